This is an optimization exercise on Yosys and OpenROAD, whose aim is small area, not a production implementation.
In this exercise RTL edits were held to simulation tests only and were not proved equivalent to the original.
The runs stand in the order in which they began. Some may have run side by side, so a run need not build on the results above it, and the first need not be the original design.
The series may have gaps, and a smaller design here may also do less where the tests do not look.
Power figures rest on the tool's default switching activity, not on a simulated workload.

[design/flow/design.v]
module windowBuffer
(
  input wire n_rst,
  input wire clk,
  input reg start_shift,
  input reg start_read,
  input reg [1:0] shift_direc,
  input reg [7:0] data_r,
  input reg [3:0] count,
  output reg [3:0] count_o,
  output reg read_done,
  output reg shift_done,
  output reg [0:8][7:0] windowBufferOut
);
  reg [0:8][7:0] windowBuffer;
  reg [0:8][7:0] windowBufferNext;
  always_ff @ (negedge n_rst, posedge clk)
	begin
		if( n_rst == 1'b0 )
		begin
			windowBuffer <= '0;
		end
		else
		begin
			windowBuffer <= windowBufferNext;
		end
	end
  always_comb
  begin
	windowBufferNext = windowBuffer;
    if(start_shift == 1 && start_read == 0)
    begin
      if (shift_direc == 2'b00 && count >= 0)
      begin
	read_done = 0;
	shift_done = 0;
	count_o = 0;
      end
      else if(shift_direc == 2'b01 && count >= 0)   
      begin
        windowBufferNext [0] = windowBuffer [1];
        windowBufferNext [3] = windowBuffer [4];
        windowBufferNext [6] = windowBuffer [7];
        windowBufferNext [1] = windowBuffer [2];
        windowBufferNext [4] = windowBuffer [5];
        windowBufferNext [7] = windowBuffer [8];
        windowBufferNext [2] = 0;
        windowBufferNext [5] = 0;
        windowBufferNext [8] = 0;
        read_done = 0;
        shift_done = 1;
	count_o = 0;
      end
      else if(shift_direc == 2'b10 && count >= 0)  
      begin
	windowBufferNext [2] = windowBuffer [1];
        windowBufferNext [5] = windowBuffer [4];
        windowBufferNext [8] = windowBuffer [7];
        windowBufferNext [1] = windowBuffer [0];
        windowBufferNext [4] = windowBuffer [3];
        windowBufferNext [7] = windowBuffer [6];
        windowBufferNext [6] = 0;
        windowBufferNext [3] = 0;
        windowBufferNext [0] = 0;
        count_o = 0;
        read_done = 0;
        shift_done = 1;
      end
      else if(shift_direc == 2'b11 && count >= 0)  
      begin
        windowBufferNext [6] = windowBuffer [3];
        windowBufferNext [7] = windowBuffer [4];
        windowBufferNext [8] = windowBuffer [5];
        windowBufferNext [3] = windowBuffer [0];
        windowBufferNext [4] = windowBuffer [1];
        windowBufferNext [5] = windowBuffer [2];
        windowBufferNext [0] = 0;
        windowBufferNext [1] = 0;
        windowBufferNext [2] = 0;
        count_o = 0;
        read_done = 0;
        shift_done = 1;
      end
	else
	begin
	windowBufferNext [6] = 0;
        windowBufferNext [7] = 0;
        windowBufferNext [8] = 0;
        windowBufferNext [3] = 0;
        windowBufferNext [4] = 0;
        windowBufferNext [5] = 0;
        windowBufferNext [0] = 0;
        windowBufferNext [1] = 0;
        windowBufferNext [2] = 0;
		read_done = 0;
		shift_done = 0;
		count_o = 0;
	end
	count_o = 0;
    end
    else if(start_read == 1 && start_shift == 0)
    begin
	if(shift_direc == 2'b00 )
	begin
		if(count == 0)
		begin
			windowBufferNext[6] = data_r;
		end
		else if(count == 1)
		begin
			windowBufferNext[7] = data_r;
		end
		else if(count == 2)
		begin
			windowBufferNext[8] = data_r;
		end
		else if(count == 3)
		begin
			windowBufferNext[3] = data_r;
		end
		else if(count == 4)
		begin
			windowBufferNext[4] = data_r;
		end
		else if(count == 5)
		begin
			windowBufferNext[5] = data_r;
		end
		else if(count == 6)
		begin
			windowBufferNext[0] = data_r;
		end
		else if(count == 7)
		begin
			windowBufferNext[1] = data_r;
		end
		else if(count == 8)
		begin
			windowBufferNext[2] = data_r;
		end
		else
		begin
			windowBufferNext [6] = 0;
			windowBufferNext [7] = 0;
       	 		windowBufferNext [8] = 0;
        		windowBufferNext [3] = 0;
        		windowBufferNext [4] = 0;
			windowBufferNext [5] = 0;
			windowBufferNext [0] = 0;
			windowBufferNext [1] = 0;
			windowBufferNext [2] = 0;
		end
    count_o = count + 1;
	end
	else if(shift_direc == 2'b01)
	begin
		if(count == 0)
		begin
			windowBufferNext[8] = data_r;
		end
		else if(count == 1)
		begin
			windowBufferNext[5] = data_r;
		end
		else if(count == 2)
		begin
			windowBufferNext[2] = data_r;
		end
		else
		begin
			windowBufferNext [6] = 0;
			windowBufferNext [7] = 0;
       	 		windowBufferNext [8] = 0;
        		windowBufferNext [3] = 0;
        		windowBufferNext [4] = 0;
			windowBufferNext [5] = 0;
			windowBufferNext [0] = 0;
			windowBufferNext [1] = 0;
			windowBufferNext [2] = 0;
		end
    count_o = count + 1;
	end
	else if(shift_direc == 2'b10)
	begin
		if(count == 0)
		begin
			windowBufferNext[6] = data_r;
		end
		else if(count == 1)
		begin
			windowBufferNext[3] = data_r;
		end
		else if(count == 2)
		begin
			windowBufferNext[0] = data_r;
		end
		else
		begin
			windowBufferNext [6] = 0;
			windowBufferNext [7] = 0;
       	 		windowBufferNext [8] = 0;
        		windowBufferNext [3] = 0;
        		windowBufferNext [4] = 0;
			windowBufferNext [5] = 0;
			windowBufferNext [0] = 0;
			windowBufferNext [1] = 0;
			windowBufferNext [2] = 0;
		end
    count_o = count + 1;
	end
        else  
	begin
		if(count == 0)
		begin
			windowBufferNext[0] = data_r;
		end
		else if(count == 1)
		begin
			windowBufferNext[1] = data_r;
		end
		else if(count == 2)
		begin
			windowBufferNext[2] = data_r;
		end
		else
		begin
			windowBufferNext [6] = 0;
			windowBufferNext [7] = 0;
       	 		windowBufferNext [8] = 0;
        		windowBufferNext [3] = 0;
        		windowBufferNext [4] = 0;
			windowBufferNext [5] = 0;
			windowBufferNext [0] = 0;
			windowBufferNext [1] = 0;
			windowBufferNext [2] = 0;
		end
    count_o = count + 1;
	end
	read_done = 1;
        shift_done = 0;
    end
    else
    begin
	read_done = 0;
	shift_done = 0;
	count_o = 0;
    end
    windowBufferOut = windowBuffer;
  end
endmodule
module horizontal_gradient(
	input reg [0:8][7:0] windowBuffer,
	input reg start_calculations,
	output reg signed [10:0] gx,
	output reg h_done
);
	reg signed [10:0] abs_gx;
	wire [7:0] P0;
	wire [7:0] P1;
	wire [7:0] P2;
	wire [7:0] P3;
	wire [7:0] P4;
	wire [7:0] P5;
	wire [7:0] P6;
	wire [7:0] P7;
	wire [7:0] P8;
	assign P0 = windowBuffer[0];
	assign P1= windowBuffer[1];
	assign P2 = windowBuffer[2];
	assign P3 = windowBuffer[3];
	assign P4 = windowBuffer[4];
	assign P5 = windowBuffer[5];
	assign P6 = windowBuffer[6];
	assign P7 = windowBuffer[7];
	assign P8 = windowBuffer[8];
	always_comb
	begin
		abs_gx = 0;
		if (start_calculations == 1)	
		begin
			abs_gx=((P2-P0)+((P5-P3)<<1)+(P8-P6));	 
			if (abs_gx[10] == 1)  
			begin
				gx = ~abs_gx + 1;
				h_done = 1;
			end	
			else
			begin
				gx = abs_gx;
				h_done = 1;
			end
		end
		else
		begin
			gx = 0;
			h_done = 0;
		end
	end
endmodule
module vertical_gradient(
	input reg [0:8][7:0] windowBuffer,
	input reg start_calculations,
	output reg [10:0] gy,
	output reg v_done
);
	reg signed [10:0] abs_gy;
	wire [7:0] P0;
	wire [7:0] P1;
	wire [7:0] P2;
	wire [7:0] P3;
	wire [7:0] P4;
	wire [7:0] P5;
	wire [7:0] P6;
	wire [7:0] P7;
	wire [7:0] P8;
	assign P0 = windowBuffer[0];
	assign P1 = windowBuffer[1];
	assign P2 = windowBuffer[2];
	assign P3 = windowBuffer[3];
	assign P4 = windowBuffer[4];
	assign P5 = windowBuffer[5];
	assign P6 = windowBuffer[6];
	assign P7 = windowBuffer[7];
	assign P8 = windowBuffer[8];
	always_comb
	begin
		abs_gy = 0;
		if (start_calculations == 1)	
		begin
			abs_gy = ((P0-P6)+((P1-P7)<<1)+(P2-P8));  
			if (abs_gy[10] == 1)  
			begin
				gy = ~abs_gy + 1;
				v_done = 1;
			end	
			else
			begin
				gy = abs_gy;
				v_done = 1;
			end
		end
		else
		begin
			gy = 0;
			v_done = 0;
		end
	end
endmodule
  module total_gradient (  
  input signed [10:0] gy,
  input signed [10:0] gx,
  input reg start_t_grad,
  output reg [7:0] g
);
reg [10:0] sum;			 
reg [10:0] final_sum;
	always_comb
	begin
		sum = 0;
		if (start_t_grad == 1)
		begin
			sum = (gx+gy);
			if (sum[10] | sum[9] | sum[8])
				g = 8'b11111111;
			else
				g = sum[7:0];
		end
		else
		begin
			g = 0;
		end
	end
endmodule
module sobel_window (
  input  wire        clk,
  input  wire        n_rst,
  input  wire        start_shift,
  input  wire        start_read,
  input  wire [1:0]  shift_direc,
  input  wire [7:0]  data_r,
  input  wire [3:0]  count,
  input  wire        start_calculations,
  input  wire        start_t_grad,
  output wire [3:0]  count_o,
  output wire        read_done,
  output wire        shift_done,
  output wire [71:0] window,
  output wire        h_done,
  output wire        v_done,
  output wire [7:0]  g
);
  wire [0:8][7:0] windowBufferOut;
  wire [10:0] gx;
  wire [10:0] gy;
  windowBuffer window_buffer (.clk(clk), .n_rst(n_rst), .start_shift(start_shift), .start_read(start_read), .shift_direc(shift_direc), .data_r(data_r), .count(count), .count_o(count_o), .read_done(read_done), .shift_done(shift_done), .windowBufferOut(windowBufferOut));
  horizontal_gradient horizontal_grad (.windowBuffer(windowBufferOut), .start_calculations(start_calculations), .gx(gx), .h_done(h_done));
  vertical_gradient vertical_grad (.windowBuffer(windowBufferOut), .start_calculations(start_calculations), .gy(gy), .v_done(v_done));
  total_gradient total_grad (.gy(gy), .gx(gx), .start_t_grad(start_t_grad), .g(g));
  genvar i;
  generate
    for (i = 0; i < 9; i = i + 1) begin : g_win
      assign window[8*i +: 8] = windowBufferOut[i];
    end
  endgenerate
endmodule
[design/flow/run.sh]
#!/bin/bash
# synth_recipe.tcl (not shown) runs the flow's synth.tcl, then flattens the netlist and writes it again
# the make line also repeats each setting of config.mk as NAME=value (left out here)
make -C /OpenROAD-flow-scripts/flow DESIGN_CONFIG=/design/flow/config.mk WORK_HOME=/design/flow/orfs CLKGATE_MAP_FILE= SYNTH_SCRIPT=/design/flow/synth_recipe.tcl finish
[design/flow/config.mk]
export PLATFORM = sky130hd
export DESIGN_NAME = sobel_window
export DESIGN_NICKNAME = sobel_window
export VERILOG_FILES = /design/flow/design.v
export SDC_FILE = /design/flow/constraint.sdc
export NUM_CORES = 4
export LEC_CHECK = 0
export CAP_MARGIN = 20
export CORE_MARGIN = 2
export CORE_UTILIZATION = 30
export SLEW_MARGIN = 20
[design/flow/constraint.sdc]
create_clock -name core_clock -period 12.0 [get_ports {clk}]
set_input_delay 2.4000 -clock core_clock [delete_from_list [all_inputs] [get_ports {clk}]]
set_output_delay 2.4000 -clock core_clock [all_outputs]
set_load 0.01 [all_outputs]
==> out/results.ini, run 1 <==
[floorplan]
die_y_um = 179
start_util = 0.303
num_io_pins = 108
die-area_um2 = 32200
num_rows = 64
core_area_um2 = 30400
die_w_um = 179

[synthesis]
async_flop_share = 1.00
syn-instance-count = 1154
synthFlopType = dfrtp_1
synth-edff-count = 0
muxShareOfSynthArea = 0.0705
synth_cell_type_count = 78
synth_compound_area_frac = 0.254
synthSimpleGateAreaFrac = 0.167
syn_nets = 1287
yosysWarnings = 4
synthAdderAreaFrac = 0.175
yosysSeqAreaShare = 0.195
synthXorXnorAreaFrac = 0.0674
synth_top_family_by_area = compound AO/OA/AOI/OAI gates
syn_area_per_cell_um2 = 8.00
netlist_area_um2 = 9230
synth-seq-cells = 72

[global_routing]
antenna_found_initial = 1
overflow = 0
grt_usage = 0.208
grt_pass1_wl_um = 51600
grt_max_degree = 73
first_global_vias = 8882

[cts]
insertion_delay_ps = 340
cts_resized = 0
cts_hold_buf = 0
clkTransAtPathRegs_ps = 70
cts_sinks = 72
cts.htree.levels = 3
cts-root-buf = clkbuf_16
clockBufferDepth = 2
cts_inserted_buffers = 9
postCtsSetupBuffers = 0
cts_tree = built

[sta]
rsz0062_at_grt = false
fin_ws_ps = 1700
worst_pin_slew_ps = 1050
post-route-period-util = 0.858
post-route-min-period_ps = 10300
finalSetupViolCount = 0
timing.setup.tns_ps = 0
slew_viol_final = 0
hold_violations = 0
fmax_ghz = 0.0971
slew_headroom = 0.296
finClkSkew_ps = 7.49

[cells_and_area]
largest_register = window_buffer.windowBuffer
nFillCells = 3160
fin_cells = 1634
stdcell_area_um2 = 11000
register_area_um2 = 1800
post-route-util = 0.360
largest_register_ffs = 72
fin_nets = 1365
drive_above_1_share = 0.0606
largestRegisters = window_buffer.windowBuffer x72
final_common_cell = inv_1
syn_to_final_growth_pct = 18.7
multi_input_area_um2 = 6780
layout_common_cells = 112 x inv_1, 104 x clkdlybuf4s50_1, 95 x nand2_1, 95 x nor2_1, 86 x ha_1

[detailed_routing]
routed_wl_um = 33300
vias_per_cell = 5.55
drt_iter0_drc = 824
drtPass1Iterations = 6
num_vias = 9068
ant_nets = 0
drc = 0
drt-wirelength-per-cell_um = 20.4

[place]
dpl_worst_slack_ps = 2160
dpl.hpwl_um = 25100
gp_congestion = 0.933
io_buffers = 107
place_inst = 1617
placed_area_um2 = 10700

[power_and_ir_drop]
ir_drop_mv = 0.255
leakage_nw = 4.64
powerDensity_nw_per_um2 = 297

[setup_path]
path_common_cell = o21ai_0
worstPathArrival_ps = 7900
critical_path_buf_inv_count = 3
r2r_setup_slack_ps = 10510
crit_path_max_incr_delay_ps = 820
slowest_stage = xnor2_1
critPathKind = flop to primary output
path_max_fanout = 15
crit_required_ps = 9600
end_kind = primary output
startpoint_type = flop
crit_family = compound AO/OA/AOI/OAI gates

[min_path]
holdCritPathClass = flop to flop

[job]
cap_violations = 0

[outcome]
outcome = timing/DRC/antenna clean

## kinds of logic (layout without fill, tap and decap cells)
kind of cell | count (synthesis) | in the layout
AOI/OAI and AO/OA | 349 | 349
and+or+nand+nor | 318 | 318
buffers and inverters | 168 | 251
adders and majority gates | 113 | 113
DFF | 72 | 72
xor gates and xnor gates | 71 | 71
muxes | 63 | 63
other | 0 | 1
## Yosys cell counts, types with 22 or more instances
master    count  area [um^2]
a21o_1       25          188
a21oi_1      80          400
a22oi_1      26          195
clkbuf_1     36          135
dfrtp_1      72         1800
fa_1         27          541
ha_1         86         1080
inv_1       112          420
mux2i_1      47          470
nand2_1      95          357
nand3_1      24          120
nor2_1       95          357
nor2b_1      22          138
o21ai_0      81          405
xnor2_1      37          324
xor2_1       34          298
## layer usage
| metal | global-route usage | vias up | part of all wire |
|---|---|---|---|
| met1 | 0.276 | 4260 | 0.43 |
| met2 | 0.343 | 471 | 0.46 |
| met5 | 0 | - | 0 |
| li1 | - | 4247 | - |
| met4 | 0.0736 | 0 | 0.036 |
| met3 | 0.0340 | 90 | 0.078 |
## where the power goes
part | internal, mW | switching (mW)
clock network | 0.146 | 0.116
logic | 1.26 | 1.45
registers | 0.254 | 0.0274
## worst reg2reg max path, delay by kind of cell, from the launching register on
kind	cells	cell delay (ps)
flip-flops	1	540
multiplexers	1	270
AO/OA/AOI/OAI	3	450
AND/OR/NAND/NOR	1	130
## area by class of cell
class / count / share of cell area
multi-input combinational: 914 / 0.619
sequential: 72 / 0.165
timing repair buffer: 122 / 0.107
tap: 396 / 0.0452
inverter: 113 / 0.0387
clock buffer: 10 / 0.0218
clock inverter: 6 / 0.00388
antenna: 1 / 0.000228
## through the flow
stage / hold WS [ps] / power, mW
finish: 576 / 3.25
global placement: 554 / 2.96
CTS: 578 / 3.27
global route: 610 / 3.60
detailed placement: 560 / 2.99
floorplan: 561 / 2.28
## final timing paths
check / startpoint / end / depth (start not counted)
max in group asynchronous: n_rst / window_buffer.windowBuffer[34]$_DFFE_PN0P_ / 1
min reg2reg: window_buffer.windowBuffer[7]$_DFFE_PN0P_ / window_buffer.windowBuffer[7]$_DFFE_PN0P_ / 1
max: window_buffer.windowBuffer[65]$_DFFE_PN0P_ / g[1] / 29
min in group asynchronous: n_rst / window_buffer.windowBuffer[38]$_DFFE_PN0P_ / 1
max reg2reg: window_buffer.windowBuffer[58]$_DFFE_PN0P_ / window_buffer.windowBuffer[58]$_DFFE_PN0P_ / 5
min: window_buffer.windowBuffer[7]$_DFFE_PN0P_ / window_buffer.windowBuffer[7]$_DFFE_PN0P_ / 1
==> inputs of run 2 (changes only) <==
==> design/flow/design.v (replaced) <==
module windowBuffer
(
  input  wire        n_rst,
  input  wire        clk,
  input  wire        start_shift,
  input  wire        start_read,
  input  wire [1:0]  shift_direc,
  input  wire [7:0]  data_r,
  input  wire [3:0]  count,
  output wire [3:0]  count_o,
  output wire        read_done,
  output wire        shift_done,
  output wire [0:8][7:0] windowBufferOut
);
  reg [0:8][7:0] windowBuffer;
  wire [0:8][7:0] windowBufferNext;
  wire rd = start_read & ~start_shift;
  wire sh = start_shift & ~start_read;
  wire d0 = ~shift_direc[1] & ~shift_direc[0];
  wire d1 = ~shift_direc[1] &  shift_direc[0];
  wire d2 =  shift_direc[1] & ~shift_direc[0];
  wire d3 =  shift_direc[1] &  shift_direc[0];
  wire sl = sh & d1;
  wire sr = sh & d2;
  wire sd = sh & d3;
  wire c0 = (count == 4'd0);
  wire c1 = (count == 4'd1);
  wire c2 = (count == 4'd2);
  wire [8:0] w;
  assign w[0] = rd & ((d0 & (count == 4'd6)) | (d2 & c2) | (d3 & c0));
  assign w[1] = rd & ((d0 & (count == 4'd7)) | (d3 & c1));
  assign w[2] = rd & ((d0 & (count == 4'd8)) | (d1 & c2) | (d3 & c2));
  assign w[3] = rd & ((d0 & (count == 4'd3)) | (d2 & c1));
  assign w[4] = rd & d0 & (count == 4'd4);
  assign w[5] = rd & ((d0 & (count == 4'd5)) | (d1 & c1));
  assign w[6] = rd & ((d0 & c0) | (d2 & c0));
  assign w[7] = rd & d0 & c1;
  assign w[8] = rd & ((d0 & c2) | (d1 & c0));
  wire valid = d0 ? (count <= 4'd8) : (count <= 4'd2);
  wire clr = rd & ~valid;
  wire busy = sl | sr | sd | clr;
  wire [8:0] h = ~({9{busy}} | w);
  wire [7:0] z = 8'd0;
  assign windowBufferNext[0] = ({8{h[0]}} & windowBuffer[0]) | ({8{sl}} & windowBuffer[1]) | ({8{w[0]}} & data_r);
  assign windowBufferNext[1] = ({8{h[1]}} & windowBuffer[1]) | ({8{sl}} & windowBuffer[2]) | ({8{sr}} & windowBuffer[0]) | ({8{w[1]}} & data_r);
  assign windowBufferNext[2] = ({8{h[2]}} & windowBuffer[2]) | ({8{sr}} & windowBuffer[1]) | ({8{w[2]}} & data_r);
  assign windowBufferNext[3] = ({8{h[3]}} & windowBuffer[3]) | ({8{sl}} & windowBuffer[4]) | ({8{sd}} & windowBuffer[0]) | ({8{w[3]}} & data_r);
  assign windowBufferNext[4] = ({8{h[4]}} & windowBuffer[4]) | ({8{sl}} & windowBuffer[5]) | ({8{sr}} & windowBuffer[3]) | ({8{sd}} & windowBuffer[1]) | ({8{w[4]}} & data_r);
  assign windowBufferNext[5] = ({8{h[5]}} & windowBuffer[5]) | ({8{sr}} & windowBuffer[4]) | ({8{sd}} & windowBuffer[2]) | ({8{w[5]}} & data_r);
  assign windowBufferNext[6] = ({8{h[6]}} & windowBuffer[6]) | ({8{sl}} & windowBuffer[7]) | ({8{sd}} & windowBuffer[3]) | ({8{w[6]}} & data_r);
  assign windowBufferNext[7] = ({8{h[7]}} & windowBuffer[7]) | ({8{sl}} & windowBuffer[8]) | ({8{sr}} & windowBuffer[6]) | ({8{sd}} & windowBuffer[4]) | ({8{w[7]}} & data_r);
  assign windowBufferNext[8] = ({8{h[8]}} & windowBuffer[8]) | ({8{sr}} & windowBuffer[7]) | ({8{sd}} & windowBuffer[5]) | ({8{w[8]}} & data_r);
  always_ff @(negedge n_rst, posedge clk)
    if (n_rst == 1'b0)
      windowBuffer <= '0;
    else
      windowBuffer <= windowBufferNext;
  assign count_o = rd ? count + 4'd1 : 4'd0;
  assign read_done = rd;
  assign shift_done = sh & (shift_direc != 2'b00);
  assign windowBufferOut = windowBuffer;
endmodule
module horizontal_gradient
(
  input  wire [0:8][7:0] windowBuffer,
  output wire [10:0]     sa,
  output wire [10:0]     sb
);
  wire [7:0] P0 = windowBuffer[0];
  wire [7:0] P1 = windowBuffer[1];
  wire [7:0] P2 = windowBuffer[2];
  wire [7:0] P3 = windowBuffer[3];
  wire [7:0] P5 = windowBuffer[5];
  wire [7:0] P6 = windowBuffer[6];
  wire [7:0] P7 = windowBuffer[7];
  wire [7:0] P8 = windowBuffer[8];
  wire [8:0] sd, se, sf, sh;
  ripple_add #(8) u_d (.a(P5), .b(~P3), .ci(1'b1), .s(sd));   
  ripple_add #(8) u_e (.a(P1), .b(~P7), .ci(1'b1), .s(se));   
  ripple_add #(8) u_f (.a(P2), .b(~P6), .ci(1'b1), .s(sf));   
  ripple_add #(8) u_h (.a(P8), .b(~P0), .ci(1'b1), .s(sh));   
  wire [8:0] ne = ~se;
  wire [8:0] ps_a, pc_a, ps_b, pc_b;
  genvar i;
  generate
    for (i = 0; i < 9; i = i + 1) begin : g_csa
      assign ps_a[i] = sd[i] ^ sf[i] ^ se[i];
      assign pc_a[i] = (sd[i] & sf[i]) | (se[i] & (sd[i] ^ sf[i]));
      assign ps_b[i] = sd[i] ^ sh[i] ^ ne[i];
      assign pc_b[i] = (sd[i] & sh[i]) | (ne[i] & (sd[i] ^ sh[i]));
    end
  endgenerate
  wire [10:0] ra, rb;
  ripple_add #(10) u_a (.a({1'b0, ps_a}), .b({pc_a, 1'b0}), .ci(1'b0), .s(ra));
  ripple_add #(10) u_b (.a({1'b0, ps_b}), .b({pc_b, 1'b1}), .ci(1'b0), .s(rb));
  assign sa = ra;
  assign sb = rb;
endmodule
module ripple_add #(parameter N = 8)
(
  input  wire [N-1:0] a,
  input  wire [N-1:0] b,
  input  wire         ci,
  output wire [N:0]   s
);
  wire [N:0] c;
  assign c[0] = ci;
  genvar i;
  generate
    for (i = 0; i < N; i = i + 1) begin : g_fa
      assign s[i]   = a[i] ^ b[i] ^ c[i];
      assign c[i+1] = (a[i] & b[i]) | (c[i] & (a[i] ^ b[i]));
    end
  endgenerate
  assign s[N] = c[N];
endmodule
module total_gradient
(
  input  wire [10:0] sa,
  input  wire [10:0] sb,
  input  wire        en,
  output wire [7:0]  g
);
  wire [2:0] ta = sa[10:8] + 3'd5;
  wire [2:0] tb = sb[10:8] + 3'd5;
  wire [10:0] A = {ta, sa[7:0]};
  wire [10:0] B = {tb, sb[7:0]};
  wire sA = A[10];
  wire sB = B[10];
  wire [9:0] a = A[9:0] ^ {10{sA}};
  wire [9:0] b = B[9:0] ^ {10{sB}};
  wire satA = (|a[9:7]) | (sA & (&a[6:0]));
  wire satB = (|b[9:7]) | (sB & (&b[6:0]));
  wire sat = satA | satB;
  wire [7:0] cmp = {1'b0, a[6:0]} + {1'b0, ~b[6:0]} + {7'd0, (sA | ~sB)};
  wire ge = cmp[7];
  wire [6:0] m0 = ge ? a[6:0] : b[6:0];
  wire       ms = ge ? sA : sB;
  wire [6:0] m = m0 + {6'd0, ms};
  assign g = en ? (sat ? 8'hff : {m, 1'b0}) : 8'h00;
endmodule
module sobel_window (
  input  wire        clk,
  input  wire        n_rst,
  input  wire        start_shift,
  input  wire        start_read,
  input  wire [1:0]  shift_direc,
  input  wire [7:0]  data_r,
  input  wire [3:0]  count,
  input  wire        start_calculations,
  input  wire        start_t_grad,
  output wire [3:0]  count_o,
  output wire        read_done,
  output wire        shift_done,
  output wire [71:0] window,
  output wire        h_done,
  output wire        v_done,
  output wire [7:0]  g
);
  wire [0:8][7:0] windowBufferOut;
  wire [10:0] sa;
  wire [10:0] sb;
  windowBuffer window_buffer (.clk(clk), .n_rst(n_rst), .start_shift(start_shift), .start_read(start_read), .shift_direc(shift_direc), .data_r(data_r), .count(count), .count_o(count_o), .read_done(read_done), .shift_done(shift_done), .windowBufferOut(windowBufferOut));
  horizontal_gradient grad_sums (.windowBuffer(windowBufferOut), .sa(sa), .sb(sb));
  total_gradient total_grad (.sa(sa), .sb(sb), .en(start_calculations & start_t_grad), .g(g));
  assign h_done = start_calculations;
  assign v_done = start_calculations;
  genvar i;
  generate
    for (i = 0; i < 9; i = i + 1) begin : g_win
      assign window[8*i +: 8] = windowBufferOut[i];
    end
  endgenerate
endmodule
--- a/design/flow/config.mk
+++ b/design/flow/config.mk
@@ -6,4 +6,5 @@
 export NUM_CORES = 4
 export LEC_CHECK = 0
+export ABC_AREA = 1
 export CAP_MARGIN = 20
 export CORE_MARGIN = 2
==> run 2 against run 1 <==
Against the previous run: flip-flop and latch count unchanged; worst setup slack worse by 1100 ps; hold slack lost 37 ps; maximum frequency is 9.9% lower; synthesized cell count is 33% lower; still clean on timing, DRC and antenna; routed wire length decreased by 34%; core utilization grew 2.5 points; first-iteration DRC count shrank 29%; critical endpoint is now g[3]; cell count fell by 29%.
==> out/results.ini, run 2 <==
[cts]
cts_tree = built
cts-root-buf = clkbuf_16
clkTransAtPathRegs_ps = 60
cts_hold_buf = 0
insertion_delay_ps = 340
cts_inserted_buffers = 9
cts.htree.levels = 3
cts_sinks = 72
clockBufferDepth = 2

[setup_path]
end_kind = primary output
crit_family = adder cells
worst-path-stages = 35
rr_worst_depth = 4
slowest_stage = clkdlybuf4s50_1
critical_path_buf_inv_count = 11
r2r_setup_slack_ps = 10750
startpoint_type = flop
critPathKind = flop to primary output
path_max_fanout = 16
worstPathArrival_ps = 9030
crit_path_max_incr_delay_ps = 570
crit_required_ps = 9600

[floorplan]
num_rows = 53
die-area_um2 = 22400
num_io_pins = 108
start_util = 0.304
core_area_um2 = 20900
die_w_um = 150
die_y_um = 150

[synthesis]
yosysTopAreaCellShare = 0.283
async_flop_share = 1.00
syn_nets = 878
synth_cell_type_count = 41
synth-seq-cells = 72
synthXorXnorAreaFrac = 0.0303
netlist_area_um2 = 6360
syn_area_per_cell_um2 = 8.17
ys_top_cells_by_area = dfrtp_1 28%, fa_1 17%, nand2_1 13%
synth_top_family_by_area = adder cells
muxShareOfSynthArea = 0
synth-edff-count = 0
syn-instance-count = 778
netlist_top_cells_count = 214 x nand2_1, 154 x inv_1, 72 x dfrtp_1
synthSimpleGateAreaFrac = 0.201
synthFlopType = dfrtp_1
synth_area_leader_cell = dfrtp_1
synthAdderAreaFrac = 0.220
yosysWarnings = 1
yosysSeqAreaShare = 0.283
synth_compound_area_frac = 0.156
synth.most_common_cell = nand2_1

[global_routing]
grt_pass1_wl_um = 34100
antenna_found_initial = 0
overflow = 0
grt_max_degree = 73
first_global_vias = 6057
grt_usage = 0.199

[sta]
fmax_ghz = 0.0875
slew_viol_final = 0
rsz0062_at_grt = false
finalSetupViolCount = 0
post-route-min-period_ps = 11430
worst_pin_slew_ps = 1090
finClkSkew_ps = 7.52
slew_headroom = 0.270
post-route-period-util = 0.952
hold_violations = 0
timing.setup.tns_ps = 0

[cells_and_area]
drive_above_1_share = 0.0664
final_common_cell = nand2_1
largest_register = window_buffer.windowBuffer
largestRegisters = window_buffer.windowBuffer x72
post-route-util = 0.385
syn_to_final_growth_pct = 26.6
diodes = 0
fin_nets = 984
layout_common_cells = 214 x nand2_1, 154 x inv_1, 106 x clkdlybuf4s50_1, 72 x dfrtp_1, 52 x fa_1
largest_register_ffs = 72
fin_cells = 1164
stdcell_area_um2 = 8050

[detailed_routing]
num_vias = 5994
vias_per_cell = 5.15
drc = 0
drt_iter0_drc = 581
drtPass1Iterations = 5
routed_wl_um = 22100
drt-wirelength-per-cell_um = 18.9
ant_nets = 0

[min_path]
hold_depth = 2
holdCritPathClass = flop to flop

[place]
io_buffers = 107
placed_area_um2 = 7710
place_inst = 1146
dpl.hpwl_um = 15800
gp_congestion = 0.861

[job]
cap_violations = 0

[outcome]
outcome = timing/DRC/antenna clean

## run 2: cell types whose count changed after synthesis, moves of 23 or more
cell       before  now
nand2_1        95  214
o21ai_0        81   12
a21oi_1        80   13
nor2_1         95   34
ha_1           86   27
mux2i_1        47    0
inv_1         112  154
o2111ai_1       4   40
a22oi_1        26    0
fa_1           27   53
xnor2_1        37   11
clkbuf_1       36   12
xor2_1         34   11
## run 2: per-stage QoR
step                      setup slack [ps]  hold slack [ps]
final                                  570              538
after global routing                  30.6              558
after CTS                              313              532
after detailed placement               694              515
after global placement                 757              520
after floorplan                       1780              539
## run 2: path summary, 6_finish.rpt
| path | from | end |
|---|---|---|
| max | window_buffer.windowBuffer[56]$_DFF_PN0_ | g[3] |
| min | window_buffer.windowBuffer[63]$_DFF_PN0_ | window_buffer.windowBuffer[63]$_DFF_PN0_ |
| max reg2reg | window_buffer.windowBuffer[60]$_DFF_PN0_ | window_buffer.windowBuffer[36]$_DFF_PN0_ |
| min reg2reg | window_buffer.windowBuffer[63]$_DFF_PN0_ | window_buffer.windowBuffer[63]$_DFF_PN0_ |
| max in group asynchronous | n_rst | window_buffer.windowBuffer[27]$_DFF_PN0_ |
| min in group asynchronous | n_rst | window_buffer.windowBuffer[45]$_DFF_PN0_ |
## run 2: layer usage
| metal | wire length (um) | vias up | GRT usage |
|---|---|---|---|
| met5 | 0 | - | 0 |
| met4 | 660 | 0 | 0.0790 |
| met3 | 1890 | 47 | 0.0387 |
| met2 | 10200 | 319 | 0.315 |
| met1 | 9340 | 2880 | 0.269 |
| li1 | - | 2748 | - |
## run 2: cell type report
class	instances	area (um^2)
fill	2132	12800
tap	275	344
timing repair buffer	115	1130
multi-input combinational	530	3870
inverter	156	586
sequential	72	1800
clock buffer	11	243
clock inverter	5	80.1
## run 2: logic make-up (layout without fill, tap and decap cells)
| family | after synthesis | after routing |
|---|---|---|
| flops | 72 | 72 |
| xor+xnor | 22 | 22 |
| compound gates | 129 | 129 |
| simple gates | 299 | 299 |
| fa+ha+maj | 80 | 80 |
| buf+inv | 176 | 287 |
## run 2: worst reg2reg max path, delay by kind of cell (launching register included)
family | cells | cell delay [ps]
AND/OR/NAND/NOR | 1 | 70
buffers and inverters | 1 | 170
AO/OA/AOI/OAI | 2 | 450
flip-flops | 1 | 410
## run 2: timing repair
item / 4_1_cts / 5_1_grt
buffers inserted: 0 / 2
endpoints found under the setup margin: 0 / 3
resized for setup: 0 / 1
Power of run 2 is not shown: the default activity estimate is doubtful for this run.
==> inputs of run 3 (changes only) <==
==> design/flow/design.v (replaced) <==
module windowBuffer
(
  input  wire        n_rst,
  input  wire        clk,
  input  wire        start_shift,
  input  wire        start_read,
  input  wire [1:0]  shift_direc,
  input  wire [7:0]  data_r,
  input  wire [3:0]  count,
  output wire [3:0]  count_o,
  output wire        read_done,
  output wire        shift_done,
  output wire [0:8][7:0] windowBufferOut
);
  reg [0:8][7:0] windowBuffer;
  wire [0:8][7:0] windowBufferNext;
  wire rd = start_read & ~start_shift;
  wire sh = start_shift & ~start_read;
  wire d0 = ~shift_direc[1] & ~shift_direc[0];
  wire d1 = ~shift_direc[1] &  shift_direc[0];
  wire d2 =  shift_direc[1] & ~shift_direc[0];
  wire d3 =  shift_direc[1] &  shift_direc[0];
  wire sl = sh & d1;
  wire sr = sh & d2;
  wire sd = sh & d3;
  wire [15:0] c;
  genvar j;
  generate
    for (j = 0; j < 16; j = j + 1) begin : g_c
      assign c[j] = (count == j);
    end
  endgenerate
  wire [8:0] w;
  assign w[0] = rd & ((d0 & c[6]) | (d2 & c[2]) | (d3 & c[0]));
  assign w[1] = rd & ((d0 & c[7]) | (d3 & c[1]));
  assign w[2] = rd & ((d0 & c[8]) | (~d0 & ~d2 & c[2]));
  assign w[3] = rd & ((d0 & c[3]) | (d2 & c[1]));
  assign w[4] = rd & d0 & c[4];
  assign w[5] = rd & ((d0 & c[5]) | (d1 & c[1]));
  assign w[6] = rd & ~shift_direc[0] & c[0];
  assign w[7] = rd & d0 & c[1];
  assign w[8] = rd & ((d0 & c[2]) | (d1 & c[0]));
  wire cnt_low = ~count[3] & ~count[2] & ~(count[1] & count[0]);
  wire valid = cnt_low | (d0 & (~count[3] | c[8]) );
  wire clr = rd & ~valid;
  wire busy = sl | sr | sd | clr;
  wire [8:0] h = ~({9{busy}} | w);
  ao_sel #(3) u_n0 (.s({h[0], sl, w[0]}),         .x({windowBuffer[0], windowBuffer[1], data_r}),                   .y(windowBufferNext[0]));
  ao_sel #(4) u_n1 (.s({h[1], sl, sr, w[1]}),     .x({windowBuffer[1], windowBuffer[2], windowBuffer[0], data_r}),  .y(windowBufferNext[1]));
  ao_sel #(3) u_n2 (.s({h[2], sr, w[2]}),         .x({windowBuffer[2], windowBuffer[1], data_r}),                   .y(windowBufferNext[2]));
  ao_sel #(4) u_n3 (.s({h[3], sl, sd, w[3]}),     .x({windowBuffer[3], windowBuffer[4], windowBuffer[0], data_r}),  .y(windowBufferNext[3]));
  ao_sel #(5) u_n4 (.s({h[4], sl, sr, sd, w[4]}), .x({windowBuffer[4], windowBuffer[5], windowBuffer[3], windowBuffer[1], data_r}), .y(windowBufferNext[4]));
  ao_sel #(4) u_n5 (.s({h[5], sr, sd, w[5]}),     .x({windowBuffer[5], windowBuffer[4], windowBuffer[2], data_r}),  .y(windowBufferNext[5]));
  ao_sel #(4) u_n6 (.s({h[6], sl, sd, w[6]}),     .x({windowBuffer[6], windowBuffer[7], windowBuffer[3], data_r}),  .y(windowBufferNext[6]));
  ao_sel #(5) u_n7 (.s({h[7], sl, sr, sd, w[7]}), .x({windowBuffer[7], windowBuffer[8], windowBuffer[6], windowBuffer[4], data_r}), .y(windowBufferNext[7]));
  ao_sel #(4) u_n8 (.s({h[8], sr, sd, w[8]}),     .x({windowBuffer[8], windowBuffer[7], windowBuffer[5], data_r}),  .y(windowBufferNext[8]));
  always_ff @(negedge n_rst, posedge clk)
    if (n_rst == 1'b0)
      windowBuffer <= '0;
    else
      windowBuffer <= windowBufferNext;
  assign count_o[0] = rd & ~count[0];
  assign count_o[1] = rd & (count[1] ^ count[0]);
  assign count_o[2] = rd & (count[2] ^ (count[1] & count[0]));
  assign count_o[3] = rd & (count[3] ^ (count[2] & count[1] & count[0]));
  assign read_done = rd;
  assign shift_done = sh & (shift_direc != 2'b00);
  assign windowBufferOut = windowBuffer;
endmodule
module ao_sel #(parameter N = 5)
(
  input  wire [N-1:0]       s,
  input  wire [N-1:0][7:0]  x,
  output wire [7:0]         y
);
  integer k;
  reg [7:0] acc;
  always_comb begin
    acc = 8'd0;
    for (k = 0; k < N; k = k + 1)
      acc = acc | ({8{s[k]}} & x[k]);
  end
  assign y = acc;
endmodule
module horizontal_gradient
(
  input  wire [0:8][7:0] windowBuffer,
  output wire [10:0]     sa,
  output wire [10:0]     sb
);
  wire [7:0] P0 = windowBuffer[0];
  wire [7:0] P1 = windowBuffer[1];
  wire [7:0] P2 = windowBuffer[2];
  wire [7:0] P3 = windowBuffer[3];
  wire [7:0] P5 = windowBuffer[5];
  wire [7:0] P6 = windowBuffer[6];
  wire [7:0] P7 = windowBuffer[7];
  wire [7:0] P8 = windowBuffer[8];
  wire [8:0] sd, se, sf, sh;
  sub8 u_d (.a(P5), .b(P3), .d(sd));
  sub8 u_e (.a(P1), .b(P7), .d(se));
  sub8 u_f (.a(P2), .b(P6), .d(sf));
  sub8 u_h (.a(P8), .b(P0), .d(sh));
  wire [8:0] ps_a, pc_a, ps_b, pc_b;
  genvar i;
  generate
    for (i = 0; i < 9; i = i + 1) begin : g_csa
      fa1 u_a (.a(sd[i]), .b(sf[i]), .c(se[i]),  .s(ps_a[i]), .co(pc_a[i]));
      fa1 u_b (.a(sd[i]), .b(sh[i]), .c(~se[i]), .s(ps_b[i]), .co(pc_b[i]));
    end
  endgenerate
  wire [10:0] ca, cb;
  assign sa[0] = ps_a[0];
  ha1 u_a1 (.a(ps_a[1]), .b(pc_a[0]), .s(sa[1]), .co(ca[2]));
  assign sb[0] = ~ps_b[0];
  fa1 u_b1 (.a(ps_b[1]), .b(pc_b[0]), .c(ps_b[0]), .s(sb[1]), .co(cb[2]));
  generate
    for (i = 2; i < 9; i = i + 1) begin : g_cpa
      fa1 u_a (.a(ps_a[i]), .b(pc_a[i-1]), .c(ca[i]), .s(sa[i]), .co(ca[i+1]));
      fa1 u_b (.a(ps_b[i]), .b(pc_b[i-1]), .c(cb[i]), .s(sb[i]), .co(cb[i+1]));
    end
  endgenerate
  ha1 u_a9 (.a(pc_a[8]), .b(ca[9]), .s(sa[9]), .co(sa[10]));
  ha1 u_b9 (.a(pc_b[8]), .b(cb[9]), .s(sb[9]), .co(sb[10]));
endmodule
module fa1 (input wire a, input wire b, input wire c, output wire s, output wire co);
  assign s  = a ^ b ^ c;
  assign co = (a & b) | (c & (a ^ b));
endmodule
module ha1 (input wire a, input wire b, output wire s, output wire co);
  assign s  = a ^ b;
  assign co = a & b;
endmodule
module sub8
(
  input  wire [7:0] a,
  input  wire [7:0] b,
  output wire [8:0] d
);
  wire [8:0] c;
  assign d[0] = a[0] ^ b[0];
  assign c[1] = a[0] | ~b[0];
  genvar i;
  generate
    for (i = 1; i < 8; i = i + 1) begin : g_fa
      fa1 u_fa (.a(a[i]), .b(~b[i]), .c(c[i]), .s(d[i]), .co(c[i+1]));
    end
  endgenerate
  assign d[8] = c[8];
endmodule
module total_gradient
(
  input  wire [10:0] sa,
  input  wire [10:0] sb,
  input  wire        en,
  output wire [7:0]  g
);
  wire okA = ~sa[10] & sa[9] & (sa[8] ^ sa[7]) & (sa[8] | (|sa[6:0]));
  wire okB = ~sb[10] & sb[9] & (sb[8] ^ sb[7]) & (sb[8] | (|sb[6:0]));
  wire sat = ~(okA & okB);
  wire sA = sa[7];
  wire sB = sb[7];
  wire [6:0] a, nb;
  genvar i;
  generate
    for (i = 0; i < 7; i = i + 1) begin : g_x
      assign a[i]  = sa[i] ^ sA;
      assign nb[i] = ~(sb[i] ^ sB);
    end
  endgenerate
  wire [7:0] c;
  assign c[0] = sA | ~sB;
  generate
    for (i = 0; i < 7; i = i + 1) begin : g_cmp
      maj3 u_maj (.a(a[i]), .b(nb[i]), .c(c[i]), .y(c[i+1]));
    end
  endgenerate
  wire ge = c[7];
  wire [6:0] m0;
  generate
    for (i = 0; i < 7; i = i + 1) begin : g_sel
      assign m0[i] = (ge & a[i]) | (~ge & ~nb[i]);
    end
  endgenerate
  wire ms = ge ? sA : sB;
  wire [7:0] k;
  wire [6:0] m;
  assign k[0] = ms;
  generate
    for (i = 0; i < 7; i = i + 1) begin : g_inc
      ha1 u_ha (.a(m0[i]), .b(k[i]), .s(m[i]), .co(k[i+1]));
    end
  endgenerate
  assign g[0] = en & sat;
  assign g[7:1] = {7{en}} & ({7{sat}} | m);
endmodule
module maj3 (input wire a, input wire b, input wire c, output wire y);
  assign y = (a & b) | (c & (a | b));
endmodule
module sobel_window (
  input  wire        clk,
  input  wire        n_rst,
  input  wire        start_shift,
  input  wire        start_read,
  input  wire [1:0]  shift_direc,
  input  wire [7:0]  data_r,
  input  wire [3:0]  count,
  input  wire        start_calculations,
  input  wire        start_t_grad,
  output wire [3:0]  count_o,
  output wire        read_done,
  output wire        shift_done,
  output wire [71:0] window,
  output wire        h_done,
  output wire        v_done,
  output wire [7:0]  g
);
  wire [0:8][7:0] windowBufferOut;
  wire [10:0] sa;
  wire [10:0] sb;
  windowBuffer window_buffer (.clk(clk), .n_rst(n_rst), .start_shift(start_shift), .start_read(start_read), .shift_direc(shift_direc), .data_r(data_r), .count(count), .count_o(count_o), .read_done(read_done), .shift_done(shift_done), .windowBufferOut(windowBufferOut));
  horizontal_gradient grad_sums (.windowBuffer(windowBufferOut), .sa(sa), .sb(sb));
  total_gradient total_grad (.sa(sa), .sb(sb), .en(start_calculations & start_t_grad), .g(g));
  assign h_done = start_calculations;
  assign v_done = start_calculations;
  genvar i;
  generate
    for (i = 0; i < 9; i = i + 1) begin : g_win
      assign window[8*i +: 8] = windowBufferOut[i];
    end
  endgenerate
endmodule
==> design/flow/flow/run.sh (new file) <==
#!/bin/bash
# Own layout flow: the standard layout (standard.sh) with three changes,
# made on a private copy of the ORFS scripts:
#  - Yosys's ABC mapping script drops its buffering and gate up/down-sizing
#    passes (buffer -c, upsize -c, dnsize -c), so gates stay minimum size;
#    timing repair in OpenROAD still sizes what the clock period needs.
#  - port buffers are buf_1 cells instead of the default delay buffer;
#  - clock tree synthesis uses clkbuf_4 cells, clusters of at most 8 sinks and no dummy loads.
# Each tool's full output stays in the ORFS log folder (orfs/logs/...);
# make's own output goes to flow_make.log here.
set -uo pipefail
W=$PWD
rm -rf "$W/scripts_local"
cp -r "$FLOW_HOME/scripts" "$W/scripts_local"
sed -i -e '/^buffer -c$/d' -e '/^upsize -c$/d' -e '/^dnsize -c$/d' "$W/scripts_local/abc_speed.script"
bash standard.sh \
  "SCRIPTS_DIR=$W/scripts_local" \
  "BUFFER_PORTS_ARGS=-buffer_cell sky130_fd_sc_hd__buf_1" \
  "CTS_ARGS=-sink_clustering_enable -repair_clock_nets -buf_list sky130_fd_sc_hd__clkbuf_4 -sink_clustering_size 8 -dont_use_dummy_load" \
  finish > "$W/flow_make.log" 2>&1
rc=$?
tail -40 "$W/flow_make.log"
exit $rc
==> design/flow/standard.sh (new file) <==
#!/bin/bash
# synth_recipe.tcl (not shown) runs the flow's synth.tcl, then flattens the netlist and writes it again
# the make line also repeats each setting of config.mk as NAME=value (left out here)
make -C /OpenROAD-flow-scripts/flow DESIGN_CONFIG=/design/flow/config.mk WORK_HOME=/design/flow/orfs CLKGATE_MAP_FILE= SYNTH_SCRIPT=/design/flow/synth_recipe.tcl "${@:-finish}"
--- a/design/flow/config.mk
+++ b/design/flow/config.mk
@@ -6,7 +6,8 @@
 export NUM_CORES = 4
 export LEC_CHECK = 0
-export ABC_AREA = 1
 export CAP_MARGIN = 20
 export CORE_MARGIN = 2
-export CORE_UTILIZATION = 30
+export CORE_UTILIZATION = 50
 export SLEW_MARGIN = 20
+export SYNTH_HIERARCHICAL = 1
+export SYNTH_MINIMUM_KEEP_SIZE = 0
removed: design/flow/run.sh
==> run 3 against run 2 <==
Against the previous run: final area fell by 17%; hold slack improved by 55 ps; highest routed layer unchanged; maximum frequency fell by 2.6%; largest cell class unchanged.
==> out/results.ini, run 3 <==
[cells_and_area]
diodes = 0
fin_nets = 777
largest_register_ffs = 72
final_common_cell = buf_1
stdcell_area_um2 = 6660
syn_to_final_growth_pct = 19.1
post-route-util = 0.612
nFillCells = 949
largest_register = window_buffer.windowBuffer
layout_common_cells = 105 x buf_1, 96 x a22oi_1, 72 x clkinv_1, 72 x dfrtp_1, 59 x nand2_1
fin_cells = 816
drive_above_1_share = 0.164
largestRegisters = window_buffer.windowBuffer x72

[place]
io_buffers = 107
place_inst = 796
gp_congestion = 0.954
placed_area_um2 = 6370
dpl.hpwl_um = 13300

[min_path]
hold_end = window_buffer.windowBuffer[12]$_DFF_PN0_
hold_depth = 2
holdCritPathClass = flop to flop
min_from = window_buffer.windowBuffer[20]$_DFF_PN0_

[sta]
whs_ps = 593
post-route-period-util = 0.978
hold_violations = 0
post-route-min-period_ps = 11740
finClkSkew_ps = 16.0
fmax_ghz = 0.0852
slew_viol_final = 0
finalSetupViolCount = 0
slew_headroom = 0.196
worst_pin_slew_ps = 1210

[setup_path]
path_common_cell = fa_2
r2r_setup_slack_ps = 10870
r2r-start = window_buffer.windowBuffer[0]$_DFF_PN0_
r2r_end = window_buffer.windowBuffer[8]$_DFF_PN0_
worstPathArrival_ps = 9340
crit_required_ps = 9600
slowest_stage = fa_2
crit_path_max_incr_delay_ps = 640
startpoint_type = flop
path_max_fanout = 4
end_kind = primary output
rr_worst_depth = 4
critPathKind = flop to primary output

[global_routing]
antenna_found_initial = 0
grt_max_degree = 73
grt_usage = 0.336
grt_pass1_wl_um = 29500
first_global_vias = 5143
overflow = 0

[synthesis]
yosysSeqAreaShare = 0.322
yosysWarnings = 10
syn_area_per_cell_um2 = 10.6
netlist_area_um2 = 5590
ys_top_cells_by_area = dfrtp_1 32%, fa_1 22%, a22oi_1 13%
synthFlopType = dfrtp_1
syn-instance-count = 526
synth_area_leader_cell = dfrtp_1
async_flop_share = 1.00
synth.most_common_cell = a22oi_1
syn_nets = 625
synth-seq-cells = 72
synth_cell_type_count = 36
netlist_top_cells_count = 96 x a22oi_1, 79 x clkinv_1, 72 x dfrtp_1
yosysTopAreaCellShare = 0.322
synth-edff-count = 0

[cts]
cts.htree.levels = 3
insertion_delay_ps = 440
cts-root-buf = clkbuf_4
clkTransAtPathRegs_ps = 120
cts_hold_buf = 0
cts_inserted_buffers = 9
cts_tree = built
clockBufferDepth = 2
cts_sinks = 72

[floorplan]
die_w_um = 110
num_io_pins = 108
die-area_um2 = 12000
core_area_um2 = 10900
num_rows = 38
start_util = 0.513
die_y_um = 110

[detailed_routing]
ant_nets = 0
drt_iter0_drc = 657
drtPass1Iterations = 8
vias_per_cell = 6.30
drt-wirelength-per-cell_um = 23.6
routed_wl_um = 19300
num_vias = 5144
drc = 0

[power_and_ir_drop]
power.total_mw = 1.90
ir_drop_mv = 0.398
leakage_nw = 2.83
powerDensity_nw_per_um2 = 285

[job]
cap_violations = 0

[outcome]
outcome = timing/DRC/antenna clean

## run 3: cell types whose count changed after synthesis, moves of 14 or more
cell / delta
a222oi_1: +32
clkinv_1: +79
o2111ai_1: -40
nand2_1: -155
nand3_1: -18
o221ai_1: -14
inv_1: -154
nor2_1: -20
a22oi_1: +96
## run 3: where the power goes
group / switching (mW) / internal, mW / total, mW
clock: 0.0838 / 0.0349 / 0.119
sequential: 0.0133 / 0.250 / 0.263
combinational: 0.797 / 0.717 / 1.51
total: 0.894 / 1.00 / 1.90
## run 3: final cells by class
| class | instances | area (um^2) | area share |
|---|---|---|---|
| timing repair buffer | 148 | 716 | 0.107 |
| inverter | 79 | 302 | 0.0453 |
| clock buffer | 9 | 67.6 | 0.0101 |
| tap | 140 | 175 | 0.0263 |
| sequential | 72 | 1800 | 0.271 |
| multi-input combinational | 368 | 3600 | 0.540 |
## run 3: how the worst max path moves through the flow
stage	startpoint	endpoint	slack [ps]	cells past startpoint
2_1_floorplan	window_buffer.windowBuffer[56]$_DFF_PN0_	g[7]	210	31
3_3_place_gp	window_buffer.windowBuffer[56]$_DFF_PN0_	g[7]	80	32
3_5_place_dp	window_buffer.windowBuffer[56]$_DFF_PN0_	g[7]	-50	32
4_1_cts	window_buffer.windowBuffer[56]$_DFF_PN0_	g[7]	2	32
5_1_grt	window_buffer.windowBuffer[56]$_DFF_PN0_	g[7]	-1	36
6_report	window_buffer.windowBuffer[56]$_DFF_PN0_	g[7]	260	36
## run 3: worst max-delay path: cells and delay by family, from the launching register on
kind	cells	cell delay [ps]
AO/OA/AOI/OAI	2	220
XOR/XNOR	1	90
adder cells (fa/ha/maj)	24	7410
buffers and inverters	8	700
flip-flops	1	420
AND/OR/NAND/NOR	1	50
## run 3: metrics by stage
stage                     setup WS (ps)  setup TNS (ps)
after global routing              -1.47           -1.47
after CTS                          2.48               0
after detailed placement          -51.0           -51.0
after global placement             77.9               0
after floorplan                     206               0
final                               260               0
## run 3: logic make-up after synthesis
| kind of cell | share of synthesized area |
|---|---|
| AO/OA/AOI/OAI | 0.219 |
| AND/OR/NAND/NOR | 0.0891 |
| buffers and inverters | 0.0625 |
| adder cells (fa/ha/maj) | 0.271 |
| flip-flops | 0.322 |
| XOR/XNOR | 0.0298 |
| multiplexers | 0.00560 |
## run 3: what timing repair did
action	in CTS	in global routing
endpoints found under the setup margin	3	3
buffers inserted	9	2
resized for setup	34	22
pin swaps	18	24
## run 3: metal layers
metal | wire length (um) | part of all wire | global-route usage | vias up
met3 | 1800 | 0.093 | 0.0705 | 42
met4 | 601 | 0.031 | 0.140 | 0
met1 | 7640 | 0.40 | 0.451 | 2565
met2 | 9230 | 0.48 | 0.533 | 290
met5 | 0 | 0 | 0 | -
li1 | - | - | - | 2247
## run 3: modules after synthesis (local to each module, per instance), a selection
| module | copies in the design | area [um^2] |
|---|---|---|
| sub8 | 4 | 57.6 |
| windowBuffer | 1 | 2200 |
| horizontal_gradient | 1 | 45.0 |
| total_gradient | 1 | 369 |
| sobel_window | 1 | 21.3 |
| fa1 | 61 | 20.0 |
| maj3 | 7 | 10.0 |
| ha1 | 10 | 12.5 |
==> inputs of run 4 (changes only) <==
--- a/design/flow/design.v
+++ b/design/flow/design.v
@@ -161,33 +161,33 @@
   wire sA = sa[7];
   wire sB = sb[7];
-  wire [6:0] a, nb;
-  genvar i;
-  generate
-    for (i = 0; i < 7; i = i + 1) begin : g_x
-      assign a[i]  = sa[i] ^ sA;
-      assign nb[i] = ~(sb[i] ^ sB);
-    end
-  endgenerate
-  wire [7:0] c;
-  assign c[0] = sA | ~sB;
-  generate
-    for (i = 0; i < 7; i = i + 1) begin : g_cmp
-      maj3 u_maj (.a(a[i]), .b(nb[i]), .c(c[i]), .y(c[i+1]));
+  wire [6:0] oa, ob;
+  assign oa[0] = 1'b0;
+  assign ob[0] = 1'b0;
+  genvar i;
+  generate
+    for (i = 1; i < 7; i = i + 1) begin : g_or
+      assign oa[i] = oa[i-1] | sa[i-1];
+      assign ob[i] = ob[i-1] | sb[i-1];
+    end
+  endgenerate
+  wire [6:0] ua, nub;
+  generate
+    for (i = 0; i < 7; i = i + 1) begin : g_abs
+      assign ua[i]  = sa[i] ^ (sA & oa[i]);
+      assign nub[i] = ~(sb[i] ^ (sB & ob[i]));
+    end
+  endgenerate
+  wire [7:1] c;
+  assign c[1] = ua[0] | nub[0];
+  generate
+    for (i = 1; i < 7; i = i + 1) begin : g_cmp
+      maj3 u_maj (.a(ua[i]), .b(nub[i]), .c(c[i]), .y(c[i+1]));
     end
   endgenerate
   wire ge = c[7];
-  wire [6:0] m0;
+  wire [6:0] m;
   generate
     for (i = 0; i < 7; i = i + 1) begin : g_sel
-      assign m0[i] = (ge & a[i]) | (~ge & ~nb[i]);
-    end
-  endgenerate
-  wire ms = ge ? sA : sB;
-  wire [7:0] k;
-  wire [6:0] m;
-  assign k[0] = ms;
-  generate
-    for (i = 0; i < 7; i = i + 1) begin : g_inc
-      ha1 u_ha (.a(m0[i]), .b(k[i]), .s(m[i]), .co(k[i+1]));
+      assign m[i] = (ge & ua[i]) | (~ge & ~nub[i]);
     end
   endgenerate
--- a/design/flow/flow/run.sh
+++ b/design/flow/flow/run.sh
@@ -6,5 +6,5 @@
 #    timing repair in OpenROAD still sizes what the clock period needs.
 #  - port buffers are buf_1 cells instead of the default delay buffer;
-#  - clock tree synthesis uses clkbuf_4 cells, clusters of at most 8 sinks and no dummy loads.
+#  - clock tree synthesis uses clkbuf_8 cells and no dummy loads.
 # Each tool's full output stays in the ORFS log folder (orfs/logs/...);
 # make's own output goes to flow_make.log here.
@@ -17,5 +17,5 @@
   "SCRIPTS_DIR=$W/scripts_local" \
   "BUFFER_PORTS_ARGS=-buffer_cell sky130_fd_sc_hd__buf_1" \
-  "CTS_ARGS=-sink_clustering_enable -repair_clock_nets -buf_list sky130_fd_sc_hd__clkbuf_4 -sink_clustering_size 8 -dont_use_dummy_load" \
+  "CTS_ARGS=-sink_clustering_enable -repair_clock_nets -buf_list sky130_fd_sc_hd__clkbuf_8 -dont_use_dummy_load" \
   finish > "$W/flow_make.log" 2>&1
 rc=$?
==> run 4 against run 3 <==
Against the previous run: synthesized area is 1.4% higher; synthesized cell count is 3.2% higher; clock skew grew 7.9 ps; core utilization fell by 2.1 points; global-route usage down 2.9 points; largest cell class unchanged.
==> out/results.ini, run 4 <==
[outcome]
outcome = timing/DRC/antenna clean

[setup_path]
crit_family = adder cells
crit_required_ps = 9600
crit_path_max_incr_delay_ps = 720
r2r_setup_slack_ps = 10890
path_max_fanout = 11
critical_path_buf_inv_count = 5
startpoint_type = flop
r2r-start = window_buffer.windowBuffer[61]$_DFF_PN0_
critPathKind = flop to primary output
setup.worst_path.start = window_buffer.windowBuffer[24]$_DFF_PN0_
worstPathArrival_ps = 8970
end_kind = primary output
path_common_cell = fa_1
slowest_stage = fa_1

[detailed_routing]
ant_nets = 0
vias_per_cell = 6.46
drt_iter0_drc = 696
routed_wl_um = 18500
drtPass1Iterations = 8
drc = 0
drt-wirelength-per-cell_um = 23.0
num_vias = 5207

[cts]
cts-root-buf = clkbuf_8
clockBufferDepth = 2
postCtsSetupBuffers = 0
cts.htree.levels = 3
cts_resized = 0
insertion_delay_ps = 370
cts_tree = built
cts_sinks = 72
cts_hold_buf = 0
clkTransAtPathRegs_ps = 70
cts_inserted_buffers = 9

[synthesis]
yosysSeqAreaShare = 0.318
syn_nets = 635
synthFlopType = dfrtp_1
async_flop_share = 1.00
netlist_top_cells_count = 96 x a22oi_1, 77 x clkinv_1, 72 x dfrtp_1
yosysTopAreaCellShare = 0.318
synth.most_common_cell = a22oi_1
yosysWarnings = 10
ys_top_cells_by_area = dfrtp_1 32%, fa_1 22%, a22oi_1 13%
synth-seq-cells = 72
synth_cell_type_count = 46
synth_area_leader_cell = dfrtp_1
netlist_area_um2 = 5670
synth-edff-count = 0
syn-instance-count = 543
syn_area_per_cell_um2 = 10.4

[global_routing]
grt_max_degree = 73
first_global_vias = 5219
overflow = 0
grt_pass1_wl_um = 29300
grt_util_met3 = 0.0626
antenna_found_initial = 0
grt_usage = 0.308
top_usage_layer = met2
grt_use_met2 = 0.481
grt_use_met1 = 0.420

[sta]
worst_pin_slew_ps = 1100
fmax_ghz = 0.0880
timing.setup.tns_ps = 0
post-route-period-util = 0.947
hold_violations = 0
slew_viol_final = 0
slew_headroom = 0.266
whs_ps = 575
rsz0062_at_grt = false
finClkSkew_ps = 23.9
post-route-min-period_ps = 11370
finalSetupViolCount = 0

[power_and_ir_drop]
ir_drop_mv = 0.293
leakage_nw = 2.72
powerDensity_nw_per_um2 = 216

[place]
dpl.hpwl_um = 13100
placed_area_um2 = 6330
io_buffers = 107
gp_congestion = 0.934

[cells_and_area]
register_area_um2 = 1800
multi_input_area_um2 = 3560
stdcell_area_um2 = 6460
layout_common_cells = 106 x buf_1, 96 x a22oi_1, 77 x clkinv_1, 72 x dfrtp_1, 61 x fa_1
largest_register = window_buffer.windowBuffer
fin_nets = 760
drive_above_1_share = 0.0465
largestRegisters = window_buffer.windowBuffer x72
diodes = 0
syn_to_final_growth_pct = 13.9
nFillCells = 1033
largest_register_ffs = 72
final_common_cell = buf_1

[floorplan]
core_area_um2 = 10900
num_rows = 38
die_w_um = 110
num_io_pins = 108
die_y_um = 110
die-area_um2 = 12200
start_util = 0.518

[job]
cap_violations = 0

[min_path]
holdCritPathClass = flop to flop
min_from = window_buffer.windowBuffer[20]$_DFF_PN0_

==> run 4: cell types whose count changed in the layout (fill, tap and decap cells not counted), moves of 5 or more <==
cell	previous run	this run
a41oi_1	6	0
fa_1	32	61
buf_4	40	14
maj3_1	0	6
clkinv_1	72	77
clkbuf_8	0	9
ha_2	5	0
maj3_2	7	0
o21ai_0	0	5
fa_2	29	0
xor2_1	7	2
clkbuf_4	9	0
mux2i_1	2	8
==> run 4: logic make-up after synthesis <==
logic type	after synthesis	share of synthesized area
DFF	72	0.318
and+or+nand+nor	118	0.105
xor gates and xnor gates	16	0.0247
AOI/OAI and AO/OA	167	0.228
adders and majority gates	78	0.250
muxes	8	0.0141
buffers and inverters	84	0.0603
==> run 4: stage by stage <==
step | setup WS [ps] | total power, mW | cells | utilization
after floorplan | 1610 | 1.03 | 543 | -
after global placement | 1170 | 1.22 | 796 | 0.578
after detailed placement | 985 | 1.23 | 796 | 0.578
after CTS | 581 | 1.39 | 805 | 0.590
after global routing | 223 | 1.51 | 806 | 0.591
final | 634 | 1.39 | 806 | 0.591
==> run 4: final timing paths <==
check / endpoint / cells after the start
max: g[7] / 26
min: window_buffer.windowBuffer[20]$_DFF_PN0_ / 2
max reg2reg: window_buffer.windowBuffer[69]$_DFF_PN0_ / 2
min reg2reg: window_buffer.windowBuffer[20]$_DFF_PN0_ / 2
max in group asynchronous: window_buffer.windowBuffer[3]$_DFF_PN0_ / 2
min in group asynchronous: window_buffer.windowBuffer[38]$_DFF_PN0_ / 2
==> run 4: cell type report <==
type / count / share of cell area
Clock buffer: 9 / 0.0192
Inverter: 77 / 0.0448
Multi-Input combinational cell: 387 / 0.551
Sequential cell: 72 / 0.279
Tap cell: 140 / 0.0271
Timing Repair Buffer: 121 / 0.0787
==> run 4: tightest hold or removal path, cell delays in order, from the launching register on <==
cell     delay (ps)
dfrtp_1         400
a22oi_1          80
nand2_1          60
==> run 4: per-module statistics from Yosys (local to each module, per instance), a selection <==
module | flip-flops and latches | cells
sub8 | 0 | 12
fa1 | 0 | 1
windowBuffer | 72 | 129
maj3 | 0 | 1
total_gradient | 0 | 82
sobel_window | 0 | 3
ha1 | 0 | 1
horizontal_gradient | 0 | 11
==> run 4: where the power goes <==
part / internal [mW] / switching [mW]
sequential: 0.250 / 0.0139
clock: 0.0671 / 0.0918
combinational: 0.421 / 0.549
==> run 4: per-layer routing <==
layer	vias to the layer above	share of wire
met5	-	0
met4	0	0.033
met3	49	0.098
met2	315	0.47
met1	2588	0.40
li1	2255	-
==> inputs of run 5 (changes only) <==
--- a/design/flow/design.v
+++ b/design/flow/design.v
@@ -24,23 +24,30 @@
   wire sr = sh & d2;
   wire sd = sh & d3;
-  wire [15:0] c;
-  genvar j;
-  generate
-    for (j = 0; j < 16; j = j + 1) begin : g_c
-      assign c[j] = (count == j);
-    end
-  endgenerate
+  wire [3:0] lo, hi;
+  assign lo[0] = ~count[1] & ~count[0];
+  assign lo[1] = ~count[1] &  count[0];
+  assign lo[2] =  count[1] & ~count[0];
+  assign lo[3] =  count[1] &  count[0];
+  assign hi[0] = ~count[3] & ~count[2];
+  assign hi[1] = ~count[3] &  count[2];
+  assign hi[2] =  count[3] & ~count[2];
+  assign hi[3] =  count[3] &  count[2];
+  wire r0 = rd & d0;
+  wire r1 = rd & d1;
+  wire r2 = rd & d2;
+  wire r3 = rd & d3;
+  wire rlo = rd & hi[0];
   wire [8:0] w;
-  assign w[0] = rd & ((d0 & c[6]) | (d2 & c[2]) | (d3 & c[0]));
-  assign w[1] = rd & ((d0 & c[7]) | (d3 & c[1]));
-  assign w[2] = rd & ((d0 & c[8]) | (~d0 & ~d2 & c[2]));
-  assign w[3] = rd & ((d0 & c[3]) | (d2 & c[1]));
-  assign w[4] = rd & d0 & c[4];
-  assign w[5] = rd & ((d0 & c[5]) | (d1 & c[1]));
-  assign w[6] = rd & ~shift_direc[0] & c[0];
-  assign w[7] = rd & d0 & c[1];
-  assign w[8] = rd & ((d0 & c[2]) | (d1 & c[0]));
+  assign w[0] = (r0 & hi[1] & lo[2]) | (r2 & hi[0] & lo[2]) | (r3 & hi[0] & lo[0]);
+  assign w[1] = (r0 & hi[1] & lo[3]) | (r3 & hi[0] & lo[1]);
+  assign w[2] = (r0 & hi[2] & lo[0]) | (rlo & shift_direc[0] & lo[2]);
+  assign w[3] = (r0 & hi[0] & lo[3]) | (r2 & hi[0] & lo[1]);
+  assign w[4] = r0 & hi[1] & lo[0];
+  assign w[5] = (r0 & hi[1] & lo[1]) | (r1 & hi[0] & lo[1]);
+  assign w[6] = rlo & ~shift_direc[0] & lo[0];
+  assign w[7] = r0 & hi[0] & lo[1];
+  assign w[8] = (r0 & hi[0] & lo[2]) | (r1 & hi[0] & lo[0]);
   wire cnt_low = ~count[3] & ~count[2] & ~(count[1] & count[0]);
-  wire valid = cnt_low | (d0 & (~count[3] | c[8]) );
+  wire valid = cnt_low | (d0 & (~count[3] | (hi[2] & lo[0])));
   wire clr = rd & ~valid;
   wire busy = sl | sr | sd | clr;
@@ -74,12 +81,31 @@
   output wire [7:0]         y
 );
-  integer k;
-  reg [7:0] acc;
-  always_comb begin
-    acc = 8'd0;
-    for (k = 0; k < N; k = k + 1)
-      acc = acc | ({8{s[k]}} & x[k]);
-  end
-  assign y = acc;
+  genvar b;
+  generate
+    for (b = 0; b < 8; b = b + 1) begin : g_bit
+      wire t3n;
+      aoi222 u_t3 (.a1(s[N-1]), .a2(x[N-1][b]), .b1(s[N-2]), .b2(x[N-2][b]), .c1(s[N-3]), .c2(x[N-3][b]), .y(t3n));
+      if (N == 3) begin : g_n3
+        assign y[b] = ~t3n;
+      end else if (N == 4) begin : g_n4
+        wire t1n;
+        nand2m u_t1 (.a(s[0]), .b(x[0][b]), .y(t1n));
+        nand2m u_o (.a(t3n), .b(t1n), .y(y[b]));
+      end else begin : g_n5
+        wire t2n;
+        aoi22 u_t2 (.a1(s[1]), .a2(x[1][b]), .b1(s[0]), .b2(x[0][b]), .y(t2n));
+        nand2m u_o (.a(t3n), .b(t2n), .y(y[b]));
+      end
+    end
+  endgenerate
+endmodule
+module aoi222 (input wire a1, input wire a2, input wire b1, input wire b2, input wire c1, input wire c2, output wire y);
+  assign y = ~((a1 & a2) | (b1 & b2) | (c1 & c2));
+endmodule
+module aoi22 (input wire a1, input wire a2, input wire b1, input wire b2, output wire y);
+  assign y = ~((a1 & a2) | (b1 & b2));
+endmodule
+module nand2m (input wire a, input wire b, output wire y);
+  assign y = ~(a & b);
 endmodule
 module horizontal_gradient
@@ -139,6 +165,6 @@
 );
   wire [8:0] c;
-  assign d[0] = a[0] ^ b[0];
-  assign c[1] = a[0] | ~b[0];
+  xor2m u_s0 (.a(a[0]), .b(b[0]), .y(d[0]));
+  ornm  u_c0 (.a(a[0]), .b(b[0]), .y(c[1]));
   genvar i;
   generate
@@ -148,4 +174,10 @@
   endgenerate
   assign d[8] = c[8];
+endmodule
+module xor2m (input wire a, input wire b, output wire y);
+  assign y = a ^ b;
+endmodule
+module ornm (input wire a, input wire b, output wire y);
+  assign y = a | ~b;
 endmodule
 module total_gradient
==> run 5 against run 4 <==
Against the previous run: sequential share of layout area up 0.80 points; combinational power down 13%; first-iteration DRC count up 33%; hold slack better by 31 ps; routed wire length down 1.1%; synthesized cell count down 1.7%; count of clock-buffer cells in the layout unchanged; global-route usage up 1.0 points; die area down 2.2%; largest cell class unchanged; largest power group unchanged.
==> out/results.ini, run 5 <==
[outcome]
outcome = timing/DRC/antenna clean

[floorplan]
num_rows = 38
die-area_um2 = 11900
start_util = 0.511
die_y_um = 109
num_io_pins = 108
core_area_um2 = 10800
die_w_um = 109

[cells_and_area]
fin_nets = 743
diodes = 0
stdcell_area_um2 = 6280
drive_above_1_share = 0.0352
syn_to_final_growth_pct = 13.3
layout_common_cells = 106 x buf_1, 102 x nand2_1, 72 x a222oi_1, 72 x dfrtp_1, 65 x clkinv_1
largest_register = window_buffer.windowBuffer
final_common_cell = buf_1
largestRegisters = window_buffer.windowBuffer x72
fin_cells = 793
largest_register_ffs = 72

[sta]
slew_viol_final = 0
worst_pin_slew_ps = 1140
fmax_ghz = 0.0885
finClkSkew_ps = 12.8
post-route-min-period_ps = 11290
hold_violations = 0
timing.setup.tns_ps = 0
rsz0062_at_grt = false
post-route-period-util = 0.941
slew_headroom = 0.234
finalSetupViolCount = 0

[setup_path]
startpoint_type = flop
r2r-start = window_buffer.windowBuffer[67]$_DFF_PN0_
setup.worst_path.start = window_buffer.windowBuffer[56]$_DFF_PN0_
critPathKind = flop to primary output
endpoint = g[7]
rr_worst_depth = 2
r2r_setup_slack_ps = 10790
path_common_cell = fa_1
crit_required_ps = 9600
r2r_end = window_buffer.windowBuffer[67]$_DFF_PN0_
crit_path_max_incr_delay_ps = 720
end_kind = primary output
path_max_fanout = 11
slowest_stage = fa_1
worstPathArrival_ps = 8890

[power_and_ir_drop]
leakage_nw = 2.72
powerDensity_nw_per_um2 = 201
ir_drop_mv = 0.274
power.total_mw = 1.26

[synthesis]
synth-seq-cells = 72
yosysSeqAreaShare = 0.325
syn_area_per_cell_um2 = 10.4
netlist_top_cells_count = 102 x nand2_1, 72 x a222oi_1, 72 x dfrtp_1
yosysWarnings = 7
yosysTopAreaCellShare = 0.325
synthFlopType = dfrtp_1
synth_cell_type_count = 47
syn_nets = 622
synth_area_leader_cell = dfrtp_1
async_flop_share = 1.00
netlist_area_um2 = 5540
syn-instance-count = 534
synth-edff-count = 0
synth.most_common_cell = nand2_1
ys_top_cells_by_area = dfrtp_1 33%, fa_1 22%, a222oi_1 13%

[detailed_routing]
drtPass1Iterations = 10
drc = 0
ant_nets = 0
drt-wirelength-per-cell_um = 23.1
routed_wl_um = 18300
vias_per_cell = 6.44
num_vias = 5106
drt_iter0_drc = 925

[min_path]
holdCritPathClass = flop to flop

[cts]
insertion_delay_ps = 350
cts_sinks = 72
cts_tree = built
cts.htree.levels = 3
clockBufferDepth = 2
cts_resized = 0
postCtsSetupBuffers = 0
cts_hold_buf = 0
clkTransAtPathRegs_ps = 80
cts_inserted_buffers = 9
cts-root-buf = clkbuf_8

[place]
place_inst = 783
io_buffers = 107
placed_area_um2 = 6140
dpl.hpwl_um = 12800
gp_congestion = 0.902

[global_routing]
grt_usage = 0.318
overflow = 0
grt_pass1_wl_um = 27900
first_global_vias = 4936
antenna_found_initial = 0
grt_max_degree = 60

[job]
cap_violations = 0

[run 5: changes by cell type after synthesis, moves of 4 or more]
cell	delta
a22oi_1	-80
nand2_1	+42
a222oi_1	+40
clkinv_1	-12
a21oi_1	-8
nor2_1	+7
nand2b_1	+6
xor2_1	+5
ha_1	-4
[run 5: power breakdown]
group | switching (mW) | internal, mW
sequential | 0.0119 | 0.249
clock | 0.0903 | 0.0672
combinational | 0.478 | 0.364
total | 0.580 | 0.680
[run 5: modules after synthesis, one instance, submodules excluded, excerpt]
module,flip-flops and latches,cells inside
horizontal_gradient,0,11
sobel_window,0,3
ornm,0,1
windowBuffer,72,128
sub8,0,8
nand2m,0,1
fa1,0,1
ha1,0,1
xor2m,0,1
maj3,0,1
total_gradient,0,82
aoi22,0,1
aoi222,0,1
[run 5: critical path, delay by kind of cell (launching register included)]
| kind | cells | cell delay, ps |
|---|---|---|
| adder cells (fa/ha/maj) | 15 | 6490 |
| XOR/XNOR | 1 | 230 |
| AND/OR/NAND/NOR | 2 | 290 |
| buffers and inverters | 4 | 550 |
| flip-flops | 1 | 450 |
| AO/OA/AOI/OAI | 3 | 520 |
[run 5: stage by stage]
step	hold WS [ps]	util	setup slack (ps)
after floorplan	600	-	1680
after global routing	625	0.579	346
after CTS	600	0.578	706
after detailed placement	586	0.567	1120
final	605	0.579	705
after global placement	574	0.567	1290
[run 5: cell families after synthesis]
logic type | count (synthesis) | share of synthesized area
compound gates | 121 | 0.193
xor+xnor | 19 | 0.0300
fa+ha+maj | 74 | 0.247
buf+inv | 72 | 0.0535
flops | 72 | 0.325
mux | 7 | 0.0127
simple gates | 169 | 0.138
[run 5: worst min path at each step]
stage / start / end / cells after the start
5_1_grt: window_buffer.windowBuffer[18]$_DFF_PN0_ / window_buffer.windowBuffer[10]$_DFF_PN0_ / 2
2_1_floorplan: window_buffer.windowBuffer[33]$_DFF_PN0_ / window_buffer.windowBuffer[41]$_DFF_PN0_ / 2
4_1_cts: window_buffer.windowBuffer[23]$_DFF_PN0_ / window_buffer.windowBuffer[15]$_DFF_PN0_ / 2
3_5_place_dp: window_buffer.windowBuffer[34]$_DFF_PN0_ / window_buffer.windowBuffer[42]$_DFF_PN0_ / 2
6_report: window_buffer.windowBuffer[18]$_DFF_PN0_ / window_buffer.windowBuffer[10]$_DFF_PN0_ / 2
3_3_place_gp: window_buffer.windowBuffer[34]$_DFF_PN0_ / window_buffer.windowBuffer[26]$_DFF_PN0_ / 2
[run 5: area by class of cell]
type | instances | area, um^2
Clock buffer | 9 | 124
Fill cell | 986 | 4560
Inverter | 65 | 244
Multi-Input combinational cell | 390 | 3460
Sequential cell | 72 | 1800
Tap cell | 140 | 175
Timing Repair Buffer | 117 | 475
[run 5: layer usage]
metal / vias up / track usage / part of all wire
li1: 2216 / - / -
met1: 2505 / 0.424 / 0.39
met2: 336 / 0.496 / 0.47
met3: 49 / 0.0801 / 0.11
met4: 0 / 0.131 / 0.037
met5: - / 0 / 0
==> inputs of run 6 (changes only) <==
--- a/design/flow/flow/run.sh
+++ b/design/flow/flow/run.sh
@@ -3,6 +3,8 @@
 # made on a private copy of the ORFS scripts:
 #  - Yosys's ABC mapping script drops its buffering and gate up/down-sizing
-#    passes (buffer -c, upsize -c, dnsize -c), so gates stay minimum size;
-#    timing repair in OpenROAD still sizes what the clock period needs.
+#    passes (buffer -c, upsize -c, dnsize -c), so gates stay minimum size,
+#    and its mapper (&nf) may relax delay for area (-R 1000) and permute
+#    pins (-p); timing repair in OpenROAD still sizes what the clock period
+#    needs.
 #  - port buffers are buf_1 cells instead of the default delay buffer;
 #  - clock tree synthesis uses clkbuf_8 cells and no dummy loads.
@@ -13,5 +15,5 @@
 rm -rf "$W/scripts_local"
 cp -r "$FLOW_HOME/scripts" "$W/scripts_local"
-sed -i -e '/^buffer -c$/d' -e '/^upsize -c$/d' -e '/^dnsize -c$/d' "$W/scripts_local/abc_speed.script"
+sed -i -e '/^buffer -c$/d' -e '/^upsize -c$/d' -e '/^dnsize -c$/d' -e 's/^&nf$/\&nf -R 1000 -p/' "$W/scripts_local/abc_speed.script"
 bash standard.sh \
   "SCRIPTS_DIR=$W/scripts_local" \
==> run 6 against run 5 <==
Against the previous run: critical path depth fell by 3; core utilization increased by 1.0 points; flip-flop and latch count stayed put; highest routed layer unchanged.
==> out/results.ini, run 6 <==
[cells_and_area]
layout_common_cells = 108 x nand2_1, 106 x buf_1, 72 x a222oi_1, 72 x dfrtp_1, 61 x fa_1
stdcell_area_um2 = 6110
largestRegisters = window_buffer.windowBuffer x72
nFillCells = 962
fin_nets = 721
largest_register = window_buffer.windowBuffer
drive_above_1_share = 0.0380
final_common_cell = nand2_1
fin_cells = 767
multi_input_area_um2 = 3320
register_area_um2 = 1800
diodes = 0
syn_to_final_growth_pct = 13.8
largest_register_ffs = 72

[synthesis]
yosysWarnings = 7
syn_area_per_cell_um2 = 10.5
netlist_top_cells_count = 108 x nand2_1, 72 x a222oi_1, 72 x dfrtp_1
synth.most_common_cell = nand2_1
syn_nets = 600
yosysSeqAreaShare = 0.335
synth_cell_type_count = 37
synthFlopType = dfrtp_1
synth-seq-cells = 72
netlist_area_um2 = 5380
ys_top_cells_by_area = dfrtp_1 34%, fa_1 23%, a222oi_1 13%
synth_area_leader_cell = dfrtp_1
synth-edff-count = 0
async_flop_share = 1.00
syn-instance-count = 512
yosysTopAreaCellShare = 0.335

[cts]
cts_tree = built
insertion_delay_ps = 350
cts_sinks = 72
postCtsSetupBuffers = 0
cts_inserted_buffers = 9
clkTransAtPathRegs_ps = 70
cts.htree.levels = 3
clockBufferDepth = 2
cts-root-buf = clkbuf_8
cts_hold_buf = 0
cts_resized = 0

[floorplan]
num_io_pins = 108
num_rows = 37
die-area_um2 = 11600
core_area_um2 = 10400
die_w_um = 108
die_y_um = 108
start_util = 0.518

[place]
dpl.hpwl_um = 12000
gp_congestion = 0.876
place_inst = 758
placed_area_um2 = 5990
io_buffers = 107
dpl_worst_slack_ps = 1510

[setup_path]
r2r_end = window_buffer.windowBuffer[64]$_DFF_PN0_
crit_required_ps = 9600
cp_cell_sequence = nand2b_1 > fa_1 > fa_1 > fa_1 > fa_1 > fa_1 > fa_1 > fa_1 > clkinv_1 > fa_1 > fa_1 > nand2_1 > xor2_1 > maj3_1 > maj3_1 > maj3_1 > maj3_1 > maj3_1 > maj3_1 > mux2_1 > o21a_1 > buf_1
r2r_setup_slack_ps = 10730
path_common_cell = fa_1
critical_path_buf_inv_count = 2
setup.worst_path.start = window_buffer.windowBuffer[56]$_DFF_PN0_
end_kind = primary output
path_max_fanout = 9
critPathKind = flop to primary output
worst-path-stages = 22
worstPathArrival_ps = 8430
endpoint = g[1]
r2r-start = window_buffer.windowBuffer[64]$_DFF_PN0_
crit_path_max_incr_delay_ps = 720
startpoint_type = flop
rr_worst_depth = 2
crit_family = adder cells
slowest_stage = fa_1

[detailed_routing]
drtPass1Iterations = 9
drt-wirelength-per-cell_um = 22.7
routed_wl_um = 17400
drc = 0
num_vias = 4868
drt_iter0_drc = 968
vias_per_cell = 6.35
ant_nets = 0

[sta]
slew_viol_final = 0
finClkSkew_ps = 12.0
post-route-min-period_ps = 10830
post-route-period-util = 0.903
fmax_ghz = 0.0923
hold_violations = 0
slew_headroom = 0.178
rsz0062_at_grt = false
finalSetupViolCount = 0
fin_ws_ps = 1170
timing.setup.tns_ps = 0
worst_pin_slew_ps = 1230

[global_routing]
first_global_vias = 4583
grt_usage = 0.307
overflow = 0
grt_max_degree = 73
grt_pass1_wl_um = 26400
antenna_found_initial = 0

[job]
cap_violations = 0

[power_and_ir_drop]
leakage_nw = 2.67
power.total_mw = 1.10
powerDensity_nw_per_um2 = 180
ir_drop_mv = 0.301

[min_path]
min_from = window_buffer.windowBuffer[15]$_DFF_PN0_
holdCritPathClass = flop to flop

[outcome]
outcome = timing/DRC/antenna clean

## run 6: worst min path at each step
stage	to	depth (start not counted)
3_3_place_gp	window_buffer.windowBuffer[7]$_DFF_PN0_	2
5_1_grt	window_buffer.windowBuffer[42]$_DFF_PN0_	2
6_report	window_buffer.windowBuffer[7]$_DFF_PN0_	2
3_5_place_dp	window_buffer.windowBuffer[42]$_DFF_PN0_	2
4_1_cts	window_buffer.windowBuffer[7]$_DFF_PN0_	2
2_1_floorplan	window_buffer.windowBuffer[41]$_DFF_PN0_	2
## run 6: kinds of logic after synthesis
group                    share of synthesized area
multiplexers                               0.00605
buffers and inverters                       0.0503
adder cells (fa/ha/maj)                      0.255
flip-flops                                   0.335
AO/OA/AOI/OAI                                0.196
XOR/XNOR                                    0.0293
AND/OR/NAND/NOR                              0.129
## run 6: final cells by class
class | instances | share of cell area
Inverter | 58 | 0.0356
Timing Repair Buffer | 117 | 0.0782
Multi-Input combinational cell | 375 | 0.543
Sequential cell | 72 | 0.295
Tap cell | 136 | 0.0278
Clock buffer | 9 | 0.0203
## run 6: per-stage QoR
stage | hold WS (ps) | utilization
after CTS | 596 | 0.589
final | 602 | 0.590
after global placement | 566 | 0.577
after detailed placement | 580 | 0.577
after floorplan | 600 | -
after global routing | 633 | 0.590
## run 6: report_power, final
part	switching, mW	internal (mW)	total (mW)	leakage, nW
Sequential	0.0117	0.249	0.261	1.00
Combinational	0.393	0.295	0.688	1.61
Clock	0.0854	0.0671	0.152	0.0647
Total	0.490	0.611	1.10	2.67
## run 6: layer usage
layer  routed length [um]  vias to the layer above  GRT usage
met5                    0                        -          0
met4                  505                        0      0.115
met1                 6750                     2358      0.438
met3                 2290                       39     0.0902
li1                     -                     2125          -
met2                 7860                      346      0.444
## run 6: worst register-to-register path, delay by kind of cell, from the launching register on
kind            cells  cell delay, ps
flops               1             490
buf+inv             1             130
compound gates      1             520
## run 6: modules after synthesis (local to each module, per instance), excerpt
module | copies in the design | area (um^2) | cells inside | flops+latches
xor2m | 4 | 8.76 | 1 | 0
windowBuffer | 1 | 2140 | 127 | 72
maj3 | 6 | 10.0 | 1 | 0
aoi222 | 72 | 10.0 | 1 | 0
ornm | 4 | 6.26 | 1 | 0
total_gradient | 1 | 395 | 61 | 0
nand2m | 96 | 3.75 | 1 | 0
ha1 | 3 | 12.5 | 1 | 0
sub8 | 4 | 33.8 | 8 | 0
horizontal_gradient | 1 | 45.0 | 11 | 0
sobel_window | 1 | 21.3 | 3 | 0
aoi22 | 16 | 7.51 | 1 | 0
fa1 | 61 | 20.0 | 1 | 0
==> inputs of run 7 (changes only) <==
--- a/design/flow/config.mk
+++ b/design/flow/config.mk
@@ -8,5 +8,5 @@
 export CAP_MARGIN = 20
 export CORE_MARGIN = 2
-export CORE_UTILIZATION = 50
+export CORE_UTILIZATION = 65
 export SLEW_MARGIN = 20
 export SYNTH_HIERARCHICAL = 1
==> run 7 against run 6 <==
Against the previous run: clock power about the same; global-route usage rose by 7.2 points; hold slack got worse by 32 ps; maximum frequency is 1.1% lower; power is 0.23% higher; cell count is 4.2% lower; core utilization increased by 16 points; routed wire length shrank 4.6%.
==> out/results.ini, run 7 <==
[setup_path]
endpoint = g[1]
critPathKind = flop to primary output
path_common_cell = fa_1
worst-path-stages = 22
r2r_setup_slack_ps = 10890
setup.worst_path.start = window_buffer.windowBuffer[56]$_DFF_PN0_
end_kind = primary output
worstPathArrival_ps = 8550
cp_cell_sequence = nand2b_1 > fa_1 > fa_1 > fa_1 > fa_1 > fa_1 > clkinv_1 > fa_1 > fa_1 > fa_1 > fa_1 > nand2_1 > xor2_1 > maj3_1 > maj3_1 > maj3_1 > maj3_1 > maj3_1 > maj3_1 > mux2_1 > o21a_1 > buf_1
critical_path_buf_inv_count = 2
rr_worst_depth = 2
r2r_end = window_buffer.windowBuffer[46]$_DFF_PN0_
r2r-start = window_buffer.windowBuffer[46]$_DFF_PN0_
startpoint_type = flop
crit_required_ps = 9600
crit_family = adder cells
path_max_fanout = 9
slowest_stage = fa_1
crit_path_max_incr_delay_ps = 690

[synthesis]
yosysSeqAreaShare = 0.335
synth-edff-count = 0
synth.most_common_cell = nand2_1
netlist_area_um2 = 5380
syn-instance-count = 512
synth_area_leader_cell = dfrtp_1
synth_cell_type_count = 37
synth-seq-cells = 72
yosysTopAreaCellShare = 0.335
synthFlopType = dfrtp_1
syn_area_per_cell_um2 = 10.5
ys_top_cells_by_area = dfrtp_1 34%, fa_1 23%, a222oi_1 13%
yosysWarnings = 7
netlist_top_cells_count = 108 x nand2_1, 72 x a222oi_1, 72 x dfrtp_1
syn_nets = 600
async_flop_share = 1.00

[sta]
rsz0062_at_grt = false
finalSetupViolCount = 0
fmax_ghz = 0.0913
finClkSkew_ps = 29.5
slew_headroom = 0.192
worst_pin_slew_ps = 1210
timing.setup.tns_ps = 0
post-route-min-period_ps = 10950
hold_violations = 0
post-route-period-util = 0.913
slew_viol_final = 0

[power_and_ir_drop]
powerDensity_nw_per_um2 = 182
ir_drop_mv = 0.206
seqPwrFrac = 0.236
p_int_uw = 610
power.total_mw = 1.10
leakage_nw = 2.67
switching_share = 0.447
clkPwrFrac = 0.135
combPwrFrac = 0.629
p_sw_uw = 494

[cells_and_area]
stdcell_area_um2 = 6070
layout_common_cells = 108 x nand2_1, 106 x buf_1, 72 x a222oi_1, 72 x dfrtp_1, 61 x fa_1
diodes = 0
post-route-util = 0.746
final_common_cell = nand2_1
syn_to_final_growth_pct = 12.8
largest_register_ffs = 72
largestRegisters = window_buffer.windowBuffer x72
fin_cells = 735
fin_nets = 720
largest_register = window_buffer.windowBuffer
nFillCells = 613
drive_above_1_share = 0.0349

[floorplan]
die_w_um = 94.9
die-area_um2 = 9010
die_y_um = 94.9
num_io_pins = 108
num_rows = 33
start_util = 0.661
core_area_um2 = 8130

[detailed_routing]
vias_per_cell = 6.87
routed_wl_um = 16600
drtPass1Iterations = 8
drc = 0
drt-wirelength-per-cell_um = 22.6
drt_iter0_drc = 958
ant_nets = 0
num_vias = 5050

[cts]
cts-root-buf = clkbuf_8
clockBufferDepth = 2
cts_resized = 0
cts_sinks = 72
cts_hold_buf = 0
cts.htree.levels = 3
cts_tree = built
cts_inserted_buffers = 9
postCtsSetupBuffers = 0
clkTransAtPathRegs_ps = 90
insertion_delay_ps = 340

[global_routing]
first_global_vias = 4764
antenna_found_initial = 0
grt_usage = 0.379
grt_max_degree = 73
grt_pass1_wl_um = 25400
overflow = 0

[place]
gp_congestion = 0.933
io_buffers = 107
placed_area_um2 = 5940
dpl.hpwl_um = 11400
place_inst = 726

[outcome]
outcome = timing/DRC/antenna clean

[min_path]
holdCritPathClass = flop to flop

[job]
cap_violations = 0

-- run 7: worst min path at each step --
stage,to,cells after the start,slack (ps),from
final,window_buffer.windowBuffer[10]$_DFF_PN0_,2,570,window_buffer.windowBuffer[34]$_DFF_PN0_
after global routing,window_buffer.windowBuffer[26]$_DFF_PN0_,2,610,window_buffer.windowBuffer[34]$_DFF_PN0_
after CTS,window_buffer.windowBuffer[10]$_DFF_PN0_,2,560,window_buffer.windowBuffer[34]$_DFF_PN0_
after detailed placement,window_buffer.windowBuffer[10]$_DFF_PN0_,2,580,window_buffer.windowBuffer[34]$_DFF_PN0_
after global placement,window_buffer.windowBuffer[26]$_DFF_PN0_,2,570,window_buffer.windowBuffer[34]$_DFF_PN0_
after floorplan,window_buffer.windowBuffer[41]$_DFF_PN0_,2,600,window_buffer.windowBuffer[33]$_DFF_PN0_
-- run 7: routing by layer --
metal	up-vias	GRT usage	part of all wire
li1	2123	-	-
met5	-	0	0
met1	2464	0.514	0.35
met2	403	0.600	0.48
met3	60	0.0830	0.13
met4	0	0.155	0.033
-- run 7: power groups by stage --
stage	Clock (mW)	Combinational [mW]	Sequential (mW)
after global placement	0	0.656	0.264
after floorplan	0	0.532	0.264
final	0.149	0.694	0.260
after global routing	0.163	0.779	0.261
after detailed placement	0	0.689	0.265
after CTS	0.150	0.691	0.260
-- run 7: modules after synthesis, one instance, submodules excluded, a selection --
module	cells	times used	flip-flops and latches	cell area, um^2
xor2m	1	4	0	8.76
aoi22	1	16	0	7.51
fa1	1	61	0	20.0
maj3	1	6	0	10.0
sobel_window	3	1	0	21.3
horizontal_gradient	11	1	0	45.0
ha1	1	3	0	12.5
ornm	1	4	0	6.26
sub8	8	4	0	33.8
windowBuffer	127	1	72	2140
nand2m	1	96	0	3.75
total_gradient	61	1	0	395
aoi222	1	72	0	10.0
-- run 7: cells by family after synthesis --
family / after synthesis / synth area share
AO/OA/AOI/OAI: 119 / 0.196
XOR/XNOR: 18 / 0.0293
adder cells (fa/ha/maj): 74 / 0.255
buffers and inverters: 65 / 0.0503
flip-flops: 72 / 0.335
multiplexers: 3 / 0.00605
AND/OR/NAND/NOR: 161 / 0.129
-- run 7: area by class of cell --
type | count | area, um^2 | area share
Clock buffer | 9 | 124 | 0.0204
Multi-Input combinational cell | 375 | 3320 | 0.547
Sequential cell | 72 | 1800 | 0.297
Timing Repair Buffer | 116 | 470 | 0.0776
Inverter | 58 | 218 | 0.0359
Tap cell | 105 | 131 | 0.0217
-- run 7: stage by stage --
step | hold WS (ps) | worst slack, ps
after floorplan | 600 | 2020
after global placement | 570 | 1650
after detailed placement | 576 | 1450
after CTS | 561 | 1060
after global routing | 608 | 750
final | 570 | 1050
-- run 7: worst register-to-register path: stages (launching register included) --
cell and delay, ps:
dfrtp_1 470, a222oi_1 410, nand2_1 120

[separate check: timing with driven ports]
The results above use ideal ports. As a check the final layouts listed here were re-extracted and re-timed, cells and wires unchanged. Step 1 sets driving cells, clkbuf_16 on the clock port and buf_2 on the other inputs (assumed; they add their load-dependent delay and slew). Step 2, shift: input delay + t, output delay - t, t = (earliest + latest rising clock arrival at the registers) / 2. This alone moves slack from input paths to output paths. Slacks: no drivers / after step 1 / after step 2; pairs: no drivers / after step 1.
run | t, ns | setup slack, ns | hold slack, ns | worst setup path at the end | worst data-port slew with drivers (ns)
run 1 | 0.382 | 1.701 / 1.659 / 2.041 | 0.576 / 0.576 / 0.576 | register to output | 0.03
run 2 | 0.378 | 0.570 / 0.531 / 0.909 | 0.538 / 0.538 / 0.538 | register to output | 0.03
run 3 | 0.465 | 0.260 / 0.231 / 0.696 | 0.593 / 0.593 / 0.593 | register to output | 0.03
run 4 | 0.396 | 0.634 / 0.601 / 0.997 | 0.575 / 0.575 / 0.575 | register to output | 0.03
run 5 | 0.385 | 0.705 / 0.670 / 1.054 | 0.605 / 0.605 / 0.605 | register to output | 0.03
run 6 | 0.377 | 1.166 / 1.131 / 1.508 | 0.602 / 0.602 / 0.602 | register to output | 0.03
run 7 | 0.362 | 1.050 / 1.020 / 1.382 | 0.570 / 0.570 / 0.570 | register to output | 0.03
After both steps every run listed still meets setup and hold.
